What follows belongs to an exercise in optimizing a design on an open flow for small area; a production flow would make more cautious choices.
At most, simulation tests tie the RTL to the original design; equivalence was not proved.
Order is by start time. A run may have started before the one above it ended, and the first run may already hold edits.
Some runs may be left out. An edit can pass the tests and still lose a function that they never use.
Function not checked in runs 3 and 4: the RTL went through the layout flow alone.
Power figures rest on the tool's default switching activity, not on a simulated workload.

[flow/design.v]
module gshare(
    input clk,
    input areset,
    input  predict_valid,
    input  [6:0] predict_pc,
    output predict_taken,
    output logic [6:0] predict_history,
    input train_valid,
    input train_taken,
    input train_mispredicted,
    input [6:0] train_history,
    input [6:0] train_pc
);
logic [1:0] PHT[128]; 
integer i;
always_ff @(posedge clk or posedge areset) begin
    if (areset) begin
        predict_history <= 7'b0;
        for (int i = 0; i < 128; i = i + 1) begin
            PHT[i] <= 1;
        end
    end
    else begin
        if (train_valid & train_mispredicted) begin
            predict_history <= {train_history[5:0], train_taken};
        end
        else if (predict_valid) begin
            predict_history <= {predict_history[5:0], predict_taken};
        end
        if(train_valid) begin
            if (train_taken)
                PHT[train_pc ^ train_history] <= (PHT[train_pc ^ train_history] == 2'b11) ? 2'b11 : (PHT[train_pc ^ train_history] + 1);
            else
                PHT[train_pc ^ train_history] <= (PHT[train_pc ^ train_history] == 2'b00) ? 2'b00 : (PHT[train_pc ^ train_history] - 1);
        end
    end
end
assign predict_taken = PHT[predict_history ^ predict_pc][1];
endmodule
[flow/run.sh]
#!/bin/bash
# synth_recipe.tcl (not shown) runs the flow's synth.tcl, then flattens the netlist and writes it again
# the make line also repeats each setting of config.mk as NAME=value (left out here)
make -C /OpenROAD-flow-scripts/flow DESIGN_CONFIG=/design/flow/config.mk WORK_HOME=/design/flow/orfs CLKGATE_MAP_FILE= SYNTH_SCRIPT=/design/flow/synth_recipe.tcl finish
[flow/config.mk]
export PLATFORM = sky130hd
export DESIGN_NAME = gshare
export DESIGN_NICKNAME = gshare
export VERILOG_FILES = /design/flow/design.v
export SDC_FILE = /design/flow/constraint.sdc
export NUM_CORES = 4
export LEC_CHECK = 0
export CAP_MARGIN = 20
export CORE_MARGIN = 2
export CORE_UTILIZATION = 40
export SLEW_MARGIN = 20
[flow/constraint.sdc]
create_clock -name core_clock -period 8.0 [get_ports {clk}]
set_input_delay 1.6000 -clock core_clock [delete_from_list [all_inputs] [get_ports {clk}]]
set_output_delay 1.6000 -clock core_clock [all_outputs]
set_load 0.01 [all_outputs]
==> run_summary.xml, run 1 <==
<?xml version="1.0" encoding="UTF-8"?>
<metrics>
  <group name="clock_network">
    <metric name="clock_transition_time_at_the_flip_flop_clock_pins_of_the_worst_setup_and_hold_paths" unit="ns">0.06</metric>
    <metric name="tritoncts_clock_tree" unit="">built</metric>
    <metric name="clock-root-buffer" unit="">clkbuf_16</metric>
    <metric name="number_of_hold_buffers_added_after_cts" unit="">0</metric>
    <metric name="tritoncts_num_sinks" unit="">263</metric>
    <metric name="post_cts_resized" unit="">0</metric>
    <metric name="cts_post_setup_buffers_inserted" unit="">0</metric>
    <metric name="h-tree-depth" unit="">1</metric>
    <metric name="clock_path_buffers" unit="">3</metric>
    <metric name="cts_made_buffers" unit="">28</metric>
    <metric name="clk-insertion-delay-late" unit="ns">0.59</metric>
  </group>
  <group name="placement">
    <metric name="dp.cells" unit="">2385</metric>
    <metric name="finalWeightedCongestion" unit="">1.05</metric>
    <metric name="dpl_worst_slack" unit="ns">1.04</metric>
    <metric name="place_hpwl" unit="um">59900</metric>
    <metric name="port-buffer-count" unit="">34</metric>
  </group>
  <group name="global_routing">
    <metric name="grt_use_met2" unit="%">59.1</metric>
    <metric name="global_route.usage.met1" unit="%">54.0</metric>
    <metric name="grt_first_pass_wirelength" unit="um">117000</metric>
    <metric name="grt_max_usage_layer" unit="">met2</metric>
    <metric name="global_route.usage.total" unit="%">40.4</metric>
    <metric name="grt_antenna_before_repair" unit="">9</metric>
    <metric name="grt_util_met3" unit="%">11.0</metric>
    <metric name="grt_pass1_vias" unit="">15500</metric>
    <metric name="pin_count_of_the_biggest_net_entering_global_routing" unit="">174</metric>
    <metric name="grt_overflow_total" unit="">0</metric>
  </group>
  <group name="power_and_ir_drop">
    <metric name="power_per_unit_of_standard_cell_area" unit="nW/um^2">233</metric>
    <metric name="power.leakage" unit="nW">6.33</metric>
    <metric name="fin_total_pwr" unit="mW">4.16</metric>
    <metric name="max-vdd-ir-drop" unit="uV">163</metric>
  </group>
  <group name="floorplanning">
    <metric name="floorplan.rows" unit="">71</metric>
    <metric name="fp.coreArea" unit="um^2">37800</metric>
    <metric name="pin_count" unit="">35</metric>
    <metric name="dieWidth" unit="um">200</metric>
    <metric name="starting_density_of_the_core" unit="%">40.8</metric>
    <metric name="die_area" unit="um^2">40200</metric>
    <metric name="fp.dieH" unit="um">200</metric>
  </group>
  <group name="timing">
    <metric name="slew_headroom" unit="%">16.7</metric>
    <metric name="totalNegativeSetupSlack" unit="ns">0</metric>
    <metric name="rsz_0062_raised_after_global_routing" unit="">no</metric>
    <metric name="worst_slew_pin_slew" unit="ns">1.25</metric>
    <metric name="timing.final.ws_setup" unit="ns">0.934</metric>
    <metric name="period_needed" unit="ns">7.07</metric>
    <metric name="timing_hold_violations_final" unit="">0</metric>
    <metric name="setup-violations-final" unit="">0</metric>
    <metric name="final-max-slew-violation-count" unit="">0</metric>
    <metric name="min_period_over_period" unit="%">88.3</metric>
    <metric name="clock_skew" unit="ns">0.0319</metric>
    <metric name="achievable-frequency" unit="GHz">0.142</metric>
  </group>
  <group name="min_path">
    <metric name="min-delay-path-class" unit="">flip-flop to flip-flop</metric>
    <metric name="hold_path_depth" unit="">2</metric>
    <metric name="holdCritStartpoint" unit="">PHT[17][0]</metric>
    <metric name="worstHoldEndpoint" unit="">PHT[17][0]</metric>
  </group>
  <group name="synthesis">
    <metric name="ys_ff_latch" unit="">263</metric>
    <metric name="post_synth.cell_area_avg" unit="um^2">8.15</metric>
    <metric name="netlist_area" unit="um^2">15400</metric>
    <metric name="async_flop_share" unit="%">100</metric>
    <metric name="synthFlopType" unit="">dfrtp_1</metric>
    <metric name="synth_seq_area_share" unit="%">43.7</metric>
    <metric name="synthesis.instances" unit="">1892</metric>
    <metric name="synth-edff-count" unit="">0</metric>
    <metric name="synth.yosys.warnings" unit="">2</metric>
    <metric name="synth_nets" unit="">1919</metric>
    <metric name="synth.distinct_cells" unit="">65</metric>
  </group>
  <group name="setup_path">
    <metric name="critical_path.startpoint" unit="">predict_pc[1]</metric>
    <metric name="critPathRequiredTime" unit="ns">6.40</metric>
    <metric name="worstReg2RegStart" unit="">predict_history[1]</metric>
    <metric name="cp_data_arrival_time" unit="ns">5.47</metric>
    <metric name="timing.reg2reg.worst_path_depth" unit="">10</metric>
    <metric name="regToRegSetupSlack" unit="ns">4.30</metric>
    <metric name="crit-reg2reg-capture" unit="">predict_history[0]</metric>
    <metric name="crit_fanout" unit="">16</metric>
    <metric name="critPathKind" unit="">input port to output port</metric>
    <metric name="cp_endpoint_kind" unit="">output port</metric>
    <metric name="start_kind" unit="">input port</metric>
  </group>
  <group name="routing">
    <metric name="drtAntennaViolNets" unit="">0</metric>
    <metric name="route.vias.total" unit="">16500</metric>
    <metric name="vias_per_cell" unit="">6.76</metric>
    <metric name="detail_route.drc_violations" unit="">0</metric>
    <metric name="drt-initial-drc-count" unit="">2311</metric>
    <metric name="drt_wl_total" unit="um">82200</metric>
    <metric name="detailedRoute.firstPassIterationCount" unit="">7</metric>
    <metric name="routedWlPerCell" unit="um">33.7</metric>
  </group>
  <group name="flow_run">
    <metric name="timing.max_cap.violations" unit="">0</metric>
  </group>
  <group name="final_layout">
    <metric name="layout.filler_cells" unit="">3748</metric>
    <metric name="final_net_count" unit="">1931</metric>
    <metric name="area_of_the_multi_input_gates" unit="um^2">8370</metric>
    <metric name="final_layout_size_suffix_gt1_share" unit="%">17.1</metric>
    <metric name="instances_no_fill" unit="">2440</metric>
    <metric name="syn_to_final_growth" unit="%">15.5</metric>
    <metric name="seq_area" unit="um^2">6740</metric>
  </group>
  <group name="status">
    <metric name="run_status" unit="">timing/DRC/antenna clean</metric>
  </group>
</metrics>
## state kept, by name, summed over array words and instances, names as in the netlist
signal,cells
PHT,256
predict_history,7
## cell type report
cell class | instances | share of cell area, %
Sequential cell | 263 | 37.8
Clock buffer | 44 | 4.72
Antenna cell | 3 | 0.0421
Inverter | 3 | 0.0842
Timing Repair Buffer | 129 | 6.19
Multi-Input combinational cell | 1479 | 47.0
Tap cell | 511 | 3.59
Clock inverter | 8 | 0.604
## cells in the mapped netlist, types with 15 or more instances
master	instances	area [um^2]
nand4_1	43	269
nand3_1	104	521
and3_1	16	100
clkbuf_1	80	300
a32oi_1	15	131
buf_1	15	56.3
clkbuf_2	18	90.1
a31oi_1	34	213
dfstp_2	128	3360
nor2_1	58	218
a22o_1	24	210
o21ai_0	233	1170
o21ai_1	60	300
a211oi_1	19	143
dfrtp_1	135	3380
nor4_1	32	200
o22ai_1	23	144
nand2_1	484	1820
buf_2	25	125
a22oi_1	43	323
a21oi_1	62	310
a2111oi_0	15	131
nor3_1	47	235
mux2i_1	23	230
## power by group
group / total [mW] / leakage, nW / switching, mW / internal, mW
registers: 1.63 / 3.19 / 0.107 / 1.52
logic: 1.18 / 2.67 / 0.869 / 0.312
clock network: 1.35 / 0.463 / 0.565 / 0.785
## worst max-delay path, cell delays in order
cell	delay [ns]
clkdlybuf4s50_1	0.57
xor2_2	0.60
buf_4	0.37
nor4_1	0.17
a32o_1	0.28
a22oi_1	0.21
o311ai_0	0.17
nor4_1	0.47
nand4_1	0.17
mux2_2	0.35
clkdlybuf4s50_1	0.49
## layout by cell type (no fill, tap or decap), drive strengths merged, types with 7 or more instances in the layout
cell             n
xnor2           15
and4             7
a221oi           9
o22ai           23
xor2            14
a31oi           35
buf             95
nand4           43
clkbuf          44
a2111oi         15
nor4            35
dfrtp          135
and3            16
o32ai            9
a22o            24
dfstp          128
a32o            11
mux2i           23
a32oi           15
and2             9
a22oi           43
a211oi          19
nand2          484
nand3          104
nor2            58
mux2            11
nor3            48
o21ai          295
a21oi           62
clkdlybuf4s50   34
## stage by stage
step / instance area (um^2) / hold slack, ns / utilization, %
2_1_floorplan: 15400 / 0.441 / -
4_1_cts: 17800 / 0.465 / 47.1
6_report: 17800 / 0.464 / 47.1
5_1_grt: 17800 / 0.474 / 47.1
3_5_place_dp: 16900 / 0.456 / 44.6
3_3_place_gp: 16900 / 0.452 / 44.6
## per-layer routing
metal | part of all wire, % | vias to the layer above
li1 | - | 6983
met1 | 40 | 8094
met2 | 42 | 1115
met3 | 11 | 295
met4 | 6.6 | 8
met5 | 0.10 | -
## how the worst max path moves through the flow
stage,endpoint,slack [ns],cells past startpoint
finish,predict_taken,0.93,11
global route,predict_taken,0.84,11
CTS,predict_taken,1.02,11
detailed placement,predict_taken,1.04,11
global placement,predict_taken,1.03,11
floorplan,predict_taken,2.70,10
## kinds of logic (layout without fill, tap and decap cells)
logic type                after synthesis  in the layout  synth area share [%]
and+or+nand+nor                       808            808                  23.1
AOI/OAI and AO/OA                     607            607                  24.5
xor gates and xnor gates               29             29                  1.99
other                                   0              3                     0
buffers and inverters                 150            184                  4.27
muxes                                  35             35                  2.44
DFF                                   263            263                  43.7
==> run 2: changes to the inputs <==
==> flow/design.v (replaced) <==
module gshare_entry (
    input  dir, stg,
    input  row_k, col_k,
    input  row_w, col_d, col_s,
    output dir_nx, stg_nx
);
    wire hit = row_k & col_k;
    assign dir_nx    = (dir & ~hit) | (row_w & col_d);
    assign stg_nx = (stg & ~hit) | (row_w & col_s);
endmodule
module gshare_sel8 (
    input  [7:0] sel,
    input  [7:0] d,
    output q
);
    assign q = |(sel & d);
endmodule
module gshare_read (
    input  [15:0]  row,
    input  [7:0]   col,
    input  [127:0] d,
    output q
);
    wire [15:0] r;
    genvar g;
    generate
        for (g = 0; g < 16; g = g + 1) begin : rd
            gshare_sel8 u (.sel(col), .d(d[g*8 +: 8]), .q(r[g]));
        end
    endgenerate
    wire q0, q1;
    gshare_sel8 u0 (.sel(row[7:0]),  .d(r[7:0]),  .q(q0));
    gshare_sel8 u1 (.sel(row[15:8]), .d(r[15:8]), .q(q1));
    assign q = q0 | q1;
endmodule
module gshare(
    input clk,
    input areset,
    input  predict_valid,
    input  [6:0] predict_pc,
    output predict_taken,
    output logic [6:0] predict_history,
    input train_valid,
    input train_taken,
    input train_mispredicted,
    input [6:0] train_history,
    input [6:0] train_pc
);
logic [127:0] dir;
logic [127:0] stg;
logic clr;
always_ff @(posedge clk or posedge areset) begin
    if (areset)
        clr <= 1'b1;
    else
        clr <= 1'b0;
end
wire [6:0] tidx = train_pc ^ train_history;
wire [6:0] pidx = predict_history ^ predict_pc;
wire [15:0] row_p = 16'd1 << pidx[6:3];
wire [7:0]  col_p = 8'd1 << pidx[2:0];
wire p_dir;
gshare_read rd_p (.row(row_p), .col(col_p), .d(dir), .q(p_dir));
assign predict_taken = p_dir & ~clr;
always_ff @(posedge clk or posedge areset) begin
    if (areset)
        predict_history <= 7'b0;
    else if (train_valid & train_mispredicted)
        predict_history <= {train_history[5:0], train_taken};
    else if (predict_valid)
        predict_history <= {predict_history[5:0], predict_taken};
end
wire [15:0] row_t = 16'd1 << tidx[6:3];
wire [7:0]  col_t = 8'd1 << tidx[2:0];
wire r_dir, r_stg;
gshare_read rd_td (.row(row_t), .col(col_t), .d(dir),    .q(r_dir));
gshare_read rd_ts (.row(row_t), .col(col_t), .d(stg), .q(r_stg));
wire t_dir    = r_dir & ~clr;
wire t_stg = r_stg & ~clr;
wire n_dir    = train_taken ? (t_dir | ~t_stg) : (t_dir & t_stg);
wire n_stg = ~(train_taken ^ t_dir);
wire [15:0] row_w = row_t & {16{train_valid}};
wire [15:0] row_k = row_w | {16{clr}};
wire [7:0]  col_k = col_t | {8{clr}};
wire [7:0]  col_d = col_t & {8{n_dir}};
wire [7:0]  col_s = col_t & {8{n_stg}};
wire [127:0] dir_nx, stg_nx;
genvar g;
generate
    for (g = 0; g < 128; g = g + 1) begin : ent
        gshare_entry u (
            .dir(dir[g]), .stg(stg[g]),
            .row_k(row_k[g/8]), .col_k(col_k[g%8]),
            .row_w(row_w[g/8]), .col_d(col_d[g%8]), .col_s(col_s[g%8]),
            .dir_nx(dir_nx[g]), .stg_nx(stg_nx[g]));
    end
endgenerate
always_ff @(posedge clk) begin
    dir    <= dir_nx;
    stg <= stg_nx;
end
endmodule
--- a/flow/config.mk
+++ b/flow/config.mk
@@ -9,3 +9,4 @@
 export CORE_MARGIN = 2
 export CORE_UTILIZATION = 40
 export SLEW_MARGIN = 20
+export SYNTH_HIERARCHICAL = 1
==> run 2 against run 1 <==
Sequential share of layout area rose by 2.7 points. Hold slack better by 0.010 ns. First-iteration DRC count is 40% lower. Setup slack improved by 0.63 ns. Via count down 35%. Die area is 27% lower. Global-route usage is 9.9 points lower. Core utilization is 0.44 points higher. Highest routed layer is now met4.
==> run_summary.xml, run 2 <==
<?xml version="1.0" encoding="UTF-8"?>
<metrics>
  <group name="status">
    <metric name="run_status" unit="">timing/DRC/antenna clean</metric>
  </group>
  <group name="final_layout">
    <metric name="most_frequent_cells_in_the_layout" unit="">256 x a22o_1, 256 x dfxtp_1, 216 x a22oi_1, 155 x nand2_1, 54 x nand4_1</metric>
    <metric name="seq_area" unit="um^2">5330</metric>
    <metric name="final_net_count" unit="">1236</metric>
    <metric name="area_of_the_multi_input_gates" unit="um^2">5800</metric>
    <metric name="layout.cell_area.non_filler" unit="um^2">13100</metric>
    <metric name="final_layout_size_suffix_gt1_share" unit="%">8.38</metric>
    <metric name="antenna_cells" unit="">0</metric>
    <metric name="reg.largest.list" unit="">dir x128, stg x128, predict_history x7</metric>
    <metric name="layout.filler_cells" unit="">2678</metric>
    <metric name="syn_to_final_growth" unit="%">17.7</metric>
  </group>
  <group name="power_and_ir_drop">
    <metric name="share_clk_of_total_power" unit="%">42.7</metric>
    <metric name="max-vdd-ir-drop" unit="uV">158</metric>
    <metric name="power_per_unit_of_standard_cell_area" unit="nW/um^2">234</metric>
    <metric name="share_seq_of_total_power" unit="%">44.5</metric>
    <metric name="power.leakage" unit="nW">4.93</metric>
    <metric name="fin_total_pwr" unit="mW">3.07</metric>
    <metric name="p_int" unit="mW">2.20</metric>
    <metric name="switchingPower" unit="mW">0.866</metric>
    <metric name="p_sw_share" unit="%">28.2</metric>
    <metric name="combinationalPowerShare" unit="%">12.8</metric>
  </group>
  <group name="clock_network">
    <metric name="post_cts_resized" unit="">0</metric>
    <metric name="clock_path_buffers" unit="">3</metric>
    <metric name="number_of_hold_buffers_added_after_cts" unit="">0</metric>
    <metric name="tritoncts_clock_tree" unit="">built</metric>
    <metric name="h-tree-depth" unit="">1</metric>
    <metric name="clk-insertion-delay-late" unit="ns">0.55</metric>
    <metric name="cts_made_buffers" unit="">28</metric>
    <metric name="tritoncts_num_sinks" unit="">264</metric>
    <metric name="clock-root-buffer" unit="">clkbuf_16</metric>
    <metric name="cts_post_setup_buffers_inserted" unit="">0</metric>
    <metric name="clock_transition_time_at_the_flip_flop_clock_pins_of_the_worst_setup_and_hold_paths" unit="ns">0.06</metric>
  </group>
  <group name="synthesis">
    <metric name="synthesis.instances" unit="">1122</metric>
    <metric name="ys_top_cells_by_count" unit="">256 x a22o_1, 256 x dfxtp_1, 216 x a22oi_1, 155 x nand2_1, 72 x nor2_1</metric>
    <metric name="synthFlopType" unit="">dfxtp_1</metric>
    <metric name="synth_seq_area_share" unit="%">47.7</metric>
    <metric name="synth_nets" unit="">1149</metric>
    <metric name="post_synth.cell_area_avg" unit="um^2">9.94</metric>
    <metric name="yosysTopAreaCell" unit="">dfxtp_1</metric>
    <metric name="netlist_area" unit="um^2">11200</metric>
    <metric name="ys_ff_latch" unit="">264</metric>
    <metric name="synth.yosys.warnings" unit="">7</metric>
    <metric name="synth-edff-count" unit="">0</metric>
    <metric name="synth_top_cells_by_area" unit="">dfxtp_1 46%, a22o_1 20%, a22oi_1 15%</metric>
    <metric name="async_flop_share" unit="%">3.03</metric>
    <metric name="post-synth-top-area-fraction" unit="%">45.9</metric>
    <metric name="synth.distinct_cells" unit="">28</metric>
  </group>
  <group name="setup_path">
    <metric name="cp_data_arrival_time" unit="ns">4.83</metric>
    <metric name="critPathRequiredTime" unit="ns">6.40</metric>
    <metric name="critPathKind" unit="">input port to output port</metric>
    <metric name="regToRegSetupSlack" unit="ns">4.61</metric>
    <metric name="crit_fanout" unit="">9</metric>
    <metric name="worstReg2RegStart" unit="">stg[104]</metric>
    <metric name="timing.critical_path.slowest_cell_delay" unit="ns">0.76</metric>
    <metric name="start_kind" unit="">input port</metric>
    <metric name="crit-reg2reg-capture" unit="">dir[102]</metric>
    <metric name="cp_endpoint_kind" unit="">output port</metric>
    <metric name="critical-path-slowest-cell" unit="">nor2_1</metric>
    <metric name="timing.critical_path.cells" unit="">clkdlybuf4s50_1, xnor2_1, nand2_1, nor2_1, buf_4, a22oi_1, nand4_1, a22oi_1, nand4_1, or2_1, nor2b_1, clkdlybuf4s50_1</metric>
    <metric name="timing.reg2reg.worst_path_depth" unit="">10</metric>
  </group>
  <group name="global_routing">
    <metric name="global_route.usage.total" unit="%">30.5</metric>
    <metric name="grt_first_pass_wirelength" unit="um">66100</metric>
    <metric name="grt_overflow_total" unit="">0</metric>
    <metric name="grt_pass1_vias" unit="">10200</metric>
    <metric name="grt_antenna_before_repair" unit="">0</metric>
    <metric name="pin_count_of_the_biggest_net_entering_global_routing" unit="">33</metric>
  </group>
  <group name="floorplanning">
    <metric name="pin_count" unit="">35</metric>
    <metric name="fp.dieH" unit="um">171</metric>
    <metric name="fp.coreArea" unit="um^2">27600</metric>
    <metric name="die_area" unit="um^2">29200</metric>
    <metric name="dieWidth" unit="um">171</metric>
    <metric name="starting_density_of_the_core" unit="%">40.4</metric>
    <metric name="floorplan.rows" unit="">61</metric>
  </group>
  <group name="timing">
    <metric name="clock_skew" unit="ns">0.0142</metric>
    <metric name="min_period_over_period" unit="%">80.4</metric>
    <metric name="worst_slew_pin_slew" unit="ns">1.23</metric>
    <metric name="timing_hold_violations_final" unit="">0</metric>
    <metric name="period_needed" unit="ns">6.43</metric>
    <metric name="final-max-slew-violation-count" unit="">0</metric>
    <metric name="achievable-frequency" unit="GHz">0.155</metric>
    <metric name="rsz_0062_raised_after_global_routing" unit="">no</metric>
    <metric name="holdWs" unit="ns">0.474</metric>
    <metric name="setup-violations-final" unit="">0</metric>
    <metric name="totalNegativeSetupSlack" unit="ns">0</metric>
    <metric name="slew_headroom" unit="%">17.6</metric>
  </group>
  <group name="min_path">
    <metric name="worstHoldEndpoint" unit="">stg[77]</metric>
    <metric name="min-delay-path-class" unit="">flip-flop to flip-flop</metric>
    <metric name="hold_path_depth" unit="">1</metric>
    <metric name="holdCritStartpoint" unit="">stg[77]</metric>
  </group>
  <group name="flow_run">
    <metric name="timing.max_cap.violations" unit="">0</metric>
  </group>
  <group name="routing">
    <metric name="drt_wl_total" unit="um">45200</metric>
    <metric name="route.vias.total" unit="">10700</metric>
    <metric name="detailedRoute.firstPassIterationCount" unit="">6</metric>
    <metric name="drt-initial-drc-count" unit="">1397</metric>
    <metric name="vias_per_cell" unit="">6.68</metric>
    <metric name="drtAntennaViolNets" unit="">0</metric>
    <metric name="detail_route.drc_violations" unit="">0</metric>
    <metric name="routedWlPerCell" unit="um">28.1</metric>
  </group>
  <group name="placement">
    <metric name="place_hpwl" unit="um">28900</metric>
    <metric name="place_area" unit="um^2">12200</metric>
    <metric name="port-buffer-count" unit="">34</metric>
    <metric name="finalWeightedCongestion" unit="">0.933</metric>
  </group>
</metrics>
run 2: Yosys stat by module, one instance, submodules excluded:
| module | area [um^2] | flops+latches | copies in the design |
|---|---|---|---|
| gshare | 6460 | 264 | 1 |
| gshare_entry | 21.3 | 0 | 128 |
| gshare_read | 6.26 | 0 | 3 |
| gshare_sel8 | 36.3 | 0 | 54 |
run 2: kinds of logic after synthesis:
| group | Yosys count | synth area share, % |
|---|---|---|
| other cells | 1 | 0.0336 |
| flops | 264 | 47.7 |
| xor+xnor | 29 | 2.48 |
| mux | 8 | 0.751 |
| compound gates | 495 | 36.0 |
| simple gates | 308 | 12.2 |
| buf+inv | 17 | 0.751 |
run 2: per-layer routing:
| metal | wire length (um) | global-route usage, % |
|---|---|---|
| met3 | 4430 | 5.88 |
| met5 | 0 | 0 |
| met4 | 2560 | 15.4 |
| met1 | 18300 | 40.4 |
| met2 | 19900 | 47.2 |
run 2: metrics by stage:
step / setup slack (ns) / utilization [%] / cells
after CTS: 1.60 / 47.4 / 1606
after floorplan: 3.25 / - / 1122
after global placement: 1.57 / 44.1 / 1555
after global routing: 1.38 / 47.5 / 1607
final: 1.57 / 47.5 / 1607
after detailed placement: 1.50 / 44.1 / 1556
run 2: power by group through the flow:
stage	Clock (mW)	Sequential [mW]	Combinational, mW
2_1_floorplan	0	1.38	0.195
3_3_place_gp	0	1.39	0.372
3_5_place_dp	0	1.39	0.374
4_1_cts	1.32	1.36	0.374
5_1_grt	1.38	1.37	0.403
6_report	1.31	1.36	0.392
run 2: worst max path at each step:
stage,from,to,slack [ns]
after floorplan,predict_pc[0],predict_taken,3.25
final,predict_pc[2],predict_taken,1.57
after CTS,predict_pc[2],predict_taken,1.60
after global placement,predict_pc[2],predict_taken,1.57
after detailed placement,predict_pc[2],predict_taken,1.50
after global routing,predict_pc[2],predict_taken,1.38
run 2: final cells by class:
type / count / area share (%)
multi-input cells: 841 / 44.2
flip-flops and latches: 264 / 40.6
clock buffers: 41 / 6.25
repair buffers: 65 / 4.42
well taps: 378 / 3.60
clock inverters: 9 / 0.753
inverters: 9 / 0.257
run 2: worst max-delay path, delay by kind of cell:
| kind | cells | cell delay, ns |
|---|---|---|
| compound gates | 2 | 0.19 |
| simple gates | 6 | 1.47 |
| xor+xnor | 1 | 0.15 |
| buf+inv | 3 | 1.40 |
==> run 3: changes to the inputs <==
==> flow/design.v (replaced) <==
module gshare_aoi222 (input a0, b0, a1, b1, a2, b2, output y);
    assign y = ~((a0 & b0) | (a1 & b1) | (a2 & b2));
endmodule
module gshare_nand2 (input a, b, output y);
    assign y = ~(a & b);
endmodule
module gshare_entry (
    input  dir, stg,
    input  row_kn, row_w,
    input  wd_dir, wd_stg,
    output dir_nx, stg_nx
);
    assign dir_nx = (dir & row_kn) | (row_w & wd_dir);
    assign stg_nx = (stg & row_kn) | (row_w & wd_stg);
endmodule
module gshare_sel8 (
    input  [7:0] sel,
    input  [7:0] d,
    output q
);
    wire [3:0] n;
    gshare_aoi222 u0 (sel[0], d[0], sel[1], d[1], sel[2], d[2], n[0]);
    gshare_aoi222 u1 (sel[3], d[3], sel[4], d[4], sel[5], d[5], n[1]);
    gshare_nand2  u2 (sel[6], d[6], n[2]);
    gshare_nand2  u3 (sel[7], d[7], n[3]);
    assign q = ~&n;
endmodule
module gshare_sel16 (
    input  [15:0] sel,
    input  [15:0] d,
    output q
);
    wire [5:0] n;
    gshare_aoi222 u0 (sel[0],  d[0],  sel[1],  d[1],  sel[2],  d[2],  n[0]);
    gshare_aoi222 u1 (sel[3],  d[3],  sel[4],  d[4],  sel[5],  d[5],  n[1]);
    gshare_aoi222 u2 (sel[6],  d[6],  sel[7],  d[7],  sel[8],  d[8],  n[2]);
    gshare_aoi222 u3 (sel[9],  d[9],  sel[10], d[10], sel[11], d[11], n[3]);
    gshare_aoi222 u4 (sel[12], d[12], sel[13], d[13], sel[14], d[14], n[4]);
    gshare_nand2  u5 (sel[15], d[15], n[5]);
    assign q = ~&n;
endmodule
module gshare(
    input clk,
    input areset,
    input  predict_valid,
    input  [6:0] predict_pc,
    output predict_taken,
    output logic [6:0] predict_history,
    input train_valid,
    input train_taken,
    input train_mispredicted,
    input [6:0] train_history,
    input [6:0] train_pc
);
logic [127:0] dir;
logic [127:0] stg;
logic run;
always_ff @(posedge clk or posedge areset) begin
    if (areset)
        run <= 1'b0;
    else
        run <= 1'b1;
end
wire [6:0] tidx = train_pc ^ train_history;
wire [6:0] pidx = predict_history ^ predict_pc;
wire [15:0] row_p = run ? (16'd1 << pidx[6:3]) : 16'd0;
wire [7:0]  col_p = 8'd1 << pidx[2:0];
wire [7:0] p_col;
genvar g;
generate
    for (g = 0; g < 8; g = g + 1) begin : prd
        wire [15:0] cd;
        for (genvar r = 0; r < 16; r = r + 1) begin : rb
            assign cd[r] = dir[r*8 + g];
        end
        gshare_sel16 u (.sel(row_p), .d(cd), .q(p_col[g]));
    end
endgenerate
wire p_dir;
gshare_sel8 p_sel (.sel(col_p), .d(p_col), .q(p_dir));
assign predict_taken = p_dir;
always_ff @(posedge clk or posedge areset) begin
    if (areset)
        predict_history <= 7'b0;
    else if (train_valid & train_mispredicted)
        predict_history <= {train_history[5:0], train_taken};
    else if (predict_valid)
        predict_history <= {predict_history[5:0], predict_taken};
end
wire [15:0] row_w = train_valid ? (16'd1 << tidx[6:3]) : 16'd0;
wire [15:0] row_r = row_w & {16{run}};
wire [7:0]  col_t = 8'd1 << tidx[2:0];
wire [7:0] old_dir, old_stg;
generate
    for (g = 0; g < 8; g = g + 1) begin : rrow
        wire [15:0] cd, cs;
        for (genvar r = 0; r < 16; r = r + 1) begin : rb
            assign cd[r] = dir[r*8 + g];
            assign cs[r] = stg[r*8 + g];
        end
        gshare_sel16 ud (.sel(row_r), .d(cd), .q(old_dir[g]));
        gshare_sel16 us (.sel(row_r), .d(cs), .q(old_stg[g]));
    end
endgenerate
wire t_dir, t_stg;
gshare_sel8 sd (.sel(col_t), .d(old_dir), .q(t_dir));
gshare_sel8 ss (.sel(col_t), .d(old_stg), .q(t_stg));
wire n_dir = train_taken ? (t_dir | ~t_stg) : (t_dir & t_stg);
wire n_stg = ~(train_taken ^ t_dir);
wire [7:0] wd_dir = (col_t & {8{n_dir}}) | (~col_t & old_dir);
wire [7:0] wd_stg = (col_t & {8{n_stg}}) | (~col_t & old_stg);
wire [15:0] row_kn = ~row_w & {16{run}};
wire [127:0] dir_nx, stg_nx;
generate
    for (g = 0; g < 128; g = g + 1) begin : ent
        gshare_entry u (
            .dir(dir[g]), .stg(stg[g]),
            .row_kn(row_kn[g/8]), .row_w(row_w[g/8]),
            .wd_dir(wd_dir[g%8]), .wd_stg(wd_stg[g%8]),
            .dir_nx(dir_nx[g]), .stg_nx(stg_nx[g]));
    end
endgenerate
always_ff @(posedge clk) begin
    dir <= dir_nx;
    stg <= stg_nx;
end
endmodule
--- a/flow/config.mk
+++ b/flow/config.mk
@@ -8,5 +8,6 @@
 export CAP_MARGIN = 20
 export CORE_MARGIN = 2
 export CORE_UTILIZATION = 40
+export CTS_BUF_LIST = sky130_fd_sc_hd__clkbuf_4
 export SLEW_MARGIN = 20
 export SYNTH_HIERARCHICAL = 1
==> run 3 against run 2 <==
Still clean. First-iteration DRC count rose by 15%. Count of clock-buffer cells in the layout rose by 62. Critical path depth fell by 2. Fmax rose by 5.2%. Critical path type unchanged. Largest cell class is now sequential cells. Highest routed layer unchanged.
==> run_summary.xml, run 3 <==
<?xml version="1.0" encoding="UTF-8"?>
<metrics>
  <group name="status">
    <metric name="run_status" unit="">timing/DRC/antenna clean</metric>
  </group>
  <group name="routing">
    <metric name="vias_per_cell" unit="">6.77</metric>
    <metric name="routedWlPerCell" unit="um">27.0</metric>
    <metric name="detailedRoute.firstPassIterationCount" unit="">10</metric>
    <metric name="drt_wl_total" unit="um">38300</metric>
    <metric name="drt-initial-drc-count" unit="">1610</metric>
    <metric name="detail_route.drc_violations" unit="">0</metric>
    <metric name="route.vias.total" unit="">9607</metric>
    <metric name="drtAntennaViolNets" unit="">0</metric>
  </group>
  <group name="setup_path">
    <metric name="cp_endpoint_kind" unit="">output port</metric>
    <metric name="critPathRequiredTime" unit="ns">6.40</metric>
    <metric name="critical-path-slowest-cell" unit="">clkdlybuf4s50_1</metric>
    <metric name="timing.critical_path.slowest_cell_delay" unit="ns">0.52</metric>
    <metric name="critPathKind" unit="">input port to output port</metric>
    <metric name="worstReg2RegStart" unit="">run</metric>
    <metric name="cp_data_arrival_time" unit="ns">4.52</metric>
    <metric name="timing.critical_path.cells" unit="">clkdlybuf4s50_1, xor2_1, nand3_1, nor2_1, a222oi_1, and4_1, nand3_1, a222oi_1, nand4_1, clkdlybuf4s50_1</metric>
    <metric name="crit_fanout" unit="">8</metric>
    <metric name="critical_path.top_delay_family" unit="">buffers and inverters</metric>
    <metric name="critical_path.startpoint" unit="">predict_pc[6]</metric>
    <metric name="timing.critical_path.buf_inv" unit="">2</metric>
    <metric name="start_kind" unit="">input port</metric>
  </group>
  <group name="final_layout">
    <metric name="layout.cell_area.non_filler" unit="um^2">12300</metric>
    <metric name="layout.core_utilization" unit="%">47.4</metric>
    <metric name="reg.largest.list" unit="">dir x128, stg x128, predict_history x7</metric>
    <metric name="seq_area" unit="um^2">5330</metric>
    <metric name="area_of_the_multi_input_gates" unit="um^2">5080</metric>
    <metric name="layout.filler_cells" unit="">2397</metric>
    <metric name="most_frequent_cells_in_the_layout" unit="">256 x a22o_1, 256 x dfxtp_1, 126 x a222oi_1, 103 x clkbuf_4, 55 x nor2_1</metric>
    <metric name="syn_to_final_growth" unit="%">17.5</metric>
    <metric name="instances_no_fill" unit="">1419</metric>
    <metric name="final_layout_size_suffix_gt1_share" unit="%">15.3</metric>
    <metric name="final_net_count" unit="">1070</metric>
  </group>
  <group name="placement">
    <metric name="dpl_worst_slack" unit="ns">1.92</metric>
    <metric name="place_area" unit="um^2">11400</metric>
    <metric name="dp.cells" unit="">1305</metric>
    <metric name="place_hpwl" unit="um">25300</metric>
    <metric name="port-buffer-count" unit="">34</metric>
    <metric name="finalWeightedCongestion" unit="">0.967</metric>
  </group>
  <group name="synthesis">
    <metric name="synth.distinct_cells" unit="">23</metric>
    <metric name="synth_nets" unit="">937</metric>
    <metric name="ys_ff_latch" unit="">264</metric>
    <metric name="post-synth-top-area-fraction" unit="%">49.1</metric>
    <metric name="async_flop_share" unit="%">3.03</metric>
    <metric name="synth_top_cells_by_area" unit="">dfxtp_1 49%, a22o_1 21%, a222oi_1 12%</metric>
    <metric name="synthesis.instances" unit="">910</metric>
    <metric name="synth.yosys.warnings" unit="">7</metric>
    <metric name="netlist_area" unit="um^2">10400</metric>
    <metric name="yosysTopAreaCell" unit="">dfxtp_1</metric>
    <metric name="synth-edff-count" unit="">0</metric>
    <metric name="synthFlopType" unit="">dfxtp_1</metric>
    <metric name="post_synth.cell_area_avg" unit="um^2">11.5</metric>
    <metric name="ys_top_cells_by_count" unit="">256 x a22o_1, 256 x dfxtp_1, 126 x a222oi_1, 56 x nor2_1, 49 x nand2_1</metric>
    <metric name="synth_seq_area_share" unit="%">51.0</metric>
  </group>
  <group name="power_and_ir_drop">
    <metric name="power_per_unit_of_standard_cell_area" unit="nW/um^2">224</metric>
    <metric name="fin_total_pwr" unit="mW">2.75</metric>
    <metric name="power.leakage" unit="nW">4.47</metric>
    <metric name="p_sw_share" unit="%">26.8</metric>
    <metric name="combinationalPowerShare" unit="%">8.3</metric>
    <metric name="max-vdd-ir-drop" unit="uV">127</metric>
    <metric name="switchingPower" unit="mW">0.736</metric>
    <metric name="share_seq_of_total_power" unit="%">49.1</metric>
    <metric name="p_int" unit="mW">2.01</metric>
    <metric name="share_clk_of_total_power" unit="%">42.6</metric>
  </group>
  <group name="global_routing">
    <metric name="pin_count_of_the_biggest_net_entering_global_routing" unit="">25</metric>
    <metric name="grt_first_pass_wirelength" unit="um">57200</metric>
    <metric name="grt_pass1_vias" unit="">9224</metric>
    <metric name="grt_use_met2" unit="%">42.9</metric>
    <metric name="global_route.usage.total" unit="%">27.9</metric>
    <metric name="grt_overflow_total" unit="">0</metric>
    <metric name="grt_max_usage_layer" unit="">met2</metric>
    <metric name="grt_antenna_before_repair" unit="">1</metric>
    <metric name="grt_util_met3" unit="%">5.49</metric>
    <metric name="global_route.usage.met1" unit="%">37.6</metric>
  </group>
  <group name="timing">
    <metric name="period_needed" unit="ns">6.12</metric>
    <metric name="timing.final.ws_setup" unit="ns">1.88</metric>
    <metric name="totalNegativeSetupSlack" unit="ns">0</metric>
    <metric name="min_period_over_period" unit="%">76.5</metric>
    <metric name="setup-violations-final" unit="">0</metric>
    <metric name="achievable-frequency" unit="GHz">0.163</metric>
    <metric name="holdWs" unit="ns">0.484</metric>
    <metric name="timing_hold_violations_final" unit="">0</metric>
    <metric name="slew_headroom" unit="%">34.6</metric>
    <metric name="clock_skew" unit="ns">0.0526</metric>
    <metric name="final-max-slew-violation-count" unit="">0</metric>
    <metric name="worst_slew_pin_slew" unit="ns">0.979</metric>
    <metric name="rsz_0062_raised_after_global_routing" unit="">no</metric>
  </group>
  <group name="floorplanning">
    <metric name="floorplan.rows" unit="">59</metric>
    <metric name="fp.dieH" unit="um">165</metric>
    <metric name="die_area" unit="um^2">27400</metric>
    <metric name="dieWidth" unit="um">165</metric>
    <metric name="pin_count" unit="">35</metric>
    <metric name="fp.coreArea" unit="um^2">25800</metric>
    <metric name="starting_density_of_the_core" unit="%">40.4</metric>
  </group>
  <group name="clock_network">
    <metric name="clock_path_buffers" unit="">3</metric>
    <metric name="tritoncts_clock_tree" unit="">built</metric>
    <metric name="clock_transition_time_at_the_flip_flop_clock_pins_of_the_worst_setup_and_hold_paths" unit="ns">0.06</metric>
    <metric name="cts_post_setup_buffers_inserted" unit="">0</metric>
    <metric name="post_cts_resized" unit="">0</metric>
    <metric name="clk-insertion-delay-late" unit="ns">0.70</metric>
    <metric name="h-tree-depth" unit="">3</metric>
    <metric name="clock-root-buffer" unit="">clkbuf_4</metric>
    <metric name="tritoncts_num_sinks" unit="">264</metric>
    <metric name="number_of_hold_buffers_added_after_cts" unit="">0</metric>
    <metric name="cts_made_buffers" unit="">71</metric>
  </group>
  <group name="flow_run">
    <metric name="timing.max_cap.violations" unit="">0</metric>
  </group>
  <group name="min_path">
    <metric name="min-delay-path-class" unit="">flip-flop to flip-flop</metric>
    <metric name="holdCritStartpoint" unit="">stg[60]</metric>
  </group>
</metrics>
[run 3: final cells by class]
class                      count  area share (%)
sequential                   264            43.4
multi-input combinational    640            41.5
clock buffer                 103            6.31
timing repair buffer          65            4.71
tap                          335            3.42
clock inverter                10           0.602
inverter                       1          0.0306
antenna                        1          0.0204
[run 3: power by group through the flow]
| stage | sequential (mW) | clock (mW) | combinational [mW] |
|---|---|---|---|
| floorplan | 1.37 | 0 | 0.127 |
| global placement | 1.38 | 0 | 0.221 |
| detailed placement | 1.38 | 0 | 0.222 |
| CTS | 1.35 | 1.20 | 0.223 |
| global route | 1.35 | 1.27 | 0.243 |
| finish | 1.35 | 1.17 | 0.228 |
[run 3: per-layer routing]
metal	share of wire, %	vias to the layer above	wire length [um]
li1	-	4222	-
met3	8.4	120	3200
met1	43	4700	16400
met5	0	-	0
met4	4.1	0	1560
met2	45	565	17100
[run 3: kinds of logic (layout without fill, tap and decap cells)]
| kind of cell | after synthesis | count (layout) | share of synthesized area, % |
|---|---|---|---|
| XOR/XNOR | 29 | 29 | 2.43 |
| other | 1 | 2 | 0.0359 |
| flip-flops | 264 | 264 | 51.0 |
| buffers and inverters | 6 | 179 | 0.228 |
| AND/OR/NAND/NOR | 181 | 181 | 8.67 |
| multiplexers | 24 | 24 | 2.51 |
| AO/OA/AOI/OAI | 405 | 405 | 35.1 |
[run 3: worst paths after layout]
kind / to / slack (ns) / cells after the start
min reg2reg: stg[60] / 0.48 / 1
max in group asynchronous: predict_history[2] / 6.57 / 2
max: predict_taken / 1.88 / 10
min in group asynchronous: predict_history[0] / 1.16 / 2
min: stg[60] / 0.48 / 1
max reg2reg: stg[53] / 3.57 / 11
[run 3: Yosys stat by module, one instance, submodules excluded]
module         area, um^2  cells
gshare               6470    447
gshare_entry         17.5      2
gshare_sel16         13.8      2
gshare_aoi222        10.0      1
gshare_sel8          6.26      1
gshare_nand2         3.75      1
[run 3: worst reg2reg max path, stage by stage (launching register included)]
cell and delay (ns):
dfrtp_1 0.72, nand3_1 0.43, nor2_1 0.07, buf_4 0.21
a222oi_1 0.54, and4_1 0.36, nand3_1 0.13, a222oi_1 0.39
nand4_1 0.21, xnor2_1 0.47, mux2_2 0.59, a22o_1 0.21
==> run 4: changes to the inputs <==
--- a/flow/config.mk
+++ b/flow/config.mk
@@ -8,6 +8,6 @@
 export CAP_MARGIN = 20
 export CORE_MARGIN = 2
 export CORE_UTILIZATION = 40
-export CTS_BUF_LIST = sky130_fd_sc_hd__clkbuf_4
+export CTS_BUF_LIST = sky130_fd_sc_hd__clkbuf_2 sky130_fd_sc_hd__clkbuf_4 sky130_fd_sc_hd__clkbuf_8
 export SLEW_MARGIN = 20
 export SYNTH_HIERARCHICAL = 1
==> run 4 against run 3 <==
Count of clock-buffer cells in the layout fell by 31. Cell area rose by 0.77%. Still clean on timing, DRC and antenna. Final cell count decreased by 2.4%. Clock power increased by 9%. Critical endpoint unchanged. Clock skew decreased by 0.034 ns. Core utilization is 0.36 points higher. Synthesized area unchanged.
==> run_summary.xml, run 4 <==
<?xml version="1.0" encoding="UTF-8"?>
<metrics>
  <group name="clock_network">
    <metric name="tritoncts_clock_tree" unit="">built</metric>
    <metric name="clock_transition_time_at_the_flip_flop_clock_pins_of_the_worst_setup_and_hold_paths" unit="ns">0.06</metric>
    <metric name="number_of_hold_buffers_added_after_cts" unit="">0</metric>
    <metric name="post_cts_resized" unit="">0</metric>
    <metric name="clock-root-buffer" unit="">clkbuf_8</metric>
    <metric name="h-tree-depth" unit="">2</metric>
    <metric name="clock_path_buffers" unit="">3</metric>
    <metric name="cts_made_buffers" unit="">44</metric>
    <metric name="clk-insertion-delay-late" unit="ns">0.57</metric>
    <metric name="tritoncts_num_sinks" unit="">264</metric>
    <metric name="cts_post_setup_buffers_inserted" unit="">0</metric>
  </group>
  <group name="power_and_ir_drop">
    <metric name="power.leakage" unit="nW">4.46</metric>
    <metric name="max-vdd-ir-drop" unit="uV">160</metric>
    <metric name="share_seq_of_total_power" unit="%">47.3</metric>
    <metric name="p_int" unit="mW">2.12</metric>
    <metric name="combinationalPowerShare" unit="%">8.0</metric>
    <metric name="share_clk_of_total_power" unit="%">44.7</metric>
    <metric name="p_sw_share" unit="%">25.8</metric>
    <metric name="switchingPower" unit="mW">0.736</metric>
    <metric name="power_per_unit_of_standard_cell_area" unit="nW/um^2">231</metric>
  </group>
  <group name="floorplanning">
    <metric name="die_area" unit="um^2">27400</metric>
    <metric name="pin_count" unit="">35</metric>
    <metric name="fp.coreArea" unit="um^2">25800</metric>
    <metric name="starting_density_of_the_core" unit="%">40.4</metric>
    <metric name="dieWidth" unit="um">165</metric>
    <metric name="floorplan.rows" unit="">59</metric>
    <metric name="fp.dieH" unit="um">165</metric>
  </group>
  <group name="setup_path">
    <metric name="worstReg2RegStart" unit="">run</metric>
    <metric name="timing.critical_path.slowest_cell_delay" unit="ns">0.53</metric>
    <metric name="cp_data_arrival_time" unit="ns">4.51</metric>
    <metric name="critPathRequiredTime" unit="ns">6.40</metric>
    <metric name="timing.critical_path.cells" unit="">clkdlybuf4s50_1, xor2_1, nand3_1, nor2_1, a222oi_1, and4_1, nand3_1, a222oi_1, nand4_1, clkdlybuf4s50_1</metric>
    <metric name="crit-reg2reg-capture" unit="">stg[53]</metric>
    <metric name="cp_endpoint_kind" unit="">output port</metric>
    <metric name="critical-path-slowest-cell" unit="">clkdlybuf4s50_1</metric>
    <metric name="crit_fanout" unit="">8</metric>
    <metric name="start_kind" unit="">input port</metric>
    <metric name="critPathKind" unit="">input port to output port</metric>
    <metric name="regToRegSetupSlack" unit="ns">3.64</metric>
    <metric name="timing.reg2reg.worst_path_depth" unit="">11</metric>
  </group>
  <group name="timing">
    <metric name="achievable-frequency" unit="GHz">0.164</metric>
    <metric name="clock_skew" unit="ns">0.0186</metric>
    <metric name="setup-violations-final" unit="">0</metric>
    <metric name="period_needed" unit="ns">6.11</metric>
    <metric name="timing_hold_violations_final" unit="">0</metric>
    <metric name="slew_headroom" unit="%">35.6</metric>
    <metric name="worst_slew_pin_slew" unit="ns">0.964</metric>
    <metric name="final-max-slew-violation-count" unit="">0</metric>
    <metric name="timing.final.ws_setup" unit="ns">1.89</metric>
    <metric name="min_period_over_period" unit="%">76.4</metric>
    <metric name="totalNegativeSetupSlack" unit="ns">0</metric>
    <metric name="rsz_0062_raised_after_global_routing" unit="">no</metric>
  </group>
  <group name="synthesis">
    <metric name="synthFlopType" unit="">dfxtp_1</metric>
    <metric name="synth.distinct_cells" unit="">23</metric>
    <metric name="synth_top_cells_by_area" unit="">dfxtp_1 49%, a22o_1 21%, a222oi_1 12%</metric>
    <metric name="async_flop_share" unit="%">3.03</metric>
    <metric name="post-synth-top-area-fraction" unit="%">49.1</metric>
    <metric name="ys_top_cells_by_count" unit="">256 x a22o_1, 256 x dfxtp_1, 126 x a222oi_1, 56 x nor2_1, 49 x nand2_1</metric>
    <metric name="netlist_area" unit="um^2">10400</metric>
    <metric name="synth.yosys.warnings" unit="">7</metric>
    <metric name="synth_seq_area_share" unit="%">51.0</metric>
    <metric name="post_synth.cell_area_avg" unit="um^2">11.5</metric>
    <metric name="ys_ff_latch" unit="">264</metric>
    <metric name="yosysTopAreaCell" unit="">dfxtp_1</metric>
    <metric name="synth_nets" unit="">937</metric>
    <metric name="synth-edff-count" unit="">0</metric>
    <metric name="synthesis.instances" unit="">910</metric>
  </group>
  <group name="routing">
    <metric name="routedWlPerCell" unit="um">27.4</metric>
    <metric name="detail_route.drc_violations" unit="">0</metric>
    <metric name="drtAntennaViolNets" unit="">0</metric>
    <metric name="drt-initial-drc-count" unit="">1416</metric>
    <metric name="detailedRoute.firstPassIterationCount" unit="">13</metric>
    <metric name="drt_wl_total" unit="um">38000</metric>
    <metric name="route.vias.total" unit="">9448</metric>
    <metric name="vias_per_cell" unit="">6.82</metric>
  </group>
  <group name="final_layout">
    <metric name="syn_to_final_growth" unit="%">18.4</metric>
    <metric name="layout.filler_cells" unit="">2346</metric>
    <metric name="reg.largest.list" unit="">dir x128, stg x128, predict_history x7</metric>
    <metric name="most_frequent_cells_in_the_layout" unit="">256 x a22o_1, 256 x dfxtp_1, 126 x a222oi_1, 55 x nor2_1, 52 x clkbuf_8</metric>
    <metric name="final_net_count" unit="">1043</metric>
    <metric name="final_layout_size_suffix_gt1_share" unit="%">13.0</metric>
    <metric name="antenna_cells" unit="">0</metric>
  </group>
  <group name="placement">
    <metric name="dpl_worst_slack" unit="ns">1.92</metric>
    <metric name="place_hpwl" unit="um">25300</metric>
    <metric name="port-buffer-count" unit="">34</metric>
    <metric name="finalWeightedCongestion" unit="">0.967</metric>
  </group>
  <group name="flow_run">
    <metric name="timing.max_cap.violations" unit="">0</metric>
  </group>
  <group name="global_routing">
    <metric name="global_route.usage.total" unit="%">27.5</metric>
    <metric name="grt_pass1_vias" unit="">8941</metric>
    <metric name="pin_count_of_the_biggest_net_entering_global_routing" unit="">25</metric>
    <metric name="grt_overflow_total" unit="">0</metric>
    <metric name="grt_antenna_before_repair" unit="">0</metric>
    <metric name="grt_first_pass_wirelength" unit="um">56800</metric>
  </group>
  <group name="min_path">
    <metric name="min-delay-path-class" unit="">flip-flop to flip-flop</metric>
    <metric name="holdCritStartpoint" unit="">stg[121]</metric>
    <metric name="hold_path_depth" unit="">1</metric>
    <metric name="worstHoldEndpoint" unit="">stg[121]</metric>
  </group>
  <group name="status">
    <metric name="run_status" unit="">timing/DRC/antenna clean</metric>
  </group>
</metrics>
## run 4: cell counts after synthesis
Identical to the previous run, type by type.
## run 4: worst max path at each step
stage | depth (start not counted) | start | slack [ns] | endpoint
floorplan | 8 | predict_pc[6] | 3.29 | predict_taken
global placement | 10 | predict_pc[6] | 1.98 | predict_taken
detailed placement | 10 | predict_pc[6] | 1.92 | predict_taken
CTS | 10 | predict_pc[6] | 1.90 | predict_taken
global route | 10 | predict_pc[6] | 1.74 | predict_taken
finish | 10 | predict_pc[6] | 1.89 | predict_taken
## run 4: power by group through the flow
stage               registers, mW  logic, mW  clock network, mW
finish                       1.35      0.227               1.27
global route                 1.35      0.243               1.35
CTS                          1.35      0.223               1.30
detailed placement           1.38      0.222                  0
global placement             1.38      0.221                  0
floorplan                    1.37      0.127                  0
## run 4: area by class of cell
class | instances | area [um^2] | area share [%]
clock buffer | 72 | 866 | 7.01
clock inverter | 8 | 77.6 | 0.628
inverter | 1 | 3.75 | 0.0304
multi-input combinational | 640 | 5080 | 41.2
sequential | 264 | 5330 | 43.1
tap | 335 | 419 | 3.39
timing repair buffer | 65 | 577 | 4.67
## run 4: worst max-delay path, delay by kind of cell
kind                   cells  cell delay (ns)
AO/OA/AOI/OAI              2             0.81
XOR/XNOR                   1             0.20
buffers and inverters      2             0.98
AND/OR/NAND/NOR            5             0.94
## run 4: kinds of logic after synthesis
group,after synthesis,share of synthesized area (%)
AO/OA/AOI/OAI,405,35.1
flip-flops,264,51.0
AND/OR/NAND/NOR,181,8.67
XOR/XNOR,29,2.43
multiplexers,24,2.51
buffers and inverters,6,0.228
other,1,0.0359
## run 4: modules after synthesis (local to each module, per instance)
module	flops+latches	copies in the design
gshare_sel16	0	24
gshare_sel8	0	3
gshare_nand2	0	30
gshare_aoi222	0	126
gshare	264	1
gshare_entry	0	128
## run 4: per-stage QoR
stage	power (mW)	hold WS [ns]	std cells	cell area [um^2]	utilization, %
2_1_floorplan	1.50	0.455	910	10400	-
3_3_place_gp	1.60	0.465	1304	11400	44.1
3_5_place_dp	1.60	0.470	1305	11400	44.2
4_1_cts	2.87	0.485	1385	12400	47.8
5_1_grt	2.95	0.488	1385	12400	47.8
6_report	2.85	0.483	1385	12400	47.8
## run 4: per-layer routing
metal | global-route usage, % | part of all wire, %
met2 | 42.4 | 45
met1 | 38.1 | 43
met5 | 0 | 0
met3 | 4.92 | 8.2
met4 | 11.3 | 4.1
==> run 5: changes to the inputs <==
--- a/flow/design.v
+++ b/flow/design.v
@@ -1,8 +1,26 @@
+module gshare_inv (input a, output y);
+    assign y = ~a;
+endmodule
+module gshare_nand2 (input a, b, output y);
+    assign y = ~(a & b);
+endmodule
+module gshare_nand3 (input a, b, c, output y);
+    assign y = ~(a & b & c);
+endmodule
+module gshare_nor2 (input a, b, output y);
+    assign y = ~(a | b);
+endmodule
+module gshare_and3 (input a, b, c, output y);
+    assign y = a & b & c;
+endmodule
+module gshare_xor2 (input a, b, output y);
+    assign y = a ^ b;
+endmodule
+module gshare_ao22 (input a0, b0, a1, b1, output y);
+    assign y = (a0 & b0) | (a1 & b1);
+endmodule
 module gshare_aoi222 (input a0, b0, a1, b1, a2, b2, output y);
     assign y = ~((a0 & b0) | (a1 & b1) | (a2 & b2));
-endmodule
-module gshare_nand2 (input a, b, output y);
-    assign y = ~(a & b);
 endmodule
 module gshare_entry (
     input  dir, stg,
@@ -10,8 +28,8 @@
     input  wd_dir, wd_stg,
     output dir_nx, stg_nx
 );
-    assign dir_nx = (dir & row_kn) | (row_w & wd_dir);
-    assign stg_nx = (stg & row_kn) | (row_w & wd_stg);
+    gshare_ao22 ud (dir, row_kn, row_w, wd_dir, dir_nx);
+    gshare_ao22 us (stg, row_kn, row_w, wd_stg, stg_nx);
 endmodule
 module gshare_sel8 (
     input  [7:0] sel,
@@ -38,6 +56,42 @@
     gshare_aoi222 u4 (sel[12], d[12], sel[13], d[13], sel[14], d[14], n[4]);
     gshare_nand2  u5 (sel[15], d[15], n[5]);
     assign q = ~&n;
+endmodule
+module gshare_dec16 (
+    input  [3:0]  x,
+    input         en,
+    output [15:0] q
+);
+    wire [3:0] xn;
+    wire [3:0] hn, ln;
+    genvar i;
+    generate
+        for (i = 0; i < 4; i = i + 1) begin : b
+            gshare_inv ui (x[i], xn[i]);
+        end
+        for (i = 0; i < 4; i = i + 1) begin : p
+            gshare_nand3 uh (en, i[1] ? x[3] : xn[3], i[0] ? x[2] : xn[2], hn[i]);
+            gshare_nand2 ul (i[1] ? x[1] : xn[1], i[0] ? x[0] : xn[0], ln[i]);
+        end
+        for (i = 0; i < 16; i = i + 1) begin : o
+            gshare_nor2 uo (hn[i / 4], ln[i % 4], q[i]);
+        end
+    endgenerate
+endmodule
+module gshare_dec8 (
+    input  [2:0] x,
+    output [7:0] q
+);
+    wire [2:0] xn;
+    genvar i;
+    generate
+        for (i = 0; i < 3; i = i + 1) begin : b
+            gshare_inv ui (x[i], xn[i]);
+        end
+        for (i = 0; i < 8; i = i + 1) begin : o
+            gshare_and3 uo (i[2] ? x[2] : xn[2], i[1] ? x[1] : xn[1], i[0] ? x[0] : xn[0], q[i]);
+        end
+    endgenerate
 endmodule
 module gshare(
     input clk,
@@ -61,12 +115,21 @@
     else
         run <= 1'b1;
 end
-wire [6:0] tidx = train_pc ^ train_history;
-wire [6:0] pidx = predict_history ^ predict_pc;
-wire [15:0] row_p = run ? (16'd1 << pidx[6:3]) : 16'd0;
-wire [7:0]  col_p = 8'd1 << pidx[2:0];
+wire clr;
+gshare_inv u_clr (run, clr);
+genvar g;
+wire [6:0] tidx, pidx;
+generate
+    for (g = 0; g < 7; g = g + 1) begin : ix
+        gshare_xor2 ut (train_pc[g], train_history[g], tidx[g]);
+        gshare_xor2 up (predict_pc[g], predict_history[g], pidx[g]);
+    end
+endgenerate
+wire [15:0] row_p;
+wire [7:0]  col_p;
+gshare_dec16 dec_rp (.x(pidx[6:3]), .en(run), .q(row_p));
+gshare_dec8  dec_cp (.x(pidx[2:0]), .q(col_p));
 wire [7:0] p_col;
-genvar g;
 generate
     for (g = 0; g < 8; g = g + 1) begin : prd
         wire [15:0] cd;
@@ -76,21 +139,32 @@
         gshare_sel16 u (.sel(row_p), .d(cd), .q(p_col[g]));
     end
 endgenerate
-wire p_dir;
-gshare_sel8 p_sel (.sel(col_p), .d(p_col), .q(p_dir));
-assign predict_taken = p_dir;
+gshare_sel8 p_sel (.sel(col_p), .d(p_col), .q(predict_taken));
+wire sel_m = train_valid & train_mispredicted;
+wire sel_p = ~sel_m & predict_valid;
+wire sel_h = ~sel_m & ~predict_valid;
+wire [6:0] hist_nx_n, hist_nx;
+generate
+    for (g = 0; g < 7; g = g + 1) begin : hst
+        gshare_aoi222 u (
+            sel_m, (g == 0) ? train_taken : train_history[g-1],
+            sel_p, (g == 0) ? predict_taken : predict_history[g-1],
+            sel_h, predict_history[g],
+            hist_nx_n[g]);
+        gshare_inv ui (hist_nx_n[g], hist_nx[g]);
+    end
+endgenerate
 always_ff @(posedge clk or posedge areset) begin
     if (areset)
         predict_history <= 7'b0;
-    else if (train_valid & train_mispredicted)
-        predict_history <= {train_history[5:0], train_taken};
-    else if (predict_valid)
-        predict_history <= {predict_history[5:0], predict_taken};
+    else
+        predict_history <= hist_nx;
 end
-wire [15:0] row_w = train_valid ? (16'd1 << tidx[6:3]) : 16'd0;
-wire [15:0] row_r = row_w & {16{run}};
-wire [7:0]  col_t = 8'd1 << tidx[2:0];
-wire [7:0] old_dir, old_stg;
+wire [15:0] row_w;
+wire [7:0]  col_w;
+gshare_dec16 dec_rw (.x(tidx[6:3]), .en(train_valid), .q(row_w));
+gshare_dec8  dec_cw (.x(tidx[2:0]), .q(col_w));
+wire [7:0] rd_dir, rd_stg;
 generate
     for (g = 0; g < 8; g = g + 1) begin : rrow
         wire [15:0] cd, cs;
@@ -98,18 +172,30 @@
             assign cd[r] = dir[r*8 + g];
             assign cs[r] = stg[r*8 + g];
         end
-        gshare_sel16 ud (.sel(row_r), .d(cd), .q(old_dir[g]));
-        gshare_sel16 us (.sel(row_r), .d(cs), .q(old_stg[g]));
-    end
-endgenerate
-wire t_dir, t_stg;
-gshare_sel8 sd (.sel(col_t), .d(old_dir), .q(t_dir));
-gshare_sel8 ss (.sel(col_t), .d(old_stg), .q(t_stg));
+        gshare_sel16 ud (.sel(row_w), .d(cd), .q(rd_dir[g]));
+        gshare_sel16 us (.sel(row_w), .d(cs), .q(rd_stg[g]));
+    end
+endgenerate
+wire r_dir, r_stg;
+gshare_sel8 sd (.sel(col_w), .d(rd_dir), .q(r_dir));
+gshare_sel8 ss (.sel(col_w), .d(rd_stg), .q(r_stg));
+wire t_dir = r_dir & run;
+wire t_stg = r_stg & run;
 wire n_dir = train_taken ? (t_dir | ~t_stg) : (t_dir & t_stg);
 wire n_stg = ~(train_taken ^ t_dir);
-wire [7:0] wd_dir = (col_t & {8{n_dir}}) | (~col_t & old_dir);
-wire [7:0] wd_stg = (col_t & {8{n_stg}}) | (~col_t & old_stg);
-wire [15:0] row_kn = ~row_w & {16{run}};
+wire [7:0]  col_k;
+wire [7:0]  wd_dir, wd_stg;
+wire [15:0] row_kn;
+generate
+    for (g = 0; g < 8; g = g + 1) begin : wd
+        gshare_nor2 uk (col_w[g], clr, col_k[g]);
+        gshare_ao22 ud (col_w[g], n_dir, col_k[g], rd_dir[g], wd_dir[g]);
+        gshare_ao22 us (col_w[g], n_stg, col_k[g], rd_stg[g], wd_stg[g]);
+    end
+    for (g = 0; g < 16; g = g + 1) begin : rk
+        gshare_nor2 uk (row_w[g], clr, row_kn[g]);
+    end
+endgenerate
 wire [127:0] dir_nx, stg_nx;
 generate
     for (g = 0; g < 128; g = g + 1) begin : ent
--- a/flow/config.mk
+++ b/flow/config.mk
@@ -7,7 +7,9 @@
 export LEC_CHECK = 0
 export CAP_MARGIN = 20
 export CORE_MARGIN = 2
-export CORE_UTILIZATION = 40
-export CTS_BUF_LIST = sky130_fd_sc_hd__clkbuf_2 sky130_fd_sc_hd__clkbuf_4 sky130_fd_sc_hd__clkbuf_8
+export CORE_UTILIZATION = 50
+export CTS_BUF_LIST = sky130_fd_sc_hd__clkbuf_8 sky130_fd_sc_hd__clkbuf_16
+export CTS_CLUSTER_DIAMETER = 70
+export CTS_CLUSTER_SIZE = 24
 export SLEW_MARGIN = 20
 export SYNTH_HIERARCHICAL = 1
==> run 5 against run 4 <==
Still clean. Core utilization increased by 10 points. Critical path depth increased by 1. Final cell count decreased by 10%. Wire length decreased by 7.8%. Power decreased by 13%. Clock skew decreased by 0.0021 ns. Count of clock-buffer cells in the layout decreased by 53. Cell area decreased by 5.8%. Critical endpoint unchanged.
==> run_summary.xml, run 5 <==
<?xml version="1.0" encoding="UTF-8"?>
<metrics>
  <group name="setup_path">
    <metric name="start_kind" unit="">input port</metric>
    <metric name="crit-reg2reg-capture" unit="">stg[101]</metric>
    <metric name="timing.critical_path.slowest_cell_delay" unit="ns">0.53</metric>
    <metric name="regToRegSetupSlack" unit="ns">4.61</metric>
    <metric name="timing.critical_path.cells" unit="">clkdlybuf4s50_1, xor2_1, inv_1, nand3_1, nor2_1, a222oi_1, and4_1, nand3_1, a222oi_1, nand4_1, clkdlybuf4s50_1</metric>
    <metric name="worstReg2RegStart" unit="">dir[99]</metric>
    <metric name="timing.reg2reg.worst_path_depth" unit="">9</metric>
    <metric name="critical-path-slowest-cell" unit="">clkdlybuf4s50_1</metric>
    <metric name="cp_endpoint_kind" unit="">output port</metric>
    <metric name="critPathRequiredTime" unit="ns">6.40</metric>
    <metric name="critPathKind" unit="">input port to output port</metric>
    <metric name="cp_data_arrival_time" unit="ns">4.70</metric>
    <metric name="crit_fanout" unit="">8</metric>
  </group>
  <group name="min_path">
    <metric name="holdCritStartpoint" unit="">stg[11]</metric>
    <metric name="min-delay-path-class" unit="">flip-flop to flip-flop</metric>
    <metric name="worstHoldEndpoint" unit="">stg[11]</metric>
    <metric name="hold_path_depth" unit="">1</metric>
  </group>
  <group name="timing">
    <metric name="achievable-frequency" unit="GHz">0.159</metric>
    <metric name="period_needed" unit="ns">6.30</metric>
    <metric name="min_period_over_period" unit="%">78.7</metric>
    <metric name="slew_headroom" unit="%">23.7</metric>
    <metric name="worst_slew_pin_slew" unit="ns">1.14</metric>
    <metric name="final-max-slew-violation-count" unit="">0</metric>
    <metric name="rsz_0062_raised_after_global_routing" unit="">no</metric>
    <metric name="clock_skew" unit="ns">0.0165</metric>
    <metric name="setup-violations-final" unit="">0</metric>
    <metric name="timing_hold_violations_final" unit="">0</metric>
    <metric name="totalNegativeSetupSlack" unit="ns">0</metric>
  </group>
  <group name="synthesis">
    <metric name="synth.yosys.warnings" unit="">7</metric>
    <metric name="synthFlopType" unit="">dfxtp_1</metric>
    <metric name="synth_compound_area_share" unit="%">36.6</metric>
    <metric name="dominant_combinational_cell_family_by_area_after_synthesis" unit="">compound AO/OA/AOI/OAI gates</metric>
    <metric name="async_flop_share" unit="%">3.03</metric>
    <metric name="yosysTopAreaCell" unit="">dfxtp_1</metric>
    <metric name="synth-edff-count" unit="">0</metric>
    <metric name="synth.distinct_cells" unit="">16</metric>
    <metric name="netlist_area" unit="um^2">10100</metric>
    <metric name="synthesis.instances" unit="">883</metric>
    <metric name="ys_ff_latch" unit="">264</metric>
    <metric name="synth_mux_area_share" unit="%">0.148</metric>
    <metric name="synth_nets" unit="">910</metric>
    <metric name="synth_simple_gate_area_share" unit="%">8.54</metric>
    <metric name="yosys.cell_count.top_type" unit="">a22o_1</metric>
    <metric name="synth_seq_area_share" unit="%">52.5</metric>
    <metric name="synth-xor-area-share" unit="%">1.30</metric>
    <metric name="synth_top_cells_by_area" unit="">dfxtp_1 51%, a22o_1 23%, a222oi_1 13%</metric>
    <metric name="ys_top_cells_by_count" unit="">272 x a22o_1, 256 x dfxtp_1, 133 x a222oi_1, 57 x nor2_1, 40 x nand2_1</metric>
    <metric name="yosys.area_share.adder" unit="%">0</metric>
    <metric name="post_synth.cell_area_avg" unit="um^2">11.5</metric>
    <metric name="post-synth-top-area-fraction" unit="%">50.5</metric>
  </group>
  <group name="placement">
    <metric name="finalWeightedCongestion" unit="">0.941</metric>
    <metric name="port-buffer-count" unit="">34</metric>
    <metric name="place_hpwl" unit="um">22500</metric>
    <metric name="place_area" unit="um^2">11100</metric>
  </group>
  <group name="global_routing">
    <metric name="global_route.usage.total" unit="%">31.6</metric>
    <metric name="grt_overflow_total" unit="">0</metric>
    <metric name="grt_antenna_before_repair" unit="">0</metric>
    <metric name="pin_count_of_the_biggest_net_entering_global_routing" unit="">34</metric>
    <metric name="grt_first_pass_wirelength" unit="um">53500</metric>
    <metric name="grt_pass1_vias" unit="">8687</metric>
  </group>
  <group name="clock_network">
    <metric name="tritoncts_num_sinks" unit="">264</metric>
    <metric name="cts_made_buffers" unit="">16</metric>
    <metric name="clk-insertion-delay-late" unit="ns">0.51</metric>
    <metric name="number_of_hold_buffers_added_after_cts" unit="">0</metric>
    <metric name="clock_transition_time_at_the_flip_flop_clock_pins_of_the_worst_setup_and_hold_paths" unit="ns">0.09</metric>
    <metric name="h-tree-depth" unit="">1</metric>
    <metric name="cts_post_setup_buffers_inserted" unit="">0</metric>
    <metric name="clock-root-buffer" unit="">clkbuf_16</metric>
    <metric name="post_cts_resized" unit="">0</metric>
    <metric name="clock_path_buffers" unit="">3</metric>
    <metric name="tritoncts_clock_tree" unit="">built</metric>
  </group>
  <group name="routing">
    <metric name="detail_route.drc_violations" unit="">0</metric>
    <metric name="routedWlPerCell" unit="um">28.2</metric>
    <metric name="route.vias.total" unit="">9291</metric>
    <metric name="drt_wl_total" unit="um">35000</metric>
    <metric name="drtAntennaViolNets" unit="">0</metric>
    <metric name="detailedRoute.firstPassIterationCount" unit="">10</metric>
    <metric name="drt-initial-drc-count" unit="">1521</metric>
    <metric name="vias_per_cell" unit="">7.49</metric>
  </group>
  <group name="floorplanning">
    <metric name="die_area" unit="um^2">21400</metric>
    <metric name="fp.coreArea" unit="um^2">20000</metric>
    <metric name="dieWidth" unit="um">146</metric>
    <metric name="starting_density_of_the_core" unit="%">50.6</metric>
    <metric name="fp.dieH" unit="um">146</metric>
    <metric name="pin_count" unit="">35</metric>
    <metric name="floorplan.rows" unit="">52</metric>
  </group>
  <group name="status">
    <metric name="run_status" unit="">timing/DRC/antenna clean</metric>
  </group>
  <group name="flow_run">
    <metric name="timing.max_cap.violations" unit="">0</metric>
  </group>
  <group name="final_layout">
    <metric name="final_layout_size_suffix_gt1_share" unit="%">7.62</metric>
    <metric name="antenna_cells" unit="">0</metric>
    <metric name="layout.cell_area.non_filler" unit="um^2">11600</metric>
    <metric name="most_frequent_cells_in_the_layout" unit="">272 x a22o_1, 256 x dfxtp_1, 133 x a222oi_1, 40 x nand2_1, 37 x nor2_1</metric>
    <metric name="syn_to_final_growth" unit="%">14.7</metric>
    <metric name="layout.filler_cells" unit="">1714</metric>
    <metric name="final_net_count" unit="">991</metric>
    <metric name="reg.largest.list" unit="">dir x128, stg x128, predict_history x7</metric>
    <metric name="mostFrequentLayoutCell" unit="">a22o_1</metric>
  </group>
  <group name="power_and_ir_drop">
    <metric name="fin_total_pwr" unit="mW">2.49</metric>
    <metric name="max-vdd-ir-drop" unit="uV">164</metric>
    <metric name="power.leakage" unit="nW">4.28</metric>
    <metric name="power_per_unit_of_standard_cell_area" unit="nW/um^2">214</metric>
  </group>
</metrics>
## run 5: changes by cell type in the layout (fill, tap and decap cells not counted), moves of 17 or more
| cell | delta |
|---|---|
| nor2_1 | -18 |
| inv_1 | +23 |
| clkbuf_4 | -20 |
| clkbuf_8 | -50 |
| clkbuf_16 | +17 |
| nor2_2 | +18 |
| mux2_2 | -17 |
## run 5: cell families after synthesis
kind of cell / Yosys count
muxes: 1
xor gates and xnor gates: 15
AOI/OAI and AO/OA: 405
buffers and inverters: 23
and+or+nand+nor: 174
DFF: 264
other: 1
## run 5: final cells by class
| type | count | area [um^2] | area share [%] |
|---|---|---|---|
| inverters | 23 | 86.3 | 0.742 |
| well taps | 270 | 338 | 2.90 |
| clock inverters | 6 | 83.8 | 0.721 |
| repair buffers | 63 | 562 | 4.83 |
| clock buffers | 19 | 453 | 3.89 |
| multi-input cells | 596 | 4780 | 41.1 |
| flip-flops and latches | 264 | 5330 | 45.8 |
## run 5: worst max-delay path by stage
| stage | slack [ns] | startpoint | end | cells after the start |
|---|---|---|---|---|
| after floorplan | 3.06 | train_history[5] | stg[104] | 12 |
| after global placement | 1.86 | predict_pc[5] | predict_taken | 11 |
| after detailed placement | 1.82 | predict_pc[4] | predict_taken | 11 |
| after CTS | 1.81 | predict_pc[4] | predict_taken | 11 |
| after global routing | 1.60 | predict_pc[4] | predict_taken | 11 |
| final | 1.70 | predict_pc[6] | predict_taken | 11 |
## run 5: Yosys stat by module, one instance, submodules excluded, excerpt
module	cells inside	times used	flops+latches	cell area, um^2
gshare_ao22	1	272	0	8.76
gshare	273	1	264	5380
gshare_aoi222	1	133	0	10.0
gshare_sel8	1	3	0	6.26
gshare_nand2	1	38	0	3.75
gshare_nor2	1	56	0	3.75
gshare_nand3	1	8	0	5.00
gshare_sel16	2	24	0	13.8
gshare_and3	1	16	0	6.26
gshare_xor2	1	14	0	8.76
gshare_inv	1	22	0	3.75
## run 5: per-layer routing
layer,vias up,track usage [%],routed length (um)
met4,0,9.42,929
met2,571,49.2,15900
met3,79,5.66,3430
met1,4637,45.0,14800
li1,4004,-,-
met5,-,0,0
## run 5: critical path, delay by kind of cell
family	cells	cell delay, ns
xor gates and xnor gates	1	0.23
buffers and inverters	3	1.09
AOI/OAI and AO/OA	2	0.79
and+or+nand+nor	5	0.99
## run 5: power by group
part	switching, mW	leakage, nW	total [mW]	internal (mW)
registers	0.0140	2.16	1.34	1.33
logic	0.163	1.85	0.223	0.0604
clock network	0.474	0.267	0.924	0.450
total	0.650	4.28	2.49	1.84
## run 5: metrics by stage
stage | cells | hold WS [ns] | worst slack, ns | utilization, %
global placement | 1215 | 0.465 | 1.86 | 55.3
floorplan | 883 | 0.455 | 3.06 | -
finish | 1241 | 0.494 | 1.70 | 58.0
CTS | 1240 | 0.492 | 1.81 | 58.0
global route | 1241 | 0.505 | 1.60 | 58.0
detailed placement | 1215 | 0.470 | 1.82 | 55.3
==> run 6: changes to the inputs <==
--- a/flow/design.v
+++ b/flow/design.v
@@ -12,6 +12,9 @@
 endmodule
 module gshare_and3 (input a, b, c, output y);
     assign y = a & b & c;
+endmodule
+module gshare_and2 (input a, b, output y);
+    assign y = a & b;
 endmodule
 module gshare_xor2 (input a, b, output y);
     assign y = a ^ b;
@@ -75,6 +78,29 @@
         end
         for (i = 0; i < 16; i = i + 1) begin : o
             gshare_nor2 uo (hn[i / 4], ln[i % 4], q[i]);
+        end
+    endgenerate
+endmodule
+module gshare_dec16w (
+    input  [3:0]  x,
+    input         en,
+    output [15:0] q,
+    output [15:0] qn
+);
+    wire [3:0] xn;
+    wire [3:0] h, l;
+    genvar i;
+    generate
+        for (i = 0; i < 4; i = i + 1) begin : b
+            gshare_inv ui (x[i], xn[i]);
+        end
+        for (i = 0; i < 4; i = i + 1) begin : p
+            gshare_and3 uh (en, i[1] ? x[3] : xn[3], i[0] ? x[2] : xn[2], h[i]);
+            gshare_nor2 ul (i[1] ? xn[1] : x[1], i[0] ? xn[0] : x[0], l[i]);
+        end
+        for (i = 0; i < 16; i = i + 1) begin : o
+            gshare_nand2 un (h[i / 4], l[i % 4], qn[i]);
+            gshare_inv   uo (qn[i], q[i]);
         end
     endgenerate
 endmodule
@@ -160,9 +186,9 @@
     else
         predict_history <= hist_nx;
 end
-wire [15:0] row_w;
+wire [15:0] row_w, row_wn;
 wire [7:0]  col_w;
-gshare_dec16 dec_rw (.x(tidx[6:3]), .en(train_valid), .q(row_w));
+gshare_dec16w dec_rw (.x(tidx[6:3]), .en(train_valid), .q(row_w), .qn(row_wn));
 gshare_dec8  dec_cw (.x(tidx[2:0]), .q(col_w));
 wire [7:0] rd_dir, rd_stg;
 generate
@@ -193,7 +219,7 @@
         gshare_ao22 us (col_w[g], n_stg, col_k[g], rd_stg[g], wd_stg[g]);
     end
     for (g = 0; g < 16; g = g + 1) begin : rk
-        gshare_nor2 uk (row_w[g], clr, row_kn[g]);
+        gshare_and2 uk (row_wn[g], run, row_kn[g]);
     end
 endgenerate
 wire [127:0] dir_nx, stg_nx;
==> flow/flow/run.sh (new file) <==
#!/bin/bash
# The standard layout (standard.sh), with two settings changed:
#  - the input and output ports are buffered with buf_1 cells;
#  - clock tree synthesis uses clkbuf_8/clkbuf_16, clusters of up to 24 sinks
#    within 70 um, and inserts no dummy loads.
# The whole make output goes to standard.log; each ORFS step also keeps its
# own log under orfs/logs/.
set -euo pipefail
bash standard.sh \
  "BUFFER_PORTS_ARGS=-buffer_cell sky130_fd_sc_hd__buf_1" \
  "CTS_ARGS=-sink_clustering_enable -repair_clock_nets -dont_use_dummy_load -buf_list {sky130_fd_sc_hd__clkbuf_8 sky130_fd_sc_hd__clkbuf_16} -sink_clustering_size 24 -sink_clustering_max_diameter 70" \
  finish > standard.log 2>&1
==> flow/standard.sh (new file) <==
#!/bin/bash
# synth_recipe.tcl (not shown) runs the flow's synth.tcl, then flattens the netlist and writes it again
# the make line also repeats each setting of config.mk as NAME=value (left out here)
make -C /OpenROAD-flow-scripts/flow DESIGN_CONFIG=/design/flow/config.mk WORK_HOME=/design/flow/orfs CLKGATE_MAP_FILE= SYNTH_SCRIPT=/design/flow/synth_recipe.tcl "${@:-finish}"
--- a/flow/config.mk
+++ b/flow/config.mk
@@ -8,8 +8,5 @@
 export CAP_MARGIN = 20
 export CORE_MARGIN = 2
 export CORE_UTILIZATION = 50
-export CTS_BUF_LIST = sky130_fd_sc_hd__clkbuf_8 sky130_fd_sc_hd__clkbuf_16
-export CTS_CLUSTER_DIAMETER = 70
-export CTS_CLUSTER_SIZE = 24
 export SLEW_MARGIN = 20
 export SYNTH_HIERARCHICAL = 1
removed: flow/run.sh
==> run 6 against run 5 <==
Non-clock buffer count fell by 13. Largest power group unchanged. Highest routed layer unchanged. Setup slack improved by 0.56 ns. Sequential cell count unchanged. Synthesized cell count increased by 1.8%. Synthesized area increased by 1.0%. Combinational power down 11%. Wire length decreased by 4.6%. Critical path type unchanged.
==> run_summary.xml, run 6 <==
<?xml version="1.0" encoding="UTF-8"?>
<metrics>
  <group name="setup_path">
    <metric name="critPathKind" unit="">input port to output port</metric>
    <metric name="start_kind" unit="">input port</metric>
    <metric name="cp_data_arrival_time" unit="ns">4.13</metric>
    <metric name="cp_endpoint_kind" unit="">output port</metric>
    <metric name="critPathRequiredTime" unit="ns">6.40</metric>
    <metric name="crit_fanout" unit="">8</metric>
  </group>
  <group name="routing">
    <metric name="drtAntennaViolNets" unit="">0</metric>
    <metric name="detailedRoute.firstPassIterationCount" unit="">9</metric>
    <metric name="route.vias.total" unit="">9180</metric>
    <metric name="vias_per_cell" unit="">7.43</metric>
    <metric name="drt-initial-drc-count" unit="">1621</metric>
    <metric name="routedWlPerCell" unit="um">27.1</metric>
    <metric name="detail_route.drc_violations" unit="">0</metric>
    <metric name="drt_wl_total" unit="um">33400</metric>
  </group>
  <group name="floorplanning">
    <metric name="fp.coreArea" unit="um^2">20200</metric>
    <metric name="dieWidth" unit="um">147</metric>
    <metric name="floorplan.rows" unit="">52</metric>
    <metric name="starting_density_of_the_core" unit="%">50.8</metric>
    <metric name="pin_count" unit="">35</metric>
    <metric name="die_area" unit="um^2">21700</metric>
    <metric name="fp.dieH" unit="um">147</metric>
  </group>
  <group name="placement">
    <metric name="port-buffer-count" unit="">34</metric>
    <metric name="place_area" unit="um^2">10800</metric>
    <metric name="finalWeightedCongestion" unit="">0.899</metric>
    <metric name="place_hpwl" unit="um">20800</metric>
  </group>
  <group name="timing">
    <metric name="clock_skew" unit="ns">0.0386</metric>
    <metric name="period_needed" unit="ns">5.73</metric>
    <metric name="totalNegativeSetupSlack" unit="ns">0</metric>
    <metric name="setup-violations-final" unit="">0</metric>
    <metric name="timing_hold_violations_final" unit="">0</metric>
    <metric name="worst_slew_pin_slew" unit="ns">0.982</metric>
    <metric name="min_period_over_period" unit="%">71.6</metric>
    <metric name="final-max-slew-violation-count" unit="">0</metric>
    <metric name="achievable-frequency" unit="GHz">0.175</metric>
    <metric name="rsz_0062_raised_after_global_routing" unit="">no</metric>
    <metric name="slew_headroom" unit="%">34.5</metric>
  </group>
  <group name="power_and_ir_drop">
    <metric name="share_seq_of_total_power" unit="%">57.9</metric>
    <metric name="power.leakage" unit="nW">4.23</metric>
    <metric name="share_clk_of_total_power" unit="%">33.5</metric>
    <metric name="max-vdd-ir-drop" unit="uV">142</metric>
    <metric name="power_per_unit_of_standard_cell_area" unit="nW/um^2">206</metric>
    <metric name="combinationalPowerShare" unit="%">8.6</metric>
    <metric name="p_sw_share" unit="%">25.4</metric>
    <metric name="p_int" unit="mW">1.73</metric>
    <metric name="switchingPower" unit="mW">0.589</metric>
  </group>
  <group name="synthesis">
    <metric name="synthFlopType" unit="">dfxtp_1</metric>
    <metric name="async_flop_share" unit="%">3.03</metric>
    <metric name="synth-edff-count" unit="">0</metric>
    <metric name="yosysTopAreaCell" unit="">dfxtp_1</metric>
    <metric name="synth_seq_area_share" unit="%">52.0</metric>
    <metric name="yosys.cell_count.top_type" unit="">a22o_1</metric>
    <metric name="post-synth-top-area-fraction" unit="%">50.0</metric>
    <metric name="synth.yosys.warnings" unit="">7</metric>
    <metric name="synth_top_cells_by_area" unit="">dfxtp_1 50%, a22o_1 23%, a222oi_1 13%</metric>
    <metric name="ys_top_cells_by_count" unit="">272 x a22o_1, 256 x dfxtp_1, 133 x a222oi_1, 52 x nand2_1, 39 x inv_1</metric>
    <metric name="netlist_area" unit="um^2">10200</metric>
    <metric name="synthesis.instances" unit="">899</metric>
    <metric name="synth.distinct_cells" unit="">16</metric>
    <metric name="synth_nets" unit="">926</metric>
    <metric name="ys_ff_latch" unit="">264</metric>
    <metric name="post_synth.cell_area_avg" unit="um^2">11.4</metric>
  </group>
  <group name="clock_network">
    <metric name="clk-insertion-delay-late" unit="ns">0.50</metric>
    <metric name="cts_made_buffers" unit="">16</metric>
    <metric name="clock_transition_time_at_the_flip_flop_clock_pins_of_the_worst_setup_and_hold_paths" unit="ns">0.09</metric>
    <metric name="tritoncts_clock_tree" unit="">built</metric>
    <metric name="cts_post_setup_buffers_inserted" unit="">0</metric>
    <metric name="h-tree-depth" unit="">1</metric>
    <metric name="number_of_hold_buffers_added_after_cts" unit="">0</metric>
    <metric name="clock_path_buffers" unit="">3</metric>
    <metric name="tritoncts_num_sinks" unit="">264</metric>
    <metric name="clock-root-buffer" unit="">clkbuf_16</metric>
    <metric name="post_cts_resized" unit="">0</metric>
  </group>
  <group name="final_layout">
    <metric name="syn_to_final_growth" unit="%">9.62</metric>
    <metric name="antenna_cells" unit="">0</metric>
    <metric name="reg.largest.list" unit="">dir x128, stg x128, predict_history x7</metric>
    <metric name="final_layout_size_suffix_gt1_share" unit="%">3.42</metric>
    <metric name="most_frequent_cells_in_the_layout" unit="">272 x a22o_1, 256 x dfxtp_1, 133 x a222oi_1, 52 x nand2_1, 39 x inv_1</metric>
    <metric name="mostFrequentLayoutCell" unit="">a22o_1</metric>
    <metric name="final_net_count" unit="">994</metric>
    <metric name="layout.cell_area.non_filler" unit="um^2">11200</metric>
  </group>
  <group name="global_routing">
    <metric name="global_route.usage.total" unit="%">29.8</metric>
    <metric name="pin_count_of_the_biggest_net_entering_global_routing" unit="">33</metric>
    <metric name="grt_overflow_total" unit="">0</metric>
    <metric name="grt_first_pass_wirelength" unit="um">50700</metric>
    <metric name="grt_pass1_vias" unit="">8408</metric>
    <metric name="grt_antenna_before_repair" unit="">0</metric>
  </group>
  <group name="min_path">
    <metric name="min-delay-path-class" unit="">flip-flop to flip-flop</metric>
  </group>
  <group name="flow_run">
    <metric name="timing.max_cap.violations" unit="">0</metric>
  </group>
  <group name="status">
    <metric name="run_status" unit="">timing/DRC/antenna clean</metric>
  </group>
</metrics>
-- run 6: layout make-up --
cell class	count	area, um^2
fillers	1752	8940
flip-flops and latches	264	5330
multi-input cells	596	4770
clock buffers	16	400
well taps	270	338
repair buffers	50	248
inverters	39	146
-- run 6: worst paths after layout --
| path | startpoint | endpoint | depth (start not counted) | slack [ns] |
|---|---|---|---|---|
| worst max-delay path | predict_pc[4] | predict_taken | 11 | 2.27 |
| worst min register to register | stg[82] | stg[82] | 1 | 0.49 |
| worst min-delay path | stg[82] | stg[82] | 1 | 0.49 |
| max in group asynchronous | areset | run | 2 | 6.70 |
| worst max register to register | dir[49] | stg[47] | 9 | 4.38 |
| min in group asynchronous | areset | predict_history[0] | 2 | 1.04 |
-- run 6: kinds of logic (layout without fill, tap and decap cells) --
kind of cell	Yosys count	in the layout	share of synthesized area [%]
buf+inv	39	105	1.43
flops	264	264	52.0
mux	1	1	0.146
xor+xnor	15	15	1.28
other cells	1	1	0.0366
simple gates	174	174	8.89
compound gates	405	405	36.2
-- run 6: per-layer routing --
| layer | GRT usage [%] | part of all wire (%) | wire [um] |
|---|---|---|---|
| met5 | 0 | 0 | 0 |
| met3 | 4.16 | 9.6 | 3220 |
| met4 | 9.38 | 3.1 | 1050 |
| met1 | 42.9 | 42 | 14100 |
| met2 | 46.4 | 45 | 15000 |
-- run 6: critical path, stage by stage --
cell and delay (ns):
buf_1 0.08, xor2_1 0.28, inv_1 0.09, nand2_1 0.14, nor2_1 0.21, a222oi_1 0.49, and4_1 0.36, nand3_1 0.14
a222oi_1 0.35, nand4_1 0.20, buf_1 0.17
-- run 6: power groups by stage --
stage | clock network, mW | logic [mW] | registers, mW
6_report | 0.777 | 0.199 | 1.34
5_1_grt | 0.837 | 0.210 | 1.34
4_1_cts | 0.794 | 0.194 | 1.34
3_5_place_dp | 0 | 0.193 | 1.37
3_3_place_gp | 0 | 0.189 | 1.37
2_1_floorplan | 0 | 0.113 | 1.37
-- run 6: Yosys stat by module, one instance, submodules excluded, excerpt --
module         cells inside  flip-flops and latches  area (um^2)  copies in the design
gshare_aoi222             1                       0         10.0                   133
gshare                  273                     264         5380                     1
gshare_sel8               1                       0         6.26                     3
gshare_inv                1                       0         3.75                    38
gshare_ao22               1                       0         8.76                   272
gshare_xor2               1                       0         8.76                    14
gshare_and3               1                       0         6.26                    20
gshare_nand3              1                       0         5.00                     4
gshare_nor2               1                       0         3.75                    28
gshare_and2               1                       0         6.26                    16
gshare_sel16              2                       0         13.8                    24
gshare_nand2              1                       0         3.75                    50
-- run 6: per-stage QoR --
stage,util [%],worst slack [ns],power (mW),cells,hold WS (ns)
final,55.7,2.27,2.32,1235,0.491
after global routing,55.7,2.01,2.39,1235,0.507
after CTS,55.7,2.31,2.33,1235,0.491
after detailed placement,53.7,2.33,1.56,1219,0.469
after global placement,53.7,2.37,1.56,1219,0.464
after floorplan,-,3.19,1.48,899,0.455
==> run 7: changes to the inputs <==
--- a/flow/design.v
+++ b/flow/design.v
@@ -85,6 +85,7 @@
     input  [3:0]  x,
     input         en,
     output [15:0] q,
+    output [15:0] qr,
     output [15:0] qn
 );
     wire [3:0] xn;
@@ -101,6 +102,7 @@
         for (i = 0; i < 16; i = i + 1) begin : o
             gshare_nand2 un (h[i / 4], l[i % 4], qn[i]);
             gshare_inv   uo (qn[i], q[i]);
+            gshare_inv   ur (qn[i], qr[i]);
         end
     endgenerate
 endmodule
@@ -186,9 +188,9 @@
     else
         predict_history <= hist_nx;
 end
-wire [15:0] row_w, row_wn;
+wire [15:0] row_w, row_r, row_wn;
 wire [7:0]  col_w;
-gshare_dec16w dec_rw (.x(tidx[6:3]), .en(train_valid), .q(row_w), .qn(row_wn));
+gshare_dec16w dec_rw (.x(tidx[6:3]), .en(train_valid), .q(row_w), .qr(row_r), .qn(row_wn));
 gshare_dec8  dec_cw (.x(tidx[2:0]), .q(col_w));
 wire [7:0] rd_dir, rd_stg;
 generate
@@ -198,8 +200,8 @@
             assign cd[r] = dir[r*8 + g];
             assign cs[r] = stg[r*8 + g];
         end
-        gshare_sel16 ud (.sel(row_w), .d(cd), .q(rd_dir[g]));
-        gshare_sel16 us (.sel(row_w), .d(cs), .q(rd_stg[g]));
+        gshare_sel16 ud (.sel(row_r), .d(cd), .q(rd_dir[g]));
+        gshare_sel16 us (.sel(row_r), .d(cs), .q(rd_stg[g]));
     end
 endgenerate
 wire r_dir, r_stg;
==> flow/flow/run.sh (replaced) <==
#!/bin/bash
# The standard layout (standard.sh), with two settings changed:
#  - the input and output ports are buffered with buf_1 cells;
#  - clock tree synthesis uses a clkbuf_4 root and clkbuf_16 buffers,
#    clusters of up to 26 sinks within 70 um, and inserts no dummy loads.
# The whole make output goes to standard.log; each ORFS step also keeps its
# own log under orfs/logs/.
set -euo pipefail
bash standard.sh \
  "BUFFER_PORTS_ARGS=-buffer_cell sky130_fd_sc_hd__buf_1" \
  "CTS_ARGS=-sink_clustering_enable -repair_clock_nets -dont_use_dummy_load -buf_list sky130_fd_sc_hd__clkbuf_16 -root_buf sky130_fd_sc_hd__clkbuf_4 -sink_clustering_size 26 -sink_clustering_max_diameter 70" \
  finish > standard.log 2>&1
==> run 7 against run 6 <==
Still clean on timing, DRC and antenna. Final cell count up 0.24%. Sequential share of layout area is 0.45 points higher. Synthesized area up 0.59%. Cell area fell by 0.94%. Power decreased by 2.2%. Sequential power barely moved. Largest power group unchanged.
==> run_summary.xml, run 7 <==
<?xml version="1.0" encoding="UTF-8"?>
<metrics>
  <group name="status">
    <metric name="run_status" unit="">timing/DRC/antenna clean</metric>
  </group>
  <group name="timing">
    <metric name="slew_headroom" unit="%">34.3</metric>
    <metric name="period_needed" unit="ns">5.78</metric>
    <metric name="worst_slew_pin_slew" unit="ns">0.986</metric>
    <metric name="clock_skew" unit="ns">0.0720</metric>
    <metric name="final-max-slew-violation-count" unit="">0</metric>
    <metric name="achievable-frequency" unit="GHz">0.173</metric>
    <metric name="timing.final.ws_setup" unit="ns">2.22</metric>
    <metric name="totalNegativeSetupSlack" unit="ns">0</metric>
    <metric name="rsz_0062_raised_after_global_routing" unit="">no</metric>
    <metric name="holdWs" unit="ns">0.489</metric>
    <metric name="min_period_over_period" unit="%">72.2</metric>
    <metric name="setup-violations-final" unit="">0</metric>
    <metric name="timing_hold_violations_final" unit="">0</metric>
  </group>
  <group name="synthesis">
    <metric name="synthesis.instances" unit="">915</metric>
    <metric name="synth-edff-count" unit="">0</metric>
    <metric name="async_flop_share" unit="%">3.03</metric>
    <metric name="netlist_area" unit="um^2">10300</metric>
    <metric name="synth.yosys.warnings" unit="">7</metric>
    <metric name="synth_top_cells_by_area" unit="">dfxtp_1 50%, a22o_1 23%, a222oi_1 13%</metric>
    <metric name="ys_top_cells_by_count" unit="">272 x a22o_1, 256 x dfxtp_1, 133 x a222oi_1, 55 x inv_1, 52 x nand2_1</metric>
    <metric name="post-synth-top-area-fraction" unit="%">49.7</metric>
    <metric name="synth_seq_area_share" unit="%">51.7</metric>
    <metric name="yosysTopAreaCell" unit="">dfxtp_1</metric>
    <metric name="post_synth.cell_area_avg" unit="um^2">11.3</metric>
    <metric name="ys_ff_latch" unit="">264</metric>
    <metric name="synth.distinct_cells" unit="">16</metric>
    <metric name="synthFlopType" unit="">dfxtp_1</metric>
    <metric name="yosys.cell_count.top_type" unit="">a22o_1</metric>
    <metric name="synth_nets" unit="">942</metric>
  </group>
  <group name="global_routing">
    <metric name="grt_first_pass_wirelength" unit="um">55400</metric>
    <metric name="grt_overflow_total" unit="">0</metric>
    <metric name="grt_antenna_before_repair" unit="">3</metric>
    <metric name="global_route.usage.total" unit="%">32.9</metric>
    <metric name="grt_pass1_vias" unit="">9058</metric>
    <metric name="pin_count_of_the_biggest_net_entering_global_routing" unit="">27</metric>
  </group>
  <group name="setup_path">
    <metric name="regToRegSetupSlack" unit="ns">4.35</metric>
    <metric name="worstReg2RegStart" unit="">dir[100]</metric>
    <metric name="cp_data_arrival_time" unit="ns">4.18</metric>
    <metric name="critPathRequiredTime" unit="ns">6.40</metric>
    <metric name="critPathKind" unit="">input port to output port</metric>
    <metric name="start_kind" unit="">input port</metric>
    <metric name="crit_fanout" unit="">8</metric>
    <metric name="timing.reg2reg.worst_path_depth" unit="">9</metric>
    <metric name="critical-path-slowest-cell" unit="">a222oi_1</metric>
    <metric name="critical_path.top_delay_family" unit="">simple AND/OR/NAND/NOR gates</metric>
    <metric name="timing.critical_path.buf_inv" unit="">3</metric>
    <metric name="timing.critical_path.slowest_cell_delay" unit="ns">0.58</metric>
    <metric name="cp_endpoint_kind" unit="">output port</metric>
    <metric name="crit-reg2reg-capture" unit="">stg[77]</metric>
    <metric name="timing.critical_path.cells" unit="">buf_1, xor2_1, inv_1, nand2_1, nor2_1, a222oi_1, and4_1, nand3_1, a222oi_1, nand4_1, buf_1</metric>
  </group>
  <group name="min_path">
    <metric name="min-delay-path-class" unit="">flip-flop to flip-flop</metric>
    <metric name="hold_path_depth" unit="">1</metric>
    <metric name="holdCritStartpoint" unit="">stg[29]</metric>
    <metric name="worstHoldEndpoint" unit="">stg[29]</metric>
  </group>
  <group name="floorplanning">
    <metric name="fp.coreArea" unit="um^2">20200</metric>
    <metric name="dieWidth" unit="um">148</metric>
    <metric name="starting_density_of_the_core" unit="%">50.9</metric>
    <metric name="pin_count" unit="">35</metric>
    <metric name="fp.dieH" unit="um">148</metric>
    <metric name="floorplan.rows" unit="">52</metric>
    <metric name="die_area" unit="um^2">21800</metric>
  </group>
  <group name="final_layout">
    <metric name="final_net_count" unit="">994</metric>
    <metric name="most_frequent_cells_in_the_layout" unit="">272 x a22o_1, 256 x dfxtp_1, 133 x a222oi_1, 55 x inv_1, 52 x nand2_1</metric>
    <metric name="mostFrequentLayoutCell" unit="">a22o_1</metric>
    <metric name="final_layout_size_suffix_gt1_share" unit="%">1.76</metric>
    <metric name="syn_to_final_growth" unit="%">7.96</metric>
    <metric name="layout.filler_cells" unit="">1808</metric>
    <metric name="reg.largest.list" unit="">dir x128, stg x128, predict_history x7</metric>
    <metric name="layout.core_utilization" unit="%">55.0</metric>
  </group>
  <group name="clock_network">
    <metric name="clock_transition_time_at_the_flip_flop_clock_pins_of_the_worst_setup_and_hold_paths" unit="ns">0.08</metric>
    <metric name="number_of_hold_buffers_added_after_cts" unit="">0</metric>
    <metric name="clock_path_buffers" unit="">3</metric>
    <metric name="cts_made_buffers" unit="">16</metric>
    <metric name="tritoncts_num_sinks" unit="">264</metric>
    <metric name="clk-insertion-delay-late" unit="ns">0.71</metric>
    <metric name="h-tree-depth" unit="">1</metric>
    <metric name="tritoncts_clock_tree" unit="">built</metric>
    <metric name="clock-root-buffer" unit="">clkbuf_4</metric>
    <metric name="post_cts_resized" unit="">0</metric>
    <metric name="cts_post_setup_buffers_inserted" unit="">0</metric>
  </group>
  <group name="placement">
    <metric name="place_hpwl" unit="um">23600</metric>
    <metric name="finalWeightedCongestion" unit="">0.981</metric>
    <metric name="dpl_worst_slack" unit="ns">2.22</metric>
    <metric name="port-buffer-count" unit="">34</metric>
  </group>
  <group name="routing">
    <metric name="drt_wl_total" unit="um">37100</metric>
    <metric name="route.vias.total" unit="">9485</metric>
    <metric name="routedWlPerCell" unit="um">30.0</metric>
    <metric name="drt-initial-drc-count" unit="">1720</metric>
    <metric name="detailedRoute.firstPassIterationCount" unit="">20</metric>
    <metric name="detail_route.drc_violations" unit="">0</metric>
    <metric name="vias_per_cell" unit="">7.66</metric>
    <metric name="drtAntennaViolNets" unit="">0</metric>
  </group>
  <group name="power_and_ir_drop">
    <metric name="max-vdd-ir-drop" unit="uV">174</metric>
    <metric name="power.leakage" unit="nW">4.28</metric>
    <metric name="power_per_unit_of_standard_cell_area" unit="nW/um^2">204</metric>
  </group>
  <group name="flow_run">
    <metric name="timing.max_cap.violations" unit="">0</metric>
  </group>
</metrics>
## run 7: cell types whose count changed after synthesis
cell	delta
inv_1	+16
## run 7: logic make-up (layout without fill, tap and decap cells)
logic type	count (synthesis)	after routing	share of synthesized area [%]
AOI/OAI and AO/OA	405	405	36.0
xor gates and xnor gates	15	15	1.27
buffers and inverters	55	105	2.00
DFF	264	264	51.7
muxes	1	1	0.146
other	1	4	0.0364
and+or+nand+nor	174	174	8.84
## run 7: where the power goes
part	leakage, nW	switching (mW)	internal, mW
clock	0.174	0.420	0.302
sequential	2.16	0.0134	1.33
combinational	1.95	0.163	0.0399
## run 7: per-module statistics from Yosys, one instance, submodules excluded, excerpt
module	cells	flops+latches
gshare_inv	1	0
gshare_sel8	1	0
gshare_nor2	1	0
gshare_ao22	1	0
gshare_and3	1	0
gshare	273	264
gshare_xor2	1	0
## run 7: metrics by stage
stage,power (mW),cells,cell area (um^2)
final,2.27,1238,11100
after global routing,2.33,1236,11100
after floorplan,1.48,915,10300
after global placement,1.56,1219,10800
after detailed placement,1.57,1219,10800
after CTS,2.27,1235,11100
## run 7: worst max-delay path by stage
stage	start	to	slack, ns	cells past startpoint
2_1_floorplan	predict_pc[5]	predict_taken	3.19	9
3_3_place_gp	predict_pc[4]	predict_taken	2.33	11
3_5_place_dp	train_history[3]	stg[45]	2.22	14
4_1_cts	predict_pc[3]	predict_taken	2.29	11
5_1_grt	predict_pc[3]	predict_taken	2.18	11
6_report	predict_pc[3]	predict_taken	2.22	11
## run 7: worst register-to-register path: cells and delay by family (launching register included)
family          cells  cell delay (ns)
compound gates      4             1.87
simple gates        4             0.89
xor+xnor            1             0.48
flops               1             0.33
## run 7: routing by layer
| layer | share of wire, % | GRT usage [%] | vias up |
|---|---|---|---|
| met5 | 0 | 0 | - |
| met4 | 4.0 | 11.5 | 0 |
| met3 | 10 | 6.39 | 110 |
| met2 | 46 | 53.8 | 608 |
| met1 | 39 | 43.7 | 4773 |
| li1 | - | - | 3994 |
## run 7: final cells by class
class,count,area [um^2],share of cell area [%]
clock buffer,16,348,3.13
timing repair buffer,34,128,1.15
tap,270,338,3.04
inverter,55,206,1.86
sequential,264,5330,47.9
multi-input combinational,596,4770,42.9
antenna,3,7.51,0.0675
==> run 8: changes to the inputs <==
==> flow/flow/run.sh (replaced) <==
#!/bin/bash
# The standard layout (standard.sh), with two settings changed:
#  - the input and output ports are buffered with buf_1 cells;
#  - clock tree synthesis uses a clkbuf_4 root and trunk, clkbuf_8 buffers
#    for clusters of up to 16 sinks within 60 um, and inserts no dummy loads.
# The whole make output goes to standard.log; each ORFS step also keeps its
# own log under orfs/logs/.
set -euo pipefail
bash standard.sh \
  "BUFFER_PORTS_ARGS=-buffer_cell sky130_fd_sc_hd__buf_1" \
  "CTS_ARGS=-sink_clustering_enable -repair_clock_nets -dont_use_dummy_load -root_buf sky130_fd_sc_hd__clkbuf_4 -buf_list sky130_fd_sc_hd__clkbuf_4 -sink_clustering_buffer sky130_fd_sc_hd__clkbuf_8 -sink_clustering_size 16 -sink_clustering_max_diameter 60" \
  finish > standard.log 2>&1
==> run 8 against run 7 <==
Still clean. Global-route usage about the same. First-iteration DRC count is 8.1% lower. Clock skew fell by 0.032 ns. Fmax decreased by 0.47%. Hold slack gained 0.0019 ns. Via count about the same. Largest power group unchanged. Highest routed layer unchanged.
==> run_summary.xml, run 8 <==
<?xml version="1.0" encoding="UTF-8"?>
<metrics>
  <group name="timing">
    <metric name="setup-violations-final" unit="">0</metric>
    <metric name="final-max-slew-violation-count" unit="">0</metric>
    <metric name="worst_slew_pin_slew" unit="ns">0.968</metric>
    <metric name="timing_hold_violations_final" unit="">0</metric>
    <metric name="achievable-frequency" unit="GHz">0.172</metric>
    <metric name="slew_headroom" unit="%">35.4</metric>
    <metric name="clock_skew" unit="ns">0.0404</metric>
    <metric name="rsz_0062_raised_after_global_routing" unit="">no</metric>
    <metric name="min_period_over_period" unit="%">72.6</metric>
    <metric name="period_needed" unit="ns">5.80</metric>
    <metric name="totalNegativeSetupSlack" unit="ns">0</metric>
  </group>
  <group name="clock_network">
    <metric name="post_cts_resized" unit="">0</metric>
    <metric name="clock_transition_time_at_the_flip_flop_clock_pins_of_the_worst_setup_and_hold_paths" unit="ns">0.09</metric>
    <metric name="clk-insertion-delay-late" unit="ns">0.69</metric>
    <metric name="h-tree-depth" unit="">1</metric>
    <metric name="clock-root-buffer" unit="">clkbuf_4</metric>
    <metric name="tritoncts_num_sinks" unit="">264</metric>
    <metric name="clock_path_buffers" unit="">3</metric>
    <metric name="tritoncts_clock_tree" unit="">built</metric>
    <metric name="cts_made_buffers" unit="">22</metric>
    <metric name="cts_post_setup_buffers_inserted" unit="">0</metric>
    <metric name="number_of_hold_buffers_added_after_cts" unit="">0</metric>
  </group>
  <group name="global_routing">
    <metric name="grt_pass1_vias" unit="">9132</metric>
    <metric name="global_route.usage.total" unit="%">32.9</metric>
    <metric name="grt_antenna_before_repair" unit="">2</metric>
    <metric name="grt_overflow_total" unit="">0</metric>
    <metric name="grt_first_pass_wirelength" unit="um">55400</metric>
    <metric name="pin_count_of_the_biggest_net_entering_global_routing" unit="">24</metric>
  </group>
  <group name="setup_path">
    <metric name="regToRegSetupSlack" unit="ns">4.37</metric>
    <metric name="cp_data_arrival_time" unit="ns">4.20</metric>
    <metric name="critical-path-slowest-cell" unit="">a222oi_1</metric>
    <metric name="crit_fanout" unit="">8</metric>
    <metric name="critPathRequiredTime" unit="ns">6.40</metric>
    <metric name="timing.critical_path.slowest_cell_delay" unit="ns">0.56</metric>
    <metric name="critPathKind" unit="">input port to output port</metric>
    <metric name="cp_endpoint_kind" unit="">output port</metric>
    <metric name="critical_path.top_delay_family" unit="">simple AND/OR/NAND/NOR gates</metric>
    <metric name="timing.critical_path.cells" unit="">buf_1, xor2_1, inv_1, nand2_1, nor2_1, a222oi_1, and4_1, nand3_1, a222oi_1, nand4_1, buf_1</metric>
    <metric name="timing.critical_path.buf_inv" unit="">3</metric>
    <metric name="start_kind" unit="">input port</metric>
  </group>
  <group name="routing">
    <metric name="route.vias.total" unit="">9491</metric>
    <metric name="vias_per_cell" unit="">7.64</metric>
    <metric name="detailedRoute.firstPassIterationCount" unit="">8</metric>
    <metric name="drtAntennaViolNets" unit="">0</metric>
    <metric name="drt_wl_total" unit="um">37000</metric>
    <metric name="drt-initial-drc-count" unit="">1581</metric>
    <metric name="detail_route.drc_violations" unit="">0</metric>
    <metric name="routedWlPerCell" unit="um">29.8</metric>
  </group>
  <group name="placement">
    <metric name="port-buffer-count" unit="">34</metric>
    <metric name="finalWeightedCongestion" unit="">0.981</metric>
    <metric name="place_hpwl" unit="um">23600</metric>
  </group>
  <group name="synthesis">
    <metric name="netlist_area" unit="um^2">10300</metric>
    <metric name="synth.yosys.warnings" unit="">7</metric>
    <metric name="yosysTopAreaCell" unit="">dfxtp_1</metric>
    <metric name="yosys.cell_count.top_type" unit="">a22o_1</metric>
    <metric name="synth-edff-count" unit="">0</metric>
    <metric name="ys_ff_latch" unit="">264</metric>
    <metric name="post_synth.cell_area_avg" unit="um^2">11.3</metric>
    <metric name="post-synth-top-area-fraction" unit="%">49.7</metric>
    <metric name="synthesis.instances" unit="">915</metric>
    <metric name="synthFlopType" unit="">dfxtp_1</metric>
    <metric name="ys_top_cells_by_count" unit="">272 x a22o_1, 256 x dfxtp_1, 133 x a222oi_1, 55 x inv_1, 52 x nand2_1</metric>
    <metric name="synth_seq_area_share" unit="%">51.7</metric>
    <metric name="synth_nets" unit="">942</metric>
    <metric name="synth.distinct_cells" unit="">16</metric>
    <metric name="synth_top_cells_by_area" unit="">dfxtp_1 50%, a22o_1 23%, a222oi_1 13%</metric>
    <metric name="async_flop_share" unit="%">3.03</metric>
  </group>
  <group name="power_and_ir_drop">
    <metric name="max-vdd-ir-drop" unit="uV">134</metric>
    <metric name="power.leakage" unit="nW">4.26</metric>
    <metric name="fin_total_pwr" unit="mW">2.18</metric>
    <metric name="power_per_unit_of_standard_cell_area" unit="nW/um^2">198</metric>
  </group>
  <group name="floorplanning">
    <metric name="dieWidth" unit="um">148</metric>
    <metric name="fp.coreArea" unit="um^2">20200</metric>
    <metric name="fp.dieH" unit="um">148</metric>
    <metric name="floorplan.rows" unit="">52</metric>
    <metric name="pin_count" unit="">35</metric>
    <metric name="starting_density_of_the_core" unit="%">50.9</metric>
    <metric name="die_area" unit="um^2">21800</metric>
  </group>
  <group name="final_layout">
    <metric name="reg.largest.list" unit="">dir x128, stg x128, predict_history x7</metric>
    <metric name="final_net_count" unit="">1000</metric>
    <metric name="final_layout_size_suffix_gt1_share" unit="%">2.37</metric>
    <metric name="most_frequent_cells_in_the_layout" unit="">272 x a22o_1, 256 x dfxtp_1, 133 x a222oi_1, 55 x inv_1, 52 x nand2_1</metric>
    <metric name="mostFrequentLayoutCell" unit="">a22o_1</metric>
    <metric name="syn_to_final_growth" unit="%">7.30</metric>
    <metric name="layout.filler_cells" unit="">1813</metric>
  </group>
  <group name="min_path">
    <metric name="min-delay-path-class" unit="">flip-flop to flip-flop</metric>
  </group>
  <group name="status">
    <metric name="run_status" unit="">timing/DRC/antenna clean</metric>
  </group>
  <group name="flow_run">
    <metric name="timing.max_cap.violations" unit="">0</metric>
  </group>
</metrics>
[run 8: cell counts after synthesis]
No cell type changed its count.
[run 8: cell families (layout without fill, tap and decap cells)]
| kind of cell | after synthesis | after routing | share of synthesized area [%] |
|---|---|---|---|
| buffers and inverters | 55 | 111 | 2.00 |
| flip-flops | 264 | 264 | 51.7 |
| AND/OR/NAND/NOR | 174 | 174 | 8.84 |
| XOR/XNOR | 15 | 15 | 1.27 |
| other | 1 | 2 | 0.0364 |
| AO/OA/AOI/OAI | 405 | 405 | 36.0 |
| multiplexers | 1 | 1 | 0.146 |
[run 8: through the flow]
stage	util (%)	cell area (um^2)	setup WS, ns	instances	hold WS, ns
floorplan	-	10300	3.19	915	0.455
global placement	53.2	10800	2.33	1219	0.465
detailed placement	53.2	10800	2.22	1219	0.469
CTS	54.6	11100	2.29	1241	0.491
global route	54.7	11100	2.18	1242	0.501
finish	54.7	11100	2.20	1242	0.491
[run 8: where the power goes]
group	internal (mW)	switching [mW]	total [mW]
Combinational	0.0399	0.163	0.203
Clock	0.227	0.413	0.640
Sequential	1.33	0.0132	1.34
[run 8: routing by layer]
metal | up-vias | GRT usage, % | part of all wire [%]
met2 | 664 | 53.3 | 46
met5 | - | 0 | 0
met4 | 0 | 13.5 | 4.6
met1 | 4700 | 43.5 | 39
met3 | 121 | 6.33 | 10
li1 | 4006 | - | -
[run 8: layout make-up]
class                           count  area [um^2]  share of cell area, %
Timing Repair Buffer               34          128                   1.15
Sequential cell                   264         5330                   48.2
Clock buffer                       22          284                   2.57
Antenna cell                        1         2.50                 0.0226
Tap cell                          270          338                   3.05
Inverter                           55          206                   1.87
Multi-Input combinational cell    596         4770                   43.2
[run 8: Yosys stat by module, one instance, submodules excluded, a selection]
module,times used,cells inside,flops+latches
gshare,1,273,264
gshare_and2,16,1,0
gshare_ao22,272,1,0
gshare_aoi222,133,1,0
gshare_inv,54,1,0
gshare_nand2,50,1,0
gshare_nand3,4,1,0
gshare_nor2,28,1,0
gshare_sel16,24,2,0
gshare_sel8,3,1,0
gshare_xor2,14,1,0
[run 8: worst paths after layout]
| check | startpoint | endpoint | cells past startpoint |
|---|---|---|---|
| worst max-delay path | predict_pc[3] | predict_taken | 11 |
| worst min-delay path | stg[29] | stg[29] | 1 |
| worst max register to register | dir[96] | stg[81] | 9 |
| worst min register to register | stg[29] | stg[29] | 1 |
| max in group asynchronous | areset | predict_history[6] | 2 |
| min in group asynchronous | areset | predict_history[4] | 2 |
==> run 9: changes to the inputs <==
--- a/flow/design.v
+++ b/flow/design.v
@@ -111,13 +111,17 @@
     output [7:0] q
 );
     wire [2:0] xn;
+    wire [3:0] hn;
     genvar i;
     generate
         for (i = 0; i < 3; i = i + 1) begin : b
             gshare_inv ui (x[i], xn[i]);
         end
+        for (i = 0; i < 4; i = i + 1) begin : p
+            gshare_nand2 uh (i[1] ? x[2] : xn[2], i[0] ? x[1] : xn[1], hn[i]);
+        end
         for (i = 0; i < 8; i = i + 1) begin : o
-            gshare_and3 uo (i[2] ? x[2] : xn[2], i[1] ? x[1] : xn[1], i[0] ? x[0] : xn[0], q[i]);
+            gshare_nor2 uo (hn[i / 2], i[0] ? xn[0] : x[0], q[i]);
         end
     endgenerate
 endmodule
==> flow/flow/run.sh (replaced) <==
#!/bin/bash
# The standard layout (standard.sh), with two settings changed:
#  - the input and output ports are buffered with buf_1 cells;
#  - clock tree synthesis uses a clkbuf_4 root and trunk, buf_6 buffers for
#    clusters of up to 14 sinks within 60 um, and inserts no dummy loads.
# The whole make output goes to standard.log; each ORFS step also keeps its
# own log under orfs/logs/.
set -euo pipefail
bash standard.sh \
  "BUFFER_PORTS_ARGS=-buffer_cell sky130_fd_sc_hd__buf_1" \
  "CTS_ARGS=-sink_clustering_enable -repair_clock_nets -dont_use_dummy_load -root_buf sky130_fd_sc_hd__clkbuf_4 -buf_list sky130_fd_sc_hd__clkbuf_4 -sink_clustering_buffer sky130_fd_sc_hd__buf_6 -sink_clustering_size 14 -sink_clustering_max_diameter 60" \
  finish > standard.log 2>&1
==> run 9 against run 8 <==
Synthesized cell count is 0.87% higher. Fmax down 0.58%. Global-route usage is 0.27 points lower. Clock skew is 0.020 ns higher. Clock power grew 1%. Setup slack worse by 0.034 ns. Final cell count up 0.89%. First-iteration DRC count down 1.5%. Critical path depth unchanged. Largest cell class unchanged.
==> run_summary.xml, run 9 <==
<?xml version="1.0" encoding="UTF-8"?>
<metrics>
  <group name="status">
    <metric name="run_status" unit="">timing/DRC/antenna clean</metric>
  </group>
  <group name="final_layout">
    <metric name="most_frequent_cells_in_the_layout" unit="">272 x a22o_1, 256 x dfxtp_1, 133 x a222oi_1, 60 x nand2_1, 55 x inv_1</metric>
    <metric name="final_layout_size_suffix_gt1_share" unit="%">2.55</metric>
    <metric name="layout.filler_cells" unit="">1787</metric>
    <metric name="mostFrequentLayoutCell" unit="">a22o_1</metric>
    <metric name="reg.largest.list" unit="">dir x128, stg x128, predict_history x7</metric>
    <metric name="syn_to_final_growth" unit="%">7.08</metric>
    <metric name="final_net_count" unit="">1010</metric>
  </group>
  <group name="floorplanning">
    <metric name="dieWidth" unit="um">148</metric>
    <metric name="fp.coreArea" unit="um^2">20200</metric>
    <metric name="starting_density_of_the_core" unit="%">50.9</metric>
    <metric name="floorplan.rows" unit="">52</metric>
    <metric name="fp.dieH" unit="um">148</metric>
    <metric name="pin_count" unit="">35</metric>
    <metric name="die_area" unit="um^2">21800</metric>
  </group>
  <group name="routing">
    <metric name="route.vias.total" unit="">9412</metric>
    <metric name="detail_route.drc_violations" unit="">0</metric>
    <metric name="routedWlPerCell" unit="um">29.3</metric>
    <metric name="drtAntennaViolNets" unit="">0</metric>
    <metric name="vias_per_cell" unit="">7.51</metric>
    <metric name="drt_wl_total" unit="um">36700</metric>
    <metric name="detailedRoute.firstPassIterationCount" unit="">11</metric>
    <metric name="drt-initial-drc-count" unit="">1557</metric>
  </group>
  <group name="timing">
    <metric name="clock_skew" unit="ns">0.0606</metric>
    <metric name="rsz_0062_raised_after_global_routing" unit="">no</metric>
    <metric name="slew_headroom" unit="%">38.5</metric>
    <metric name="period_needed" unit="ns">5.84</metric>
    <metric name="totalNegativeSetupSlack" unit="ns">0</metric>
    <metric name="timing_hold_violations_final" unit="">0</metric>
    <metric name="worst_slew_pin_slew" unit="ns">0.922</metric>
    <metric name="setup-violations-final" unit="">0</metric>
    <metric name="min_period_over_period" unit="%">73.0</metric>
    <metric name="timing.final.ws_setup" unit="ns">2.16</metric>
    <metric name="achievable-frequency" unit="GHz">0.171</metric>
    <metric name="final-max-slew-violation-count" unit="">0</metric>
  </group>
  <group name="flow_run">
    <metric name="timing.max_cap.violations" unit="">0</metric>
  </group>
  <group name="setup_path">
    <metric name="cp_endpoint_kind" unit="">output port</metric>
    <metric name="critical-path-slowest-cell" unit="">a222oi_1</metric>
    <metric name="timing.reg2reg.worst_path_depth" unit="">9</metric>
    <metric name="critPathRequiredTime" unit="ns">6.40</metric>
    <metric name="start_kind" unit="">input port</metric>
    <metric name="regToRegSetupSlack" unit="ns">4.29</metric>
    <metric name="crit_fanout" unit="">8</metric>
    <metric name="timing.critical_path.buf_inv" unit="">3</metric>
    <metric name="worstReg2RegStart" unit="">dir[98]</metric>
    <metric name="timing.critical_path.cells" unit="">buf_1, xor2_1, inv_1, nand2_1, nor2_1, a222oi_1, and4_1, nand3_1, a222oi_1, nand4_1, buf_1</metric>
    <metric name="timing.critical_path.slowest_cell_delay" unit="ns">0.64</metric>
    <metric name="critPathKind" unit="">input port to output port</metric>
    <metric name="cp_data_arrival_time" unit="ns">4.24</metric>
    <metric name="crit-reg2reg-capture" unit="">stg[113]</metric>
    <metric name="critical_path.top_delay_family" unit="">simple AND/OR/NAND/NOR gates</metric>
  </group>
  <group name="synthesis">
    <metric name="post_synth.cell_area_avg" unit="um^2">11.2</metric>
    <metric name="async_flop_share" unit="%">3.03</metric>
    <metric name="netlist_area" unit="um^2">10300</metric>
    <metric name="synth_nets" unit="">950</metric>
    <metric name="synth_top_cells_by_area" unit="">dfxtp_1 50%, a22o_1 23%, a222oi_1 13%</metric>
    <metric name="synth_seq_area_share" unit="%">51.7</metric>
    <metric name="synth.distinct_cells" unit="">16</metric>
    <metric name="synth.yosys.warnings" unit="">7</metric>
    <metric name="synthFlopType" unit="">dfxtp_1</metric>
    <metric name="ys_top_cells_by_count" unit="">272 x a22o_1, 256 x dfxtp_1, 133 x a222oi_1, 60 x nand2_1, 55 x inv_1</metric>
    <metric name="yosysTopAreaCell" unit="">dfxtp_1</metric>
    <metric name="ys_ff_latch" unit="">264</metric>
    <metric name="post-synth-top-area-fraction" unit="%">49.8</metric>
    <metric name="synth-edff-count" unit="">0</metric>
    <metric name="synthesis.instances" unit="">923</metric>
    <metric name="yosys.cell_count.top_type" unit="">a22o_1</metric>
  </group>
  <group name="min_path">
    <metric name="worstHoldEndpoint" unit="">stg[81]</metric>
    <metric name="min-delay-path-class" unit="">flip-flop to flip-flop</metric>
    <metric name="hold_path_depth" unit="">1</metric>
    <metric name="holdCritStartpoint" unit="">stg[81]</metric>
  </group>
  <group name="global_routing">
    <metric name="grt_util_met3" unit="%">7.16</metric>
    <metric name="grt_use_met2" unit="%">51.6</metric>
    <metric name="global_route.usage.total" unit="%">32.7</metric>
    <metric name="global_route.usage.met1" unit="%">44.6</metric>
    <metric name="grt_overflow_total" unit="">0</metric>
    <metric name="grt_first_pass_wirelength" unit="um">55400</metric>
    <metric name="pin_count_of_the_biggest_net_entering_global_routing" unit="">24</metric>
    <metric name="grt_antenna_before_repair" unit="">3</metric>
    <metric name="grt_max_usage_layer" unit="">met2</metric>
    <metric name="grt_pass1_vias" unit="">9009</metric>
  </group>
  <group name="clock_network">
    <metric name="clock_path_buffers" unit="">3</metric>
    <metric name="number_of_hold_buffers_added_after_cts" unit="">0</metric>
    <metric name="cts_post_setup_buffers_inserted" unit="">0</metric>
    <metric name="tritoncts_num_sinks" unit="">264</metric>
    <metric name="clk-insertion-delay-late" unit="ns">0.69</metric>
    <metric name="h-tree-depth" unit="">1</metric>
    <metric name="post_cts_resized" unit="">0</metric>
    <metric name="clock_transition_time_at_the_flip_flop_clock_pins_of_the_worst_setup_and_hold_paths" unit="ns">0.07</metric>
    <metric name="cts_made_buffers" unit="">24</metric>
    <metric name="clock-root-buffer" unit="">clkbuf_4</metric>
    <metric name="tritoncts_clock_tree" unit="">built</metric>
  </group>
  <group name="power_and_ir_drop">
    <metric name="power.leakage" unit="nW">4.21</metric>
    <metric name="power_per_unit_of_standard_cell_area" unit="nW/um^2">198</metric>
    <metric name="max-vdd-ir-drop" unit="uV">131</metric>
  </group>
  <group name="placement">
    <metric name="finalWeightedCongestion" unit="">0.992</metric>
    <metric name="port-buffer-count" unit="">34</metric>
    <metric name="dpl_worst_slack" unit="ns">2.10</metric>
    <metric name="place_hpwl" unit="um">24000</metric>
  </group>
</metrics>
run 9: cell types whose count changed after synthesis, sizes merged:
| cell | before | now |
|---|---|---|
| and3 | 20 | 4 |
| nand2 | 52 | 60 |
| nor2 | 29 | 45 |
run 9: metrics by stage:
| stage | hold slack, ns | total power, mW | util [%] | instance area [um^2] | instances |
|---|---|---|---|---|---|
| 6_report | 0.493 | 2.19 | 54.5 | 11000 | 1253 |
| 2_1_floorplan | 0.455 | 1.48 | - | 10300 | 923 |
| 3_5_place_dp | 0.470 | 1.56 | 53.2 | 10800 | 1227 |
| 3_3_place_gp | 0.465 | 1.56 | 53.2 | 10800 | 1227 |
| 4_1_cts | 0.490 | 2.19 | 54.5 | 11000 | 1251 |
| 5_1_grt | 0.502 | 2.27 | 54.5 | 11000 | 1252 |
run 9: per-layer routing:
layer | routed length (um) | part of all wire, %
met3 | 3630 | 9.9
met1 | 14700 | 40
met5 | 21 | 0.057
met2 | 17000 | 46
met4 | 1320 | 3.6
run 9: modules after synthesis (local to each module, per instance), excerpt:
module	cells inside	flops+latches	copies in the design	cell area, um^2
gshare	273	264	1	5380
gshare_sel16	2	0	24	13.8
gshare_ao22	1	0	272	8.76
gshare_sel8	1	0	3	6.26
gshare_and3	1	0	4	6.26
gshare_nand3	1	0	4	5.00
gshare_nor2	1	0	44	3.75
gshare_inv	1	0	54	3.75
run 9: report_power, final:
part           switching, mW  internal, mW  total (mW)
sequential            0.0135          1.33        1.34
clock                  0.430         0.216       0.647
combinational          0.162        0.0386       0.200
run 9: area by class of cell:
cell class / count / area, um^2 / share of cell area [%]
Antenna cell: 2 / 5.00 / 0.0454
Timing Repair Buffer: 34 / 128 / 1.16
Tap cell: 270 / 338 / 3.06
Inverter: 55 / 206 / 1.87
Multi-Input combinational cell: 604 / 4760 / 43.2
Sequential cell: 264 / 5330 / 48.3
Clock buffer: 24 / 259 / 2.35
run 9: kinds of logic (layout without fill, tap and decap cells):
| kind of cell | Yosys count | in the layout | synth area share (%) |
|---|---|---|---|
| AND/OR/NAND/NOR | 182 | 182 | 8.75 |
| other | 1 | 3 | 0.0364 |
| AO/OA/AOI/OAI | 405 | 405 | 36.1 |
| flip-flops | 264 | 264 | 51.7 |
| multiplexers | 1 | 1 | 0.146 |
| XOR/XNOR | 15 | 15 | 1.28 |
| buffers and inverters | 55 | 113 | 2.01 |
run 9: worst max path at each step:
stage | from | end | depth (start not counted)
floorplan | predict_pc[5] | predict_taken | 9
global placement | train_history[4] | stg[120] | 14
detailed placement | train_history[4] | stg[24] | 14
CTS | predict_pc[4] | predict_taken | 11
global route | predict_pc[4] | predict_taken | 11
finish | predict_pc[4] | predict_taken | 11

afterwards: timing with drivers on the ports:
Ports are ideal in the flow. The routed layouts listed here were re-timed in OpenROAD. Step 1: set_driving_cell puts a clkbuf_16 on clk and a buf_2 on each other input, an assumption about the parent block. Step 2, shift: input delay + t, output delay - t, t = (earliest + latest rising clock arrival at the registers) / 2. This alone moves slack from input paths to output paths. Three values: ideal ports, drivers, drivers and shift; two values: the first two.
run | t, ns | setup WS [ns] | latest minus earliest clock arrival (ns)
run 1 | 0.628 | 0.934 / 0.899 / 0.899 | 0.032 / 0.032
run 2 | 0.597 | 1.567 / 1.541 / 1.420 | 0.014 / 0.014
run 3 | 0.718 | 1.884 / 1.850 / 1.850 | 0.052 / 0.053
run 4 | 0.611 | 1.886 / 1.854 / 1.854 | 0.019 / 0.019
run 5 | 0.548 | 1.705 / 1.673 / 1.608 | 0.016 / 0.017
run 6 | 0.530 | 2.269 / 2.247 / 2.121 | 0.039 / 0.039
run 7 | 0.718 | 2.223 / 2.200 / 1.967 | 0.072 / 0.072
run 8 | 0.716 | 2.195 / 2.173 / 2.014 | 0.041 / 0.040
run 9 | 0.706 | 2.162 / 2.137 / 1.902 | 0.060 / 0.061
After both steps every run listed still meets setup and hold. For run 9, which loses most, drivers alone change the setup slack by -0.025 ns; drivers and shift together by -0.260 ns.
